This design comes from an exercise in tuning for small area on the open sky130 flow, not from production work.
Function was checked by simulation only, so behaviour that the tests miss may differ from the original.
The runs stand in the order in which they began. Some may have run side by side, so a run need not build on the results above it, and the first need not be the original design.
Some runs may be left out. An edit can pass the tests and still lose a function that they never use.
No driver is modelled on the clock port, so clock power and skew are understated where the tree is cut down; a real chip needs a root buffer or a tree.
Power figures rest on the tool's default switching activity, not on a simulated workload.

### design/flow/run.sh
#!/bin/bash
# synth_recipe.tcl (not shown) runs the flow's synth.tcl, then flattens the netlist and writes it again
# the make line also repeats each setting of config.mk as NAME=value (left out here)
make -C /OpenROAD-flow-scripts/flow DESIGN_CONFIG=/design/flow/config.mk WORK_HOME=/design/flow/orfs CLKGATE_MAP_FILE= SYNTH_SCRIPT=/design/flow/synth_recipe.tcl finish
### design/flow/config.mk
export PLATFORM = sky130hd
export DESIGN_NAME = converter_top
export DESIGN_NICKNAME = converter_top
export VERILOG_FILES = /design/flow/design.v
export SDC_FILE = /design/flow/constraint.sdc
export NUM_CORES = 4
export LEC_CHECK = 0
export CAP_MARGIN = 20
export CORE_MARGIN = 2
export CORE_UTILIZATION = 40
export SLEW_MARGIN = 20
### design/flow/constraint.sdc
create_clock -name core_clock -period 20.0 [get_ports {clk}]
set_input_delay 4.0000 -clock core_clock [delete_from_list [all_inputs] [get_ports {clk}]]
set_output_delay 4.0000 -clock core_clock [all_outputs]
set_load 0.01 [all_outputs]
### design/flow/design.v
`timescale 1ns / 1ps
module converter_sub(freq, enable, clk, rst, beep, clk_cnt, button0, switch, a_to_g);
    input [31:0] freq;  
    input enable;  
    input clk;  
    input rst;  
    input button0;  
    input [7:0]switch;
    input [15:0]clk_cnt;  
    output beep;  
    output [39:0]a_to_g;  
    reg [31:0] count;  
    reg Beep;  
    reg [39:0] a_to_g;
    assign beep = Beep;
    parameter dit = 8'b01111111;  
    parameter dah = 8'b11110111;  
    parameter blank = 8'b11111111;  
always @ (posedge clk) begin  
    if(rst) begin
        count <= 0;
        Beep <= 0;
    end
    else if(count >= freq) begin
        count <= 0;
        if(enable) Beep <= ~Beep;
    end
        else count <= count + 1;
end
always @ (*) begin  
    a_to_g[31:0] <= {4{blank}};  
    case({switch,button0})
        9'b011100000: a_to_g[39:32] <= 8'b10001000;  
        9'b110101010: a_to_g[39:32] <= 8'b11100000;  
        9'b110111010: a_to_g[39:32] <= 8'b10110001;  
        9'b110101000: a_to_g[39:32] <= 8'b11000010;  
        9'b010000000: a_to_g[39:32] <= 8'b10110000;  
        9'b010111010: a_to_g[39:32] <= 8'b10111000;  
        9'b111101000: a_to_g[39:32] <= 8'b10100001;  
        9'b010101010: a_to_g[39:32] <= 8'b11001000;  
        9'b010100000: a_to_g[39:32] <= 8'b10110011;  
        9'b011111110: a_to_g[39:32] <= 8'b10100111;  
        9'b110111000: a_to_g[39:32] <= 8'b11011000;  
        9'b011101010: a_to_g[39:32] <= 8'b11110001;  
        9'b111100000: a_to_g[39:32] <= 8'b10101010;  
        9'b110100000: a_to_g[39:32] <= 8'b11101010;  
        9'b111111000: a_to_g[39:32] <= 8'b10100010;  
        9'b011111010: a_to_g[39:32] <= 8'b10011000;  
        9'b111101110: a_to_g[39:32] <= 8'b10001100;  
        9'b011101000: a_to_g[39:32] <= 8'b11111010;  
        9'b010101000: a_to_g[39:32] <= 8'b10100100;  
        9'b110000000: a_to_g[39:32] <= 8'b11110000;  
        9'b010111000: a_to_g[39:32] <= 8'b11000001;  
        9'b010101110: a_to_g[39:32] <= 8'b11000011;  
        9'b011111000: a_to_g[39:32] <= 8'b11010100;  
        9'b110101110: a_to_g[39:32] <= 8'b10100011;  
        9'b110111110: a_to_g[39:32] <= 8'b11000100;  
        9'b111101010: a_to_g[39:32] <= 8'b10110110;  
        default a_to_g[39:32] <= 8'b11111111;  
    endcase
    case({switch,button0,clk_cnt[15:14]})  
        11'b01000000100: a_to_g[31:24] <= dit;  
        11'b00100000100: a_to_g[31:24] <= dah;  
        11'b00010000100: a_to_g[31:24] <= dah;  
        11'b00001000100: a_to_g[31:24] <= dah;  
        11'b00000100100: a_to_g[31:24] <= dit;  
        11'b00000010100: a_to_g[31:24] <= dit;  
        11'b00000001100: a_to_g[31:24] <= dah;  
        11'b00111111100: a_to_g[31:24] <= dit;  
        11'b01011111100: a_to_g[31:24] <= dit;  
        11'b01101111100: a_to_g[31:24] <= dit;  
        11'b01110111100: a_to_g[31:24] <= dah;  
        11'b01111011100: a_to_g[31:24] <= dit;  
        11'b01111101100: a_to_g[31:24] <= dah;  
        11'b01111110100: a_to_g[31:24] <= dah;  
        11'b11000000100: a_to_g[31:24] <= dah;  
        11'b10100000100: a_to_g[31:24] <= dit;  
        11'b10010000100: a_to_g[31:24] <= dah;  
        11'b10000100100: a_to_g[31:24] <= dit;  
        11'b10000010100: a_to_g[31:24] <= dit;  
        11'b10000001100: a_to_g[31:24] <= dah;  
        11'b10111111100: a_to_g[31:24] <= dit;  
        11'b11011111100: a_to_g[31:24] <= dit;  
        11'b11101111100: a_to_g[31:24] <= dit;  
        11'b11111011100: a_to_g[31:24] <= dah;  
        11'b11111101100: a_to_g[31:24] <= dah;  
        11'b11111110100: a_to_g[31:24] <= dah;  
        11'b01000000101: a_to_g[23:16] <= dah;  
        11'b00100000101: a_to_g[23:16] <= dit;  
        11'b00010000101: a_to_g[23:16] <= dit;  
        11'b00001000101: a_to_g[23:16] <= dit;  
        11'b00000010101: a_to_g[23:16] <= dit;  
        11'b00000001101: a_to_g[23:16] <= dah;  
        11'b00111111101: a_to_g[23:16] <= dit;  
        11'b01011111101: a_to_g[23:16] <= dit;  
        11'b01101111101: a_to_g[23:16] <= dah;  
        11'b01110111101: a_to_g[23:16] <= dit;  
        11'b01111011101: a_to_g[23:16] <= dah;  
        11'b01111101101: a_to_g[23:16] <= dah;  
        11'b01111110101: a_to_g[23:16] <= dit;  
        11'b11000000101: a_to_g[23:16] <= dah;  
        11'b10100000101: a_to_g[23:16] <= dah;  
        11'b10010000101: a_to_g[23:16] <= dah;  
        11'b10000100101: a_to_g[23:16] <= dah;  
        11'b10000010101: a_to_g[23:16] <= dit;  
        11'b10111111101: a_to_g[23:16] <= dit;  
        11'b11011111101: a_to_g[23:16] <= dit;  
        11'b11101111101: a_to_g[23:16] <= dah;  
        11'b11111011101: a_to_g[23:16] <= dit;  
        11'b11111101101: a_to_g[23:16] <= dit;  
        11'b11111110101: a_to_g[23:16] <= dah;  
        11'b00100000110: a_to_g[15:8] <= dit;  
        11'b00010000110: a_to_g[15:8] <= dah;  
        11'b00001000110: a_to_g[15:8] <= dit;  
        11'b00000010110: a_to_g[15:8] <= dah;  
        11'b00000001110: a_to_g[15:8] <= dit;  
        11'b00111111110: a_to_g[15:8] <= dit;  
        11'b01101111110: a_to_g[15:8] <= dah;  
        11'b01110111110: a_to_g[15:8] <= dah;  
        11'b01111011110: a_to_g[15:8] <= dit;  
        11'b11000000110: a_to_g[15:8] <= dah;  
        11'b10100000110: a_to_g[15:8] <= dah;  
        11'b10010000110: a_to_g[15:8] <= dit;  
        11'b10000100110: a_to_g[15:8] <= dit;  
        11'b10000010110: a_to_g[15:8] <= dit;  
        11'b10111111110: a_to_g[15:8] <= dah;  
        11'b11011111110: a_to_g[15:8] <= dit;  
        11'b11101111110: a_to_g[15:8] <= dah;  
        11'b11111011110: a_to_g[15:8] <= dit;  
        11'b11111101110: a_to_g[15:8] <= dah;  
        11'b11111110110: a_to_g[15:8] <= dit;  
        11'b00100000111: a_to_g[7:0] <= dit;  
        11'b00010000111: a_to_g[7:0] <= dit;  
        11'b00000010111: a_to_g[7:0] <= dit;  
        11'b00111111111: a_to_g[7:0] <= dit;  
        11'b01101111111: a_to_g[7:0] <= dah;  
        11'b01111011111: a_to_g[7:0] <= dit;  
        11'b10100000111: a_to_g[7:0] <= dit;  
        11'b10010000111: a_to_g[7:0] <= dah;  
        11'b11011111111: a_to_g[7:0] <= dah;  
        11'b11111011111: a_to_g[7:0] <= dah;  
        11'b11111101111: a_to_g[7:0] <= dah;  
        11'b11111110111: a_to_g[7:0] <= dit;  
        default: begin
            a_to_g[31:24] <= blank;  
            a_to_g[23:16] <= blank;  
            a_to_g[15:8] <= blank;  
            a_to_g[7:0] <= blank;  
        end
    endcase
end
endmodule
`timescale 1ns / 1ps
module converter_top(clk, rst, button0, button1, button2, button3, switch, LED, NUM, display, beep);
    input clk, button0, button1, button2, button3;  
    input rst;  
    input [7:0]switch;
    output [3:0]NUM;  
    output [7:0]display;  
    output [7:0]LED;  
    output beep;
    wire [39:0] a_to_g;
    reg [31:0] freq;
    reg enable;
    reg [15:0] clk_cnt;
    reg [3:0] NUM;
    reg [7:0] display;
    parameter DO_L = 95602;
    parameter RE_L = 85179;
    parameter MI_L = 75872;
    parameter FA_L = 71633;
    parameter SO_L = 63376;
    parameter LA_L = 56818;
    parameter SI_L = 50607;
    parameter DO_M = 47801;
    parameter RE_M = 42589;
    parameter MI_M = 37936;
    parameter FA_M = 35791;
    parameter SO_M = 31887;
    parameter LA_M = 28409;
    parameter SI_M = 25419;
    parameter DO_H = 23886;
    parameter RE_H = 21267;
    parameter MI_H = 18939;
    parameter FA_H = 17876;
    parameter SO_H = 15924;
    parameter LA_H = 14184;
    parameter SI_H = 12637;
    assign LED[7] = switch[7];
    assign LED[6] = switch[6];
    assign LED[5] = switch[5];
    assign LED[4] = switch[4];
    assign LED[3] = switch[3];
    assign LED[2] = switch[2];
    assign LED[1] = switch[1];
    assign LED[0] = switch[0];
always @ (posedge clk)  
    if(rst)
        clk_cnt <= 0;
    else
        clk_cnt <= clk_cnt + 1;
always @ (posedge clk) begin 
    if(button0)
        case(clk_cnt[15:14])
            2'b00: begin
                NUM <= 4'b0111;
                display <= a_to_g[31:24];
            end
            2'b01: begin
                NUM <= 4'b1011;
                display <= a_to_g[23:16];
            end
            2'b10: begin
                NUM <= 4'b1101;
                display <= a_to_g[15:8];
            end
            2'b11: begin
                NUM <= 4'b1110;
                display <= a_to_g[7:0];
            end
        endcase
    else begin
        NUM <= 4'b0000;
        display <= a_to_g[39:32];
    end
end
always @ (*) begin  
    case ({switch[6:0],button3,button2,button1})
        10'b1000000100: begin
            freq <= DO_L;
            enable <= 1;
        end
        10'b0100000100: begin
            freq <= RE_L;
            enable <= 1;
        end
        10'b0010000100: begin
            freq <= MI_L;
            enable <= 1;
        end
        10'b0001000100: begin
            freq <= FA_L;
            enable <= 1;
        end
        10'b0000100100: begin
            freq <= SO_L;
            enable <= 1;
        end
        10'b0000010100: begin
            freq <= LA_L;
            enable <= 1;
        end
        10'b0000001100: begin
            freq <= SI_L;
           enable <= 1;
        end
        10'b1000000010: begin
            freq <= DO_M;
            enable <= 1;
        end
        10'b0100000010: begin
            freq <= RE_M;
            enable <= 1;
        end
        10'b0010000010: begin
            freq <= MI_M;
            enable <= 1;
        end
        10'b0001000010: begin
            freq <= FA_M;
            enable <= 1;
        end
        10'b0000100010: begin
            freq <= SO_M;
            enable <= 1;
        end
        10'b0000010010: begin
            freq <= LA_M;
            enable <= 1;
        end
        10'b0000001010: begin
            freq <= SI_M;
            enable <= 1;
        end
        10'b1000000001: begin
            freq <= DO_H;
            enable <= 1;
        end
        10'b0100000001: begin
            freq <= RE_H;
            enable <= 1;
        end
        10'b0010000001: begin
            freq <= MI_H;
            enable <= 1;
        end
        10'b0001000001: begin
            freq <= FA_H;
            enable <= 1;
        end
        10'b0000100001: begin
            freq <= SO_H;
            enable <= 1;
        end
        10'b0000010001: begin
            freq <= LA_H;
            enable <= 1;
        end
        10'b0000001001: begin
            freq <= SI_H;
            enable <= 1;
        end
        default: begin
            freq <= 100;
            enable <= 0;
        end
    endcase
end
converter_sub PART1(.clk(clk),
                    .rst(rst),
                    .beep(beep),
                    .freq(freq),
                    .enable(enable),
                    .clk_cnt(clk_cnt),
                    .button0(button0),
                    .switch(switch),
                    .a_to_g(a_to_g)
                   );
endmodule
==> notes.md, run 1 <==
Counting flops and latches in the post-synthesis netlist gives 61. In this run the count of I/O pins placed on the die edge is 35. The remaining routing DRC violations was 0; the number of buffers inserted during clock tree synthesis was 9.

In this run, the clock network consumes 48.9% of the power. Total core area: 0.0113 mm^2. The largest fanout of any net on the critical path was 30; the die boundary height was 111 um. The critical path in this run is classified as in2out. The number of warnings issued by yosys was 2. Setup repair after global routing left no endpoint under its margin.

The die width was 111 um. Initial antenna violation count: 0. The run gives 5.25% as the global routing met3 resource utilization. In the layout the commonest cells are nor2_1 (69), dfxtp_1 (61), nand2_1 (54). Across all layers, the routed design uses 4446 vias.

For this block, the routed nets add up to 12.3 mm of wire. After detailed routing, the average wire length per cell comes to 16.3 um. The standard cell area after detailed placement came out at 0.00489 mm^2.

Static timing analysis puts the maximum clock frequency at 0.102 GHz. Top cell family by delay on the critical path: buffers and inverters. At the later pin of the worst-skew pair, clock insertion delay measures 0.32 ns.

The endpoint class of the critical path was a primary output. The signal on the critical path passes through clkdlybuf4s50_1 > clkdlybuf4s50_1. The worst path needs 9.84 ns of the cycle, external delays included. Combinational logic burns 12.0% of the power. The logs give 0.00458 ns for the final clock skew and 0.0000408 V for the peak supply drop. The placer congestion estimate is 0.976, and the buffer and inverter count on the worst path is 2. The type of the worst min-delay path was reg2reg.

For this run, the register share of the synthesized area comes to 26.7%. In this run the power spent charging and discharging nets is 0.0764 mW. The run gives 638 as the final net count. By instance count, the cell type seen most on the critical path is clkdlybuf4s50_1. The worst path uses 49.2% of the clock period. The count of input and output buffers is 34, and the post-route setup TNS is 0 ns. The effective utilization at floorplan was 40.5%; the slew at the pin closest to its max-slew limit was 1.02 ns. For the full die area, the log shows 0.0123 mm^2. The repair_antennas step left the layout with diodes totalling 0. Dividing total power by cell area gives a power density of 62.0 mW/mm^2.

The run finished with no timing, DRC or antenna violations. The number of hold violations in the final report came out at 0. The gate count after technology mapping is 591, and the first-pass GRT wire length is 20.9 mm. The number of flops mapped to enable cells by yosys is 0. No sink is reached through more buffers than the 2 on the longest clock path.

The post-cts sizing count was 0. The first routing iteration left 375 violations. The tools report the number of placed cells counting well taps as 737.

The number of setup buffers added after CTS is 0. The met2 layer usage reported by global route is 34.2%. The tree built by TritonCTS fans out to 61 sinks. After detailed routing, the number of vias per cell comes to 5.90. The area added between synthesis and finish came out at 13.7%. The post-synthesis average cell area came out at 7.73 um^2. Of the total power, the share spent switching nets is 23.7%. The most frequent standard cell in the layout excluding fill and tap cells was nor2_1. Most instantiated flip-flop cell in the synthesis netlist: dfxtp_1. The layer with the highest usage after global routing is met2. The cell-internal power is 0.246 mW, and the delay of the slowest critical-path stage is 1.14 ns. The first detailed-routing pass took 6 iterations.

After floorplanning, the core was divided into 39 placement rows. The run gives 0 as the leftover overflow at the end of global routing. The run gives 20.4% as the overall track demand over capacity in global routing. The analysis attributes to cell leakage a power of 1.88 nW. The tools report the core occupancy in the finished layout as 46.1%. Entering global routing, the biggest net connects 41 pins. The launching element type of the critical path was an input pin. Buffers inserted to repair hold after CTS numbered 0. On the critical path, the stage with the largest delay is an instance of clkdlybuf4s50_1. The clock tree synthesis step divided the H-tree into 3 levels. Cells with a size suffix above 1 make up 8.36% of the layout. Per report_power, the sequential group accounts for 39.1% of the total.

The finished layout holds 753 standard cells, fillers aside. In this run, distinct cell masters in the synthesized netlist total 83. Data arrives at the worst endpoint at 5.84 ns. Setup violations remaining at the end of the flow were counted as 0. After routing the design area is 0.00520 mm^2. The final antenna-violating net count is 0. TritonCTS built the clock tree. For this run, asynchronously set or reset flops after synthesis account for 0%. Clock-pin slew was measured on the worst setup and hold paths at 0.05 ns. In the global route stage, met1 resource usage came out at 24.5%.

The via count of the first global-routing pass was 4453; the max-slew violation count was 0. CTS placed an instance of clkbuf_16 at the clock tree root. The tool flagged a number of max-cap violations equal to 0. The synthesized netlist occupies a cell area of 0.00457 mm^2. Detailed placement finished with a half-perimeter wire length of 8.81 mm. Power comes to 0.322 mW. The headroom to the max-slew limit was 31.5%; the critical path required time was 16.00 ns.
## stage by stage
| step | hold WS [ns] | setup slack [ns] |
|---|---|---|
| after floorplan | 0.413 | 11.88 |
| after global placement | 0.422 | 10.12 |
| after detailed placement | 0.441 | 10.09 |
| after CTS | 0.448 | 10.08 |
| after global routing | 0.471 | 10.08 |
| final | 0.440 | 10.16 |
## cells in the mapped netlist, types with 11 or more instances
master	number	area [um^2]
nor2_1	69	259
dfxtp_1	61	1220
nand2_1	54	203
nand3_1	34	170
a21oi_1	29	145
buf_2	26	130
xor2_1	23	201
nor3_1	22	110
ha_1	19	238
o21ai_0	18	90.1
nor4_1	16	100
nand4_1	15	93.8
and3_1	13	81.3
xnor2_1	12	105
buf_4	11	82.6
inv_1	11	41.3
## cell families (layout without fill, tap and decap cells)
family | count (synthesis) | after routing | share of synthesized area (%)
adder cells (fa/ha/maj) | 19 | 19 | 5.20
multiplexers | 4 | 4 | 0.931
AO/OA/AOI/OAI | 117 | 117 | 17.8
other | 1 | 14 | 0.0820
flip-flops | 61 | 61 | 26.7
AND/OR/NAND/NOR | 292 | 292 | 35.0
XOR/XNOR | 35 | 35 | 6.71
buffers and inverters | 62 | 68 | 7.53
## area by class of cell
cell class	count	area, um^2
clock buffers	13	270
clock inverters	3	42.5
fillers	1122	6080
inverters	11	41.3
multi-input cells	481	3050
flip-flops and latches	61	1220
well taps	143	179
repair buffers	41	388
## registers in the layout (all words and copies together) (netlist names)
| register | cells |
|---|---|
| PART1.count | 32 |
| clk_cnt | 16 |
| display | 8 |
| NUM | 4 |
| PART1.Beep | 1 |
## worst reg2reg max path: cells and delay by family, from the launching register on
family / cells / cell delay (ns)
DFF: 1 / 0.41
AOI/OAI and AO/OA: 6 / 1.19
and+or+nand+nor: 1 / 0.45
adders and majority gates: 1 / 0.27
## routing by layer
metal / wire length, um / vias to the layer above
met1: 5260 / 2074
met5: 0 / -
li1: - / 2158
met2: 5900 / 172
met3: 700 / 42
met4: 430 / 0
## power groups by stage
stage               registers [mW]  logic (mW)  clock network (mW)
CTS                          0.126      0.0384               0.161
detailed placement           0.129      0.0383                   0
finish                       0.126      0.0388               0.158
global route                 0.126      0.0421               0.169
global placement             0.128      0.0381                   0
floorplan                    0.129      0.0270                   0
## path summary, 6_finish.rpt
path                                   from                   endpoint  slack [ns]  depth (start not counted)
setup / recovery                  switch[7]                     LED[7]       10.16                          2
hold / removal        clk_cnt[0]$_SDFF_PP0_      clk_cnt[0]$_SDFF_PP0_        0.44                          1
hold reg to reg       clk_cnt[0]$_SDFF_PP0_      clk_cnt[0]$_SDFF_PP0_        0.44                          1
setup reg to reg  PART1.count[9]$_SDFF_PP0_  PART1.count[5]$_SDFF_PP0_       17.60                          8
==> run 2, diff against run 1 <==
==> design/flow/design.v (replaced) <==
module converter_sub(clk, rst, switch, button1, button2, button3, beep);
    input clk, rst;
    input [6:0] switch;
    input button1, button2, button3;
    output beep;
    wire [6:0] s = switch;
    wire b1 = button1, b2 = button2, b3 = button3;
    wire s_any = |s;
    wire s_two = (s[0]&(|s[6:1])) | (s[1]&(|s[6:2])) | (s[2]&(|s[6:3])) | (s[3]&(|s[6:4])) | (s[4]&(|s[6:5])) | (s[5]&s[6]);
    wire b_one = (b1 ^ b2 ^ b3) & ~(b1 & b2 & b3);
    wire valid = s_any & ~s_two & b_one;
    wire [16:0] n;
    assign n[0] = valid ? ((b3 & (s[5] | s[3] | s[0])) | (b2 & (s[6] | s[5] | s[3] | s[2] | s[1] | s[0])) | (b1 & (s[5] | s[4] | s[0]))) : 1'b0;
    assign n[1] = valid ? ((b3 & (s[6] | s[5] | s[1] | s[0])) | (b2 & (s[3] | s[2] | s[0])) | (b1 & (s[6] | s[5] | s[4]))) : 1'b0;
    assign n[2] = valid ? ((b3 & (s[0])) | (b2 & (s[5] | s[3] | s[2])) | (b1 & (s[6] | s[3] | s[2] | s[0]))) : 1'b1;
    assign n[3] = valid ? ((b3 & (s[5] | s[0])) | (b2 & (s[6] | s[5] | s[3] | s[2] | s[1] | s[0])) | (b1 & (s[6] | s[4] | s[1] | s[0]))) : 1'b0;
    assign n[4] = valid ? ((b3 & (s[6] | s[5] | s[3] | s[2] | s[1])) | (b2 & (s[6] | s[5] | s[4] | s[1])) | (b1 & (s[5] | s[4] | s[3] | s[2] | s[0]))) : 1'b0;
    assign n[5] = valid ? ((b3 & (s[6] | s[5] | s[4] | s[1] | s[0])) | (b2 & (s[6] | s[4] | s[1])) | (b1 & (s[4] | s[2] | s[1]))) : 1'b1;
    assign n[6] = valid ? ((b3 & (s[6] | s[4] | s[3] | s[1])) | (b2 & (s[5] | s[3] | s[1] | s[0])) | (b1 & (s[6] | s[4] | s[3] | s[1] | s[0]))) : 1'b1;
    assign n[7] = valid ? ((b3 & (s[5] | s[3] | s[2] | s[1] | s[0])) | (b2 & (s[6] | s[3] | s[2] | s[1])) | (b1 & (s[4] | s[3]))) : 1'b0;
    assign n[8] = valid ? ((b3 & (s[6] | s[3] | s[2] | s[1] | s[0])) | (b2 & (s[3] | s[0])) | (b1 & (s[6] | s[5] | s[4] | s[3] | s[1] | s[0]))) : 1'b0;
    assign n[9] = valid ? ((b3 & (s[3] | s[2])) | (b2 & (s[6] | s[5] | s[3] | s[1] | s[0])) | (b1 & (s[5] | s[2] | s[1]))) : 1'b0;
    assign n[10] = valid ? ((b3 & (s[6] | s[5] | s[3] | s[2] | s[1] | s[0])) | (b2 & (s[5] | s[4] | s[2] | s[1])) | (b1 & (s[6] | s[3] | s[2] | s[1]))) : 1'b0;
    assign n[11] = valid ? ((b3 & (s[5] | s[4] | s[1])) | (b2 & (s[6] | s[3] | s[2] | s[1])) | (b1 & (s[6] | s[4] | s[2]))) : 1'b0;
    assign n[12] = valid ? ((b3 & (s[6] | s[3] | s[2] | s[1])) | (b2 & (s[6] | s[4] | s[2])) | (b1 & (s[6] | s[5] | s[2] | s[1] | s[0]))) : 1'b0;
    assign n[13] = valid ? ((b3 & (s[6] | s[4] | s[2])) | (b2 & (s[6] | s[5] | s[2] | s[1] | s[0])) | (b1 & (s[2] | s[1] | s[0]))) : 1'b0;
    assign n[14] = valid ? ((b3 & (s[6] | s[5] | s[2] | s[1] | s[0])) | (b2 & (s[2] | s[1] | s[0])) | (b1 & (s[6] | s[5] | s[4] | s[3]))) : 1'b0;
    assign n[15] = valid ? ((b3 & (s[2] | s[1] | s[0])) | (b2 & (s[6] | s[5] | s[4] | s[3]))) : 1'b0;
    assign n[16] = valid ? ((b3 & (s[6] | s[5] | s[4] | s[3]))) : 1'b0;
    wire [17:0] g;
    assign g[0] = 1'b1;
    genvar i;
    generate for (i=0;i<17;i=i+1) begin : c
        assign g[i+1] = (count[i] & ~n[i]) | (count[i] & g[i]) | (~n[i] & g[i]);
    end endgenerate
    wire ge = g[17];
    reg [16:0] count;
    reg Beep;
    assign beep = Beep;
    always @(posedge clk) begin
        if (rst) begin
            count <= 17'd0;
            Beep <= 1'b0;
        end else if (ge) begin
            count <= 17'd0;
            if (valid) Beep <= ~Beep;
        end else
            count <= count + 17'd1;
    end
endmodule
module converter_top(clk, rst, button0, button1, button2, button3, switch, LED, NUM, display, beep);
    input clk, button0, button1, button2, button3;
    input rst;  
    input [7:0] switch;
    output [3:0] NUM;
    output [7:0] display;
    output [7:0] LED;
    output beep;
    assign LED = switch;
    reg [13:0] lfsr;
    reg [1:0] phase;
    wire lfsr_low0 = ~|lfsr[12:0];
    wire lfsr_wrap = lfsr_low0 & ~lfsr[13];
    wire lfsr_fb = lfsr[13] ^ lfsr[8] ^ lfsr[10] ^ lfsr[12] ^ lfsr_low0;
    always @(posedge clk)
        if (rst) begin
            lfsr  <= 14'd0;
            phase <= 2'b11;
        end else begin
            lfsr  <= {lfsr[12:0], lfsr_fb};
            if (lfsr_wrap) phase <= phase + 2'd1;
        end
    wire [4:0] enc_code;
    assign enc_code[0] = ((switch == 8'b00100000) | (switch == 8'b00010000) | (switch == 8'b00000010) | (switch == 8'b00111111) | (switch == 8'b01101111) | (switch == 8'b01111011) | (switch == 8'b10100000) | (switch == 8'b10010000) | (switch == 8'b11011111) | (switch == 8'b11111011) | (switch == 8'b11111101) | (switch == 8'b11111110));
    assign enc_code[1] = ((switch == 8'b00001000) | (switch == 8'b00000001) | (switch == 8'b01101111) | (switch == 8'b01110111) | (switch == 8'b11000000) | (switch == 8'b10010000) | (switch == 8'b10000100) | (switch == 8'b10000010) | (switch == 8'b10111111) | (switch == 8'b11011111) | (switch == 8'b11101111) | (switch == 8'b11111011) | (switch == 8'b11111101));
    assign enc_code[2] = ((switch == 8'b01000000) | (switch == 8'b00010000) | (switch == 8'b00000010) | (switch == 8'b01011111) | (switch == 8'b01101111) | (switch == 8'b01110111) | (switch == 8'b01111101) | (switch == 8'b01111110) | (switch == 8'b11000000) | (switch == 8'b10100000) | (switch == 8'b10111111) | (switch == 8'b11101111) | (switch == 8'b11111101));
    assign enc_code[3] = ((switch == 8'b01000000) | (switch == 8'b00000100) | (switch == 8'b00000001) | (switch == 8'b01101111) | (switch == 8'b01111011) | (switch == 8'b01111101) | (switch == 8'b11000000) | (switch == 8'b10100000) | (switch == 8'b10010000) | (switch == 8'b10000100) | (switch == 8'b10000001) | (switch == 8'b11101111) | (switch == 8'b11111110));
    assign enc_code[4] = ~((switch == 8'b01000000) | (switch == 8'b00000100) | (switch == 8'b00000010) | (switch == 8'b00111111) | (switch == 8'b01011111) | (switch == 8'b01101111) | (switch == 8'b01111011) | (switch == 8'b10100000) | (switch == 8'b10000100) | (switch == 8'b10000010) | (switch == 8'b10111111) | (switch == 8'b11011111) | (switch == 8'b11101111));
    wire [3:0] dah = {switch[7], switch[5], switch[3], switch[1]};
    wire [3:0] has = {switch[6], switch[4], switch[2], switch[0]};
    wire dec_ok = has[3] & (has[3] | ~has[2]) & (has[2] | ~has[1]) & (has[1] | ~has[0])
                & ~|(dah & ~has);
    wire [4:0] dec_raw = {has[3] ? dah[3] : 1'b1,
                          has[2] ? dah[2] : has[3],
                          has[1] ? dah[1] : has[2],
                          has[0] ? dah[0] : has[1],
                          has[0]};
    wire [4:0] dec_code = dec_ok ? dec_raw : 5'b10000;
    reg [4:0] code;
    reg mode;
    always @(posedge clk) begin
        code <= button0 ? enc_code : dec_code;
        mode <= button0;
    end
    wire [6:0] glyph;
    assign glyph[0] = ~((code == 5'b01100) | (code == 5'b10001) | (code == 5'b10010) | (code == 5'b01000) | (code == 5'b00101) | (code == 5'b00001) | (code == 5'b10110) | (code == 5'b11100) | (code == 5'b10100) | (code == 5'b11110) | (code == 5'b01101) | (code == 5'b11011) | (code == 5'b01010) | (code == 5'b00010) | (code == 5'b11000) | (code == 5'b01110) | (code == 5'b10111) | (code == 5'b11001));
    assign glyph[1] = ~((code == 5'b01100) | (code == 5'b10001) | (code == 5'b10101) | (code == 5'b01000) | (code == 5'b00101) | (code == 5'b11010) | (code == 5'b00001) | (code == 5'b10110) | (code == 5'b01001) | (code == 5'b01101) | (code == 5'b11011) | (code == 5'b00010) | (code == 5'b11000) | (code == 5'b00110) | (code == 5'b01110) | (code == 5'b10111));
    assign glyph[2] = ~((code == 5'b01100) | (code == 5'b10001) | (code == 5'b10101) | (code == 5'b10010) | (code == 5'b01000) | (code == 5'b00101) | (code == 5'b11010) | (code == 5'b00001) | (code == 5'b00100) | (code == 5'b10110) | (code == 5'b01001) | (code == 5'b11100) | (code == 5'b10100) | (code == 5'b11110) | (code == 5'b01101) | (code == 5'b01010) | (code == 5'b11000) | (code == 5'b00110) | (code == 5'b00011) | (code == 5'b10011));
    assign glyph[3] = ~((code == 5'b10001) | (code == 5'b10101) | (code == 5'b10010) | (code == 5'b01000) | (code == 5'b11010) | (code == 5'b00100) | (code == 5'b01111) | (code == 5'b01001) | (code == 5'b11110) | (code == 5'b00010) | (code == 5'b11000) | (code == 5'b00110) | (code == 5'b00011) | (code == 5'b01110) | (code == 5'b10011) | (code == 5'b10111) | (code == 5'b11001));
    assign glyph[4] = ~((code == 5'b01100) | (code == 5'b10001) | (code == 5'b10010) | (code == 5'b11010) | (code == 5'b00001) | (code == 5'b01111) | (code == 5'b11100) | (code == 5'b10100) | (code == 5'b11110) | (code == 5'b11011) | (code == 5'b00010) | (code == 5'b00110) | (code == 5'b00011) | (code == 5'b10011) | (code == 5'b10111));
    assign glyph[5] = ~((code == 5'b01100) | (code == 5'b10010) | (code == 5'b00001) | (code == 5'b10110) | (code == 5'b01101) | (code == 5'b11011) | (code == 5'b00110) | (code == 5'b00011) | (code == 5'b01110) | (code == 5'b10111));
    assign glyph[6] = ~((code == 5'b01100) | (code == 5'b10101) | (code == 5'b01000) | (code == 5'b00101) | (code == 5'b11010) | (code == 5'b00100) | (code == 5'b01111) | (code == 5'b11100) | (code == 5'b11110) | (code == 5'b01101) | (code == 5'b11011) | (code == 5'b00010) | (code == 5'b10011) | (code == 5'b11001));
    reg sym_bit, sym_has;
    always @(*) begin
        case (phase)
            2'd0: begin sym_bit = code[4]; sym_has = |code[3:0]; end
            2'd1: begin sym_bit = code[3]; sym_has = |code[2:0]; end
            2'd2: begin sym_bit = code[2]; sym_has = |code[1:0]; end
            default: begin sym_bit = code[1]; sym_has = code[0]; end
        endcase
    end
    assign display = mode ? {~(sym_has & ~sym_bit), 3'b111, ~(sym_has & sym_bit), 3'b111}
                          : {1'b1, glyph};
    assign NUM = mode ? ~(4'b1000 >> phase) : 4'b0000;
    converter_sub PART1(.clk(clk), .rst(rst), .switch(switch[6:0]),
                        .button1(button1), .button2(button2), .button3(button3), .beep(beep));
endmodule
==> design/flow/flow/run.sh (new file) <==
#!/bin/bash
# Layout flow: the standard synthesis, then an area re-mapping of the
# combinational logic (registers untouched), then the standard ORFS steps
# with small port buffers and a small clock tree.
set -euo pipefail
W=$(pwd)
R=$W/orfs/results/$FLOW_PLATFORM/converter_top/base
LIB=$FLOW_HOME/platforms/$FLOW_PLATFORM/lib/sky130_fd_sc_hd__tt_025C_1v80.lib

# 1. standard synthesis (yosys only)
bash standard.sh $R/1_2_yosys.v > $W/log_synth.txt 2>&1
cp $R/1_2_yosys.v $W/synth_standard.v

# 2. re-map the combinational logic for area; registers keep names and cells
sed -e "s|@LIB@|$LIB|g; s|@IN@|$W/synth_standard.v|; s|@TOP@|$FLOW_TOP|g; s|@SCRIPT@|$W/flow/remap.abc|; s|@STAT@|$W/remap_stat.txt|; s|@OUT@|$W/synth_remapped.v|" \
    $W/flow/remap.ys > $W/remap.ys
yosys -l $W/log_remap.txt -s $W/remap.ys > /dev/null 2>&1
cp $W/synth_remapped.v $R/1_2_yosys.v
touch $R/1_2_yosys.v $R/1_2_yosys.sdc

# 3. the rest of the standard flow
export BUFFER_PORTS_ARGS="-buffer_cell sky130_fd_sc_hd__buf_1"
if [ -f $W/flow/cts_args.txt ]; then export CTS_ARGS="$(cat $W/flow/cts_args.txt)"; fi
bash standard.sh > $W/log_layout.txt 2>&1
==> design/flow/flow/cts_args.txt (new file) <==
-sink_clustering_enable -sink_clustering_size 10 -repair_clock_nets -buf_list sky130_fd_sc_hd__clkbuf_4 -root_buf sky130_fd_sc_hd__clkbuf_4 -dont_use_dummy_load
==> design/flow/flow/remap.abc (new file) <==
&get -n
&deepsyn -J 50 -T 600
&put
dch -f
amap
topo
==> design/flow/flow/remap.ys (new file) <==
read_liberty -ignore_miss_func @LIB@
read_verilog @IN@
hierarchy -top @TOP@
setattr -mod -set keep_hierarchy 1 sky130_fd_sc_hd__dfxtp_1 sky130_fd_sc_hd__dfxtp_2 sky130_fd_sc_hd__dfxtp_4
flatten
opt_clean -purge
abc -script @SCRIPT@ -liberty @LIB@ -dont_use sky130_fd_sc_hd__probe_p_8 -dont_use sky130_fd_sc_hd__probec_p_8
opt_clean -purge
hilomap -singleton -hicell sky130_fd_sc_hd__conb_1 HI -locell sky130_fd_sc_hd__conb_1 LO
insbuf -buf sky130_fd_sc_hd__buf_1 A X
select @TOP@
tee -o @STAT@ stat -liberty @LIB@
write_verilog -noattr -noexpr -nohex -nodec -selected @OUT@
==> design/flow/standard.sh (new file) <==
#!/bin/bash
# synth_recipe.tcl (not shown) runs the flow's synth.tcl, then flattens the netlist and writes it again
# the make line also repeats each setting of config.mk as NAME=value (left out here)
make -C /OpenROAD-flow-scripts/flow DESIGN_CONFIG=/design/flow/config.mk WORK_HOME=/design/flow/orfs CLKGATE_MAP_FILE= SYNTH_SCRIPT=/design/flow/synth_recipe.tcl "${@:-finish}"
--- a/design/flow/config.mk
+++ b/design/flow/config.mk
@@ -8,4 +8,5 @@
 export CAP_MARGIN = 20
 export CORE_MARGIN = 2
-export CORE_UTILIZATION = 40
+export CORE_UTILIZATION = 75
+export PLACE_DENSITY = 0.85
 export SLEW_MARGIN = 20
removed: design/flow/run.sh
==> run 2 against run 1 <==
Against the previous run: worst hold slack worse by 0.023 ns; highest routed layer unchanged; sequential power is 32% lower; setup slack better by 1.2 ns; routed wire length fell by 43%; first-iteration DRC count is 56% higher; synthesized cell count down 31%; count of clock-buffer cells in the layout shrank 8; sequential cell count shrank 21; combinational power up 1%; critical path depth unchanged; critical path type unchanged; largest cell class unchanged; still clean; global-route usage up 17 points.
==> notes.md, run 2 <==
For this run, the number of Yosys warnings is 2. Measured against its own limit, the worst slew margin works out to 46.1%. The register with the most flip-flops in the layout has 17 of them. The final clock skew came out at 0.0255 ns. The critical path goes through buf_1 > buf_1.

Counting flops per register, the top entry is PART1.count. TritonCTS built the clock tree. The max-slew violation count was 0. Setup repair after global routing left no endpoint under its margin.

For the worst setup path, the data required time is 16.00 ns. The switching part of the total power works out to 33.3%. In the final layout, the registers with the most flip-flops are PART1.count x17, lfsr x14, code x5. The flow ran to the end and the layout has no timing, DRC or antenna violations. Across the VDD grid, the largest voltage drop is 0.0000579 V. In the routed design, unresolved DRC markers number 0.

The routed length per placed instance was 14.6 um; the maximum root-to-sink buffer count was 2. The critical path's most frequent cell is buf_1. In the layout the commonest cells are nor2_1 (85), clkinv_1 (70), dfxtp_1 (40). The via count of the first global-routing pass is 2846, and the proportion of layout cells with a drive suffix above 1 is 1.14%.

The HPWL after detailed placement came out at 5.21 mm. In this run, CTS created clock tree buffers numbering 5. For the number of hold violations in the final report, the log shows 0. The largest individual stage delay along the critical path comes from the cell buf_1. Clock latency on the worst-skew pair, taken at its later pin, is 0.35 ns. For this design the ratio of total power to cell area is 56.7 mW/mm^2.

The worst setup path is launched from an input pin. For this run, the top clock speed supported by timing is 0.115 GHz. The internal portion of the total power is 0.107 mW. The leftover overflow at the end of global routing is 0, and the total detailed-routing wirelength is 7.04 mm. For the number of top-level pins, the log shows 35. The die covers 0.00400 mm^2.

The run gives 3131 as the count of vias placed by the detailed router. The library cell used most frequently in the layout, excluding fill and tap cells, is nor2_1. Compared with the post-synthesis result, the final layout area differs by 7.32%. The type of the setup path with the least slack is in2out. The initialized floorplan defines 21 standard-cell rows. The detailed-routing iteration count for the pre-antenna-repair pass was 6. The slew at the pin closest to its max-slew limit came out at 0.788 ns.

The period utilization is 43.3%. Summed over all failing endpoints, the final setup total negative slack is 0 ns. The number of antenna diodes in the final layout is 0.

The first global-routing pass estimated 12.2 mm of wire. At the worst endpoint, the arrival time is 4.66 ns. The tools report the combinational share of power as 24.6%. The total core area came out at 0.00336 mm^2. Grouping stages by cell kind, the critical path spends the most delay in buffers and inverters. The final net count is 453. The clock sink total is 40, and the final setup violation count is 0.

Once the clock tree was built, the resizer swapped 0 gates to a different size. The clock slew at the register clock pins of the worst setup and hold paths was 0.12 ns; the die width was 63.2 um. The tools report the clock network fraction of design power as 21.9%. The tree is rooted in a clkbuf_4. Buffers inserted to repair hold after CTS numbered 0.

The tools report the number of setup buffers added after CTS as 0. Type of the worst min-delay path: reg2reg. The tools report the largest net degree at the start of global routing as 20. Of the total power, registers draw 53.5%. The max-cap violation count was 0. Prior to clock tree synthesis, the placed netlist has a worst setup slack of 11.31 ns. For the effective utilization at floorplan, the log shows 78.2%. For the final antenna-violating net count, the log shows 0. After technology mapping, the gate count stands at 406. For the switching power, the log shows 0.0534 mW. The largest fanout of any net on the critical path is 15, and the ratio of routed vias to standard cells is 6.48.

The tools report the endpoint class of the critical path as a primary output. For this run, the total global-route usage over all layers was measured as 37.0%. CTS built an H-tree with a depth of 2. For the finished layout, the period the worst path requires is 8.66 ns.

The tools report the cell area after synthesis as 0.00263 mm^2. The run gives 0 as the initial antenna violation count. In this run the mean area of a mapped cell was 6.48 um^2. Setup slack on the critical path of the routed design comes to 11.34 ns. In this design, the stage delay of the slowest critical-path cell is 0.45 ns. The congestion estimate from routability-driven global placement came to 1.08. The run gives 586 as the violation count after the first detailed-routing iteration.

In this run the tool buffered the top-level ports with 34 buffer cells. The die is 63.2 um tall. Summed over all cells, the static leakage comes to 0.909 nW. Counting both buffers and inverters, the worst setup path holds a total of 2.
==> run 2: cell types whose count changed in the layout (fill, tap and decap cells not counted), moves of 13 or more <==
cell	before	now
clkinv_1	0	70
buf_1	0	34
clkdlybuf4s50_1	33	0
nand2_1	54	28
nand3_1	34	10
xor2_1	23	0
dfxtp_1	61	40
ha_1	19	0
nor2_1	69	85
conb_1	14	0
o21ai_0	18	32
a211oi_1	4	17
==> run 2: routing by layer <==
| metal | part of all wire [%] | global-route usage [%] | vias to the layer above |
|---|---|---|---|
| li1 | - | - | 1517 |
| met1 | 41 | 47.2 | 1372 |
| met2 | 46 | 60.4 | 196 |
| met3 | 9.2 | 7.50 | 46 |
| met4 | 4.6 | 16.6 | 0 |
| met5 | 0 | 0 | - |
==> run 2: power groups by stage <==
| stage | logic [mW] | registers, mW | clock network (mW) |
|---|---|---|---|
| floorplan | 0.0268 | 0.0864 | 0 |
| global placement | 0.0369 | 0.0871 | 0 |
| detailed placement | 0.0380 | 0.0872 | 0 |
| CTS | 0.0382 | 0.0855 | 0.0352 |
| global route | 0.0437 | 0.0860 | 0.0380 |
| finish | 0.0393 | 0.0856 | 0.0351 |
==> run 2: worst paths after layout <==
kind         slack [ns]                         end  cells after the start                       from
min                0.42         lfsr[10]$_SDFF_PP0_                      2         lfsr[9]$_SDFF_PP0_
min reg2reg        0.42         lfsr[10]$_SDFF_PP0_                      2         lfsr[9]$_SDFF_PP0_
max reg2reg       16.25  PART1.count[16]$_SDFF_PP0_                     26  PART1.count[0]$_SDFF_PP0_
max               11.34                      LED[3]                      2                  switch[3]
==> run 2: area by class of cell <==
type                            count  area [um^2]
Multi-Input combinational cell    288         1540
Tap cell                           46         57.6
Clock buffer                        5         37.5
Timing Repair Buffer               34          128
Sequential cell                    40          801
Fill cell                         232          539
Inverter                           70          263
==> run 2: tightest hold or removal path: cells and delay by family, from the launching register on <==
family / cells / cell delay [ns]
AND/OR/NAND/NOR: 1 / 0.03
buffers and inverters: 1 / 0.05
flip-flops: 1 / 0.32
==> run 2: through the flow <==
| step | instance area, um^2 | hold WS (ns) | util, % | power, mW | std cells |
|---|---|---|---|---|---|
| after floorplan | 2630 | 0.397 | - | 0.113 | 406 |
| after global placement | 2790 | 0.401 | 82.8 | 0.124 | 478 |
| after detailed placement | 2790 | 0.409 | 82.8 | 0.125 | 478 |
| after CTS | 2820 | 0.418 | 84.0 | 0.159 | 483 |
| after global routing | 2820 | 0.445 | 84.0 | 0.168 | 483 |
| final | 2820 | 0.417 | 84.0 | 0.160 | 483 |
==> run 3, diff against run 2 <==
==> design/flow/design.v (replaced) <==
module converter_sub(clk, rst, switch, button1, button2, button3, beep);
    input clk, rst;
    input [6:0] switch;
    input button1, button2, button3;
    output beep;
    wire [6:0] s = switch;
    wire b1 = button1, b2 = button2, b3 = button3;
    wire s_any = |s;
    wire s_two = (s[0]&(|s[6:1])) | (s[1]&(|s[6:2])) | (s[2]&(|s[6:3])) | (s[3]&(|s[6:4])) | (s[4]&(|s[6:5])) | (s[5]&s[6]);
    wire b_one = (b1 ^ b2 ^ b3) & ~(b1 & b2 & b3);
    wire valid = s_any & ~s_two & b_one;
    wire b1v = b1 & valid, b2v = b2 & valid, b3v = b3 & valid;
    wire [16:0] n;
    assign n[0] = (b3v & (s[5] | s[3] | s[0])) | (b2v & (s[6] | s[5] | s[3] | s[2] | s[1] | s[0])) | (b1v & (s[5] | s[4] | s[0]));
    assign n[1] = (b3v & (s[6] | s[5] | s[1] | s[0])) | (b2v & (s[3] | s[2] | s[0])) | (b1v & (s[6] | s[5] | s[4]));
    assign n[2] = (b3v & (s[0])) | (b2v & (s[5] | s[3] | s[2])) | (b1v & (s[6] | s[3] | s[2] | s[0])) | ~valid;
    assign n[3] = (b3v & (s[5] | s[0])) | (b2v & (s[6] | s[5] | s[3] | s[2] | s[1] | s[0])) | (b1v & (s[6] | s[4] | s[1] | s[0]));
    assign n[4] = (b3v & (s[6] | s[5] | s[3] | s[2] | s[1])) | (b2v & (s[6] | s[5] | s[4] | s[1])) | (b1v & (s[5] | s[4] | s[3] | s[2] | s[0]));
    assign n[5] = (b3v & (s[6] | s[5] | s[4] | s[1] | s[0])) | (b2v & (s[6] | s[4] | s[1])) | (b1v & (s[4] | s[2] | s[1])) | ~valid;
    assign n[6] = (b3v & (s[6] | s[4] | s[3] | s[1])) | (b2v & (s[5] | s[3] | s[1] | s[0])) | (b1v & (s[6] | s[4] | s[3] | s[1] | s[0])) | ~valid;
    assign n[7] = (b3v & (s[5] | s[3] | s[2] | s[1] | s[0])) | (b2v & (s[6] | s[3] | s[2] | s[1])) | (b1v & (s[4] | s[3]));
    assign n[8] = (b3v & (s[6] | s[3] | s[2] | s[1] | s[0])) | (b2v & (s[3] | s[0])) | (b1v & (s[6] | s[5] | s[4] | s[3] | s[1] | s[0]));
    assign n[9] = (b3v & (s[3] | s[2])) | (b2v & (s[6] | s[5] | s[3] | s[1] | s[0])) | (b1v & (s[5] | s[2] | s[1]));
    assign n[10] = (b3v & (s[6] | s[5] | s[3] | s[2] | s[1] | s[0])) | (b2v & (s[5] | s[4] | s[2] | s[1])) | (b1v & (s[6] | s[3] | s[2] | s[1]));
    assign n[11] = (b3v & (s[5] | s[4] | s[1])) | (b2v & (s[6] | s[3] | s[2] | s[1])) | (b1v & (s[6] | s[4] | s[2]));
    assign n[12] = (b3v & (s[6] | s[3] | s[2] | s[1])) | (b2v & (s[6] | s[4] | s[2])) | (b1v & (s[6] | s[5] | s[2] | s[1] | s[0]));
    assign n[13] = (b3v & (s[6] | s[4] | s[2])) | (b2v & (s[6] | s[5] | s[2] | s[1] | s[0])) | (b1v & (s[2] | s[1] | s[0]));
    assign n[14] = (b3v & (s[6] | s[5] | s[2] | s[1] | s[0])) | (b2v & (s[2] | s[1] | s[0])) | (b1v & (s[6] | s[5] | s[4] | s[3]));
    assign n[15] = (b3v & (s[2] | s[1] | s[0])) | (b2v & (s[6] | s[5] | s[4] | s[3]));
    assign n[16] = (b3v & (s[6] | s[5] | s[4] | s[3]));
    wire [17:0] g;
    assign g[0] = 1'b1;
    genvar i;
    generate for (i = 0; i < 17; i = i + 1) begin : cmp
        assign g[i+1] = (count[i] & ~n[i]) | (count[i] & g[i]) | (~n[i] & g[i]);
    end endgenerate
    wire ge = g[17];
    reg [16:0] count;
    reg Beep;
    assign beep = Beep;
    always @(posedge clk) begin
        if (rst) begin
            count <= 17'd0;
            Beep <= 1'b0;
        end else if (ge) begin
            count <= 17'd0;
            if (valid) Beep <= ~Beep;
        end else
            count <= count + 17'd1;
    end
endmodule
module converter_top(clk, rst, button0, button1, button2, button3, switch, LED, NUM, display, beep);
    input clk, button0, button1, button2, button3;
    input rst;  
    input [7:0] switch;
    output [3:0] NUM;
    output [7:0] display;
    output [7:0] LED;
    output beep;
    assign LED = switch;
    reg [13:0] q;
    reg [1:0] phase;
    wire [13:0] s = q ^ 14'b10101010101010;
    wire s_low0 = ~|s[12:0];
    wire s_wrap = s_low0 & ~s[13];
    wire s_fb = s[13] ^ s[12] ^ s[10] ^ s[8] ^ s_low0;
    always @(posedge clk)
        if (rst) begin
            q     <= 14'b10101010101010;
            phase <= 2'b11;
        end else begin
            q     <= {s[12:0], s_fb} ^ 14'b10101010101010;
            if (s_wrap) phase <= phase + 2'd1;
        end
    wire [4:0] enc_code;
    wire cold = (switch[6] & switch[5]) | (switch[6] & switch[4]) | (switch[5] & switch[4]);
    wire [6:0] x = switch[6:0] ^ {7{cold}};
    wire x_one = (|x) & ~((x[0]&(|x[6:1])) | (x[1]&(|x[6:2])) | (x[2]&(|x[6:3])) | (x[3]&(|x[6:4])) | (x[4]&(|x[6:5])) | (x[5]&x[6]));
    wire [2:0] pos = {x[6]|x[5]|x[4], x[6]|x[3]|x[2], x[5]|x[3]|x[1]};
    wire [4:0] letter = {switch[7], cold, pos};
    wire enc_ok = x_one & ~(switch[7] & x[3]);
    wire [4:0] enc_letter;
    assign enc_letter[0] = ((letter == 5'b00101) | (letter == 5'b00100) | (letter == 5'b00001) | (letter == 5'b01110) | (letter == 5'b01100) | (letter == 5'b01010) | (letter == 5'b10101) | (letter == 5'b10100) | (letter == 5'b11101) | (letter == 5'b11010) | (letter == 5'b11001) | (letter == 5'b11000));
    assign enc_letter[1] = ((letter == 5'b00011) | (letter == 5'b00000) | (letter == 5'b01100) | (letter == 5'b01011) | (letter == 5'b10110) | (letter == 5'b10100) | (letter == 5'b10010) | (letter == 5'b10001) | (letter == 5'b11110) | (letter == 5'b11101) | (letter == 5'b11100) | (letter == 5'b11010) | (letter == 5'b11001));
    assign enc_letter[2] = ((letter == 5'b00110) | (letter == 5'b00100) | (letter == 5'b00001) | (letter == 5'b01101) | (letter == 5'b01100) | (letter == 5'b01011) | (letter == 5'b01001) | (letter == 5'b01000) | (letter == 5'b10110) | (letter == 5'b10101) | (letter == 5'b11110) | (letter == 5'b11100) | (letter == 5'b11001));
    assign enc_letter[3] = ((letter == 5'b00110) | (letter == 5'b00010) | (letter == 5'b00000) | (letter == 5'b01100) | (letter == 5'b01010) | (letter == 5'b01001) | (letter == 5'b10110) | (letter == 5'b10101) | (letter == 5'b10100) | (letter == 5'b10010) | (letter == 5'b10000) | (letter == 5'b11100) | (letter == 5'b11000));
    assign enc_letter[4] = ~((letter == 5'b00110) | (letter == 5'b00010) | (letter == 5'b00001) | (letter == 5'b01110) | (letter == 5'b01101) | (letter == 5'b01100) | (letter == 5'b01010) | (letter == 5'b10101) | (letter == 5'b10010) | (letter == 5'b10001) | (letter == 5'b11110) | (letter == 5'b11101) | (letter == 5'b11100));
    assign enc_code = enc_ok ? enc_letter : 5'b10000;
    wire [3:0] dah = {switch[7], switch[5], switch[3], switch[1]};
    wire [3:0] has = {switch[6], switch[4], switch[2], switch[0]};
    wire dec_ok = has[3] & (has[3] | ~has[2]) & (has[2] | ~has[1]) & (has[1] | ~has[0])
                & ~|(dah & ~has);
    wire [4:0] dec_raw = {has[3] ? dah[3] : 1'b1,
                          has[2] ? dah[2] : has[3],
                          has[1] ? dah[1] : has[2],
                          has[0] ? dah[0] : has[1],
                          has[0]};
    wire [4:0] dec_code = (dec_ok ? dec_raw : 5'b10000) ^ 5'd0;
    reg [4:0] code_q;
    reg mode;
    wire [4:0] code = code_q ^ 5'd0;
    always @(posedge clk) begin
        code_q <= button0 ? enc_code : dec_code;
        mode <= button0;
    end
    wire [6:0] glyph;
    assign glyph[0] = ~((code_q == 5'b01100) | (code_q == 5'b10001) | (code_q == 5'b10010) | (code_q == 5'b01000) | (code_q == 5'b00101) | (code_q == 5'b00001) | (code_q == 5'b10110) | (code_q == 5'b11100) | (code_q == 5'b10100) | (code_q == 5'b11110) | (code_q == 5'b01101) | (code_q == 5'b11011) | (code_q == 5'b01010) | (code_q == 5'b00010) | (code_q == 5'b11000) | (code_q == 5'b01110) | (code_q == 5'b10111) | (code_q == 5'b11001));
    assign glyph[1] = ~((code_q == 5'b01100) | (code_q == 5'b10001) | (code_q == 5'b10101) | (code_q == 5'b01000) | (code_q == 5'b00101) | (code_q == 5'b11010) | (code_q == 5'b00001) | (code_q == 5'b10110) | (code_q == 5'b01001) | (code_q == 5'b01101) | (code_q == 5'b11011) | (code_q == 5'b00010) | (code_q == 5'b11000) | (code_q == 5'b00110) | (code_q == 5'b01110) | (code_q == 5'b10111));
    assign glyph[2] = ~((code_q == 5'b01100) | (code_q == 5'b10001) | (code_q == 5'b10101) | (code_q == 5'b10010) | (code_q == 5'b01000) | (code_q == 5'b00101) | (code_q == 5'b11010) | (code_q == 5'b00001) | (code_q == 5'b00100) | (code_q == 5'b10110) | (code_q == 5'b01001) | (code_q == 5'b11100) | (code_q == 5'b10100) | (code_q == 5'b11110) | (code_q == 5'b01101) | (code_q == 5'b01010) | (code_q == 5'b11000) | (code_q == 5'b00110) | (code_q == 5'b00011) | (code_q == 5'b10011));
    assign glyph[3] = ~((code_q == 5'b10001) | (code_q == 5'b10101) | (code_q == 5'b10010) | (code_q == 5'b01000) | (code_q == 5'b11010) | (code_q == 5'b00100) | (code_q == 5'b01111) | (code_q == 5'b01001) | (code_q == 5'b11110) | (code_q == 5'b00010) | (code_q == 5'b11000) | (code_q == 5'b00110) | (code_q == 5'b00011) | (code_q == 5'b01110) | (code_q == 5'b10011) | (code_q == 5'b10111) | (code_q == 5'b11001));
    assign glyph[4] = ~((code_q == 5'b01100) | (code_q == 5'b10001) | (code_q == 5'b10010) | (code_q == 5'b11010) | (code_q == 5'b00001) | (code_q == 5'b01111) | (code_q == 5'b11100) | (code_q == 5'b10100) | (code_q == 5'b11110) | (code_q == 5'b11011) | (code_q == 5'b00010) | (code_q == 5'b00110) | (code_q == 5'b00011) | (code_q == 5'b10011) | (code_q == 5'b10111));
    assign glyph[5] = ~((code_q == 5'b01100) | (code_q == 5'b10010) | (code_q == 5'b00001) | (code_q == 5'b10110) | (code_q == 5'b01101) | (code_q == 5'b11011) | (code_q == 5'b00110) | (code_q == 5'b00011) | (code_q == 5'b01110) | (code_q == 5'b10111));
    assign glyph[6] = ~((code_q == 5'b01100) | (code_q == 5'b10101) | (code_q == 5'b01000) | (code_q == 5'b00101) | (code_q == 5'b11010) | (code_q == 5'b00100) | (code_q == 5'b01111) | (code_q == 5'b11100) | (code_q == 5'b11110) | (code_q == 5'b01101) | (code_q == 5'b11011) | (code_q == 5'b00010) | (code_q == 5'b10011) | (code_q == 5'b11001));
    reg sym_bit, sym_has;
    always @(*) begin
        case (phase)
            2'd0: begin sym_bit = code[4]; sym_has = |code[3:0]; end
            2'd1: begin sym_bit = code[3]; sym_has = |code[2:0]; end
            2'd2: begin sym_bit = code[2]; sym_has = |code[1:0]; end
            default: begin sym_bit = code[1]; sym_has = code[0]; end
        endcase
    end
    assign display = mode ? {~(sym_has & ~sym_bit), 3'b111, ~(sym_has & sym_bit), 3'b111}
                          : {1'b1, glyph};
    assign NUM = mode ? ~(4'b1000 >> phase) : 4'b0000;
    converter_sub PART1(.clk(clk), .rst(rst), .switch(switch[6:0]),
                        .button1(button1), .button2(button2), .button3(button3), .beep(beep));
endmodule
--- a/design/flow/flow/run.sh
+++ b/design/flow/flow/run.sh
@@ -12,8 +12,27 @@
 cp $R/1_2_yosys.v $W/synth_standard.v
 
-# 2. re-map the combinational logic for area; registers keep names and cells
-sed -e "s|@LIB@|$LIB|g; s|@IN@|$W/synth_standard.v|; s|@TOP@|$FLOW_TOP|g; s|@SCRIPT@|$W/flow/remap.abc|; s|@STAT@|$W/remap_stat.txt|; s|@OUT@|$W/synth_remapped.v|" \
-    $W/flow/remap.ys > $W/remap.ys
-yosys -l $W/log_remap.txt -s $W/remap.ys > /dev/null 2>&1
+# 2. re-map the combinational logic for area with several deepsyn seeds and
+#    keep the smallest result; registers keep their names and cells
+mkdir -p $W/remap
+run_seed() {
+  local s=$1
+  sed -e "s|@SEED@|$s|" $W/flow/remap.abc > $W/remap/s$s.abc
+  sed -e "s|@LIB@|$LIB|g; s|@IN@|$W/synth_standard.v|; s|@TOP@|$FLOW_TOP|g; s|@SCRIPT@|$W/remap/s$s.abc|; s|@STAT@|$W/remap/stat$s.txt|; s|@OUT@|$W/remap/out$s.v|" \
+      $W/flow/remap.ys > $W/remap/r$s.ys
+  yosys -l $W/remap/log$s.txt -s $W/remap/r$s.ys > /dev/null 2>&1 || true
+}
+for batch in "1 2 3 4" "5 6 7 8"; do
+  for s in $batch; do run_seed $s & done
+  wait
+done
+best=""; best_area=""
+for s in 1 2 3 4 5 6 7 8; do
+  [ -f $W/remap/stat$s.txt ] && [ -f $W/remap/out$s.v ] || continue
+  a=$(grep "Chip area" $W/remap/stat$s.txt | awk '{print $NF}')
+  echo "seed $s area $a" >> $W/remap/summary.txt
+  if [ -z "$best" ] || awk "BEGIN{exit !($a < $best_area)}"; then best=$s; best_area=$a; fi
+done
+echo "best seed $best area $best_area" >> $W/remap/summary.txt
+cp $W/remap/out$best.v $W/synth_remapped.v
 cp $W/synth_remapped.v $R/1_2_yosys.v
 touch $R/1_2_yosys.v $R/1_2_yosys.sdc
@@ -22,3 +41,4 @@
 export BUFFER_PORTS_ARGS="-buffer_cell sky130_fd_sc_hd__buf_1"
 if [ -f $W/flow/cts_args.txt ]; then export CTS_ARGS="$(cat $W/flow/cts_args.txt)"; fi
+if [ -f $W/flow/post_cts.tcl ]; then export POST_CTS_TCL=$W/flow/post_cts.tcl; fi
 bash standard.sh > $W/log_layout.txt 2>&1
==> design/flow/flow/post_cts.tcl (new file) <==
set ::clk_leaf_max 10
set block [ord::get_db_block]
set root ""
set leaves {}
foreach inst [$block getInsts] {
  if {![string match "sky130_fd_sc_hd__clkbuf_*" [[$inst getMaster] getName]]} { continue }
  set in [[$inst findITerm A] getNet]
  if {$in eq "NULL"} { continue }
  if {[llength [$in getBTerms]] > 0} { set root $inst } else { lappend leaves $inst }
}
set nleaf 0
foreach leaf $leaves {
  set out [[$leaf findITerm X] getNet]
  set sinks 0
  foreach it [$out getITerms] { if {[$it isInputSignal]} { incr sinks } }
  puts "clock leaf [$leaf getName]: $sinks sinks"
  if {$sinks > $::clk_leaf_max} { replace_cell [$leaf getName] sky130_fd_sc_hd__clkbuf_8 }
  incr nleaf
}
if {$root ne "" && $nleaf > 0 && $nleaf <= 4} {
  puts "removing clock root [$root getName]"
  remove_buffers [$root getName]
}
detailed_placement
check_placement -verbose
estimate_parasitics -placement
==> design/flow/flow/remap.abc (replaced) <==
&get -n
&deepsyn -J 50 -T 900 -S @SEED@
&put
dch -f
amap
topo
--- a/design/flow/flow/remap.ys
+++ b/design/flow/flow/remap.ys
@@ -5,5 +5,5 @@
 flatten
 opt_clean -purge
-abc -script @SCRIPT@ -liberty @LIB@ -dont_use sky130_fd_sc_hd__probe_p_8 -dont_use sky130_fd_sc_hd__probec_p_8
+abc -script @SCRIPT@ -liberty @LIB@ -dont_use sky130_fd_sc_hd__probe_p_8 -dont_use sky130_fd_sc_hd__probec_p_8 -dont_use sky130_fd_sc_hd__lpflow_bleeder_1 -dont_use sky130_fd_sc_hd__lpflow_clkbufkapwr_1 -dont_use sky130_fd_sc_hd__lpflow_clkbufkapwr_16 -dont_use sky130_fd_sc_hd__lpflow_clkbufkapwr_2 -dont_use sky130_fd_sc_hd__lpflow_clkbufkapwr_4 -dont_use sky130_fd_sc_hd__lpflow_clkbufkapwr_8 -dont_use sky130_fd_sc_hd__lpflow_clkinvkapwr_1 -dont_use sky130_fd_sc_hd__lpflow_clkinvkapwr_16 -dont_use sky130_fd_sc_hd__lpflow_clkinvkapwr_2 -dont_use sky130_fd_sc_hd__lpflow_clkinvkapwr_4 -dont_use sky130_fd_sc_hd__lpflow_clkinvkapwr_8 -dont_use sky130_fd_sc_hd__lpflow_decapkapwr_12 -dont_use sky130_fd_sc_hd__lpflow_decapkapwr_3 -dont_use sky130_fd_sc_hd__lpflow_decapkapwr_4 -dont_use sky130_fd_sc_hd__lpflow_decapkapwr_6 -dont_use sky130_fd_sc_hd__lpflow_decapkapwr_8 -dont_use sky130_fd_sc_hd__lpflow_inputiso0n_1 -dont_use sky130_fd_sc_hd__lpflow_inputiso0p_1 -dont_use sky130_fd_sc_hd__lpflow_inputiso1n_1 -dont_use sky130_fd_sc_hd__lpflow_inputiso1p_1 -dont_use sky130_fd_sc_hd__lpflow_inputisolatch_1 -dont_use sky130_fd_sc_hd__lpflow_isobufsrc_1 -dont_use sky130_fd_sc_hd__lpflow_isobufsrc_16 -dont_use sky130_fd_sc_hd__lpflow_isobufsrc_2 -dont_use sky130_fd_sc_hd__lpflow_isobufsrc_4 -dont_use sky130_fd_sc_hd__lpflow_isobufsrc_8 -dont_use sky130_fd_sc_hd__lpflow_isobufsrckapwr_16 -dont_use sky130_fd_sc_hd__lpflow_lsbuf_lh_hl_isowell_tap_1 -dont_use sky130_fd_sc_hd__lpflow_lsbuf_lh_hl_isowell_tap_2 -dont_use sky130_fd_sc_hd__lpflow_lsbuf_lh_hl_isowell_tap_4 -dont_use sky130_fd_sc_hd__lpflow_lsbuf_lh_isowell_4 -dont_use sky130_fd_sc_hd__lpflow_lsbuf_lh_isowell_tap_1 -dont_use sky130_fd_sc_hd__lpflow_lsbuf_lh_isowell_tap_2 -dont_use sky130_fd_sc_hd__lpflow_lsbuf_lh_isowell_tap_4 
 opt_clean -purge
 hilomap -singleton -hicell sky130_fd_sc_hd__conb_1 HI -locell sky130_fd_sc_hd__conb_1 LO
==> run 3 against run 2 <==
Against the previous run: fmax rose by 0.68%; first-iteration DRC count fell by 12%; routed wire length fell by 5.6%; register-to-register slack improved by 0.83 ns; power rose by 1.2%; combinational power rose by 11%.
==> notes.md, run 3 <==
The top cell types in the final layout, fill and taps aside, are nor2_1 (78), nand2_1 (48), clkinv_1 (43). Final setup violation count: 0. Leaving out fill and tap cells, the most frequent cell in the layout is nor2_1. The max-slew violation count came out at 0. Setup repair after global routing left no endpoint under its margin. The top cell family by delay on the critical path was buffers and inverters. The violation count after the first detailed-routing iteration is 515.

Based on the critical path, the design can be clocked at up to 0.116 GHz. For the standby leakage power, the log shows 0.938 nW. Type of the worst min-delay path: reg2reg. The die covers 0.00381 mm^2.

The run finished with no timing, DRC or antenna violations. The worst path in the final design needs a cycle of 8.60 ns, including I/O delays and setup. The detail route stage leaves a number of antenna-violating nets equal to 0. Clock latency on the worst-skew pair, taken at its later pin, is 0.15 ns.

The area added between synthesis and finish is 7.86%. The cell area that synthesis handed to floorplanning was 0.00250 mm^2. The die is 61.7 um wide.

The final layout contains routed wiring with a total length of 6.64 mm. After legalization and detailed placement, the total HPWL measured 5.06 mm. By instance count, the cell type seen most on the critical path is buf_1.

The slowest stage of the critical path belongs to the cell buf_1. The clock slew at the register clock pins of the worst setup and hold paths is 0.08 ns, and the slew at the pin closest to its max-slew limit is 1.20 ns. The largest registers in the layout are PART1.count x17, q x14, code_q x5. For the worst setup path, the data required time is 16.00 ns. In this run the vertical extent of the chip is 61.7 um. The register with the most flip-flops in the layout has 17 of them.

Together, buffers and inverters on the worst path number 2. Counting every instance in the synthesized netlist gives 378. The initialized floorplan defines 20 standard-cell rows. The endpoint class of the critical path was a primary output. In the finished design, the share of the clock period the worst path needs comes to 43.0%. The total area inside the core boundary comes to 0.00310 mm^2. The detailed-routing iteration count for the pre-antenna-repair pass is 9.

The detailed router placed 2979 vias in this run. Power density over the cells: 60.1 mW/mm^2. For the final clock skew, the log shows 0.0112 ns. The number of hold violations in the final report was 0; the routed length per placed instance was 14.7 um. The tools report the core occupancy in the finished layout as 86.9%. More flip-flops sit in one register than any other, and that register is PART1.count. The tools report the largest net degree at the start of global routing as 18. Adding up every negative setup slack in the final design gives 0 ns. The number of top-level pins was 35; the placer congestion estimate was 1.08.

Data arrives at the worst endpoint at 4.60 ns. In this run the tightest slew margin relative to its limit is 17.9%. The logs give 36.0% for the overall track demand over capacity in global routing and 0.0000472 V for the peak supply drop.

The signal on the critical path passes through buf_1 > buf_1. The tightest hold path in the finished design has a slack of 0.394 ns. For this run the aggregate overflow at the end of global routing stands at 0. Number of inserted diodes: 0.

Across the run, the number of max-cap violations was 0. The final net count is 425, and the proportion of layout cells with a drive suffix above 1 is 1.22%. On the worst path, the slowest cell contributes a delay of 0.38 ns. In the routed layout, each cell is associated on average with a via count of 6.58. The tools report the clock sink total as 40.

The tools report the number of warnings issued by yosys as 2. Via count of the first global-routing pass: 2477. The post-synthesis average cell area is 6.61 um^2. The remaining routing DRC violations is 0, and the largest fanout of any net on the critical path is 10. The first global-routing pass estimated 10.5 mm of wire. The tools report the launching element type of the critical path as an input pin.

The type of the setup path with the least slack is in2out. The initial antenna violation count is 0. The count of input and output buffers was 34. The tools report the effective utilization at floorplan as 80.5%.
## run 3: cell type report
cell class / instances / area [um^2]
Multi-Input combinational cell: 287 / 1510
Sequential cell: 40 / 801
Fill cell: 189 / 408
Inverter: 43 / 161
Timing Repair Buffer: 35 / 135
Tap cell: 44 / 55.1
Clock buffer: 4 / 36.3
## run 3: path summary, 6_finish.rpt
kind / startpoint / cells after the start / end / slack [ns]
worst max register to register: PART1.count[0]$_SDFF_PP0_ / 17 / PART1.count[16]$_SDFF_PP0_ / 17.08
worst max-delay path: switch[6] / 2 / LED[6] / 11.40
worst min-delay path: q[6]$_SDFF_PP0_ / 1 / q[7]$_SDFF_PP1_ / 0.39
worst min register to register: q[6]$_SDFF_PP0_ / 1 / q[7]$_SDFF_PP1_ / 0.39
## run 3: stage by stage
step	setup WS, ns	area [um^2]	instances	total power [mW]
finish	11.40	2700	453	0.162
global route	11.37	2700	453	0.171
detailed placement	11.42	2660	449	0.131
global placement	11.42	2660	449	0.129
floorplan	11.88	2500	378	0.118
## run 3: power by group
part	internal, mW	switching [mW]	leakage, nW	total (mW)
registers	0.0826	0.00418	0.326	0.0868
logic	0.0144	0.0292	0.592	0.0436
clock network	0.0118	0.0197	0.0210	0.0315
total	0.109	0.0531	0.938	0.162
## run 3: layer usage
layer / global-route usage (%) / wire length (um)
met2: 66.0 / 3160
met4: 10.3 / 235
met5: 0 / 0
met1: 42.7 / 2630
met3: 6.83 / 620
==> run 4, diff against run 3 <==
--- a/design/flow/flow/run.sh
+++ b/design/flow/flow/run.sh
@@ -22,10 +22,10 @@
   yosys -l $W/remap/log$s.txt -s $W/remap/r$s.ys > /dev/null 2>&1 || true
 }
-for batch in "1 2 3 4" "5 6 7 8"; do
+for batch in "1 2 3 4" "5 6 7 8" "9 10 11 12" "13 14 15 16" "17 18 19 20" "21 22 23 24"; do
   for s in $batch; do run_seed $s & done
   wait
 done
 best=""; best_area=""
-for s in 1 2 3 4 5 6 7 8; do
+for s in $(seq 1 24); do
   [ -f $W/remap/stat$s.txt ] && [ -f $W/remap/out$s.v ] || continue
   a=$(grep "Chip area" $W/remap/stat$s.txt | awk '{print $NF}')
==> run 4 against run 3 <==
Against the previous run: sequential cell count is the same; cell area shrank 0.93%; die area shrank 0.66%; clock skew grew 0.021 ns; still clean; via count shrank 0.70%; largest cell class unchanged; critical path depth is the same.
==> notes.md, run 4 <==
Traced cell by cell, the critical path runs through buf_1 > buf_1. For the full die area, the log shows 0.00378 mm^2. The clock slew at the register clock pins of the worst setup and hold paths was 0.08 ns; the violation count after the first detailed-routing iteration was 537.

The gate count after technology mapping came out at 377. Leaving out fill and tap cells, the most frequent cells in the layout are nor2_1 (87), clkinv_1 (61), dfxtp_1 (40). The tools report the initial antenna violation count as 0. Across the run, the number of max-cap violations was 0.

The first global-routing pass estimated 10.3 mm of wire. The tools report the number of warnings issued by yosys as 2. Per report_power, the clock group accounts for 20.9% of the total.

The detailed router placed 2958 vias in this run. Setup repair after global routing left no endpoint under its margin. For this run, the slowest stage of the critical path takes 0.36 ns. The critical path contains buffers and inverters numbering 2 combined. In this run the mean area of a mapped cell was 6.58 um^2. The share of total power dissipated in sequential elements is 55.6%. The final setup violation count was 0; the routed length per placed instance was 15.0 um.

The post-route setup TNS was 0 ns. Grouping stages by cell kind, the critical path spends the most delay in buffers and inverters. Clock tree synthesis found a total of 40 sinks.

The register with the most flip-flops in the layout has 17 of them. Measured along the y axis, the die boundary spans 61.5 um. The logs give 0.0000748 V for the peak supply drop and 0.105 mW for the cell-internal power. The region available for standard cell placement spans 0.00310 mm^2. At the pin with the least slew margin, the transition time is 0.997 ns.

The count of buffers added on input and output ports is 34. The largest registers in the layout are PART1.count x17, q x14, code_q x5. In the routed design, unresolved DRC markers number 0.

In this run the worst path has a maximum fanout of 10. After floorplanning, the core was divided into 20 placement rows. The final clock skew was 0.0322 ns; the switching part of the total power was 31.3%.

Entering global routing, the biggest net connects 18 pins. The HPWL after detailed placement was 4.82 mm; the cell area after synthesis was 0.00248 mm^2. Summed over all layers, the global routing overflow is 0. For this design, the slowest cell found on the critical path is buf_1. The worst pin sits at a relative slew slack of 31.8%. During I/O placement, the number of pins put on the boundary was 35. The effective utilization at floorplan is 80.0%. The area growth from synthesis to layout is 7.61%. In this run the horizontal extent of the chip is 61.5 um. The endpoint class of the critical path is a primary output. The final net count was 423; the standby leakage power was 0.887 nW. In this run the worst hold path is classified as reg2reg. The later pin in the worst-skew pair is clocked with a latency of 0.17 ns. Ratio of routed vias to standard cells: 6.56. The max-slew violation count is 0, and the clock period minus worst slack is 8.56 ns. At the worst endpoint, the arrival time is 4.56 ns. The launching element type of the critical path is an input pin.

The setup path with the least slack is of type in2out. Overall track demand over capacity in global routing: 35.7%. The proportion of layout cells with a drive suffix above 1 was 0.983%; the period utilization was 42.8%. Combinational logic burns 23.5% of the power. The power density over the cells came out at 57.4 mW/mm^2. For the fmax, the log shows 0.117 GHz. The placer congestion estimate was 1.07; the number of inserted diodes was 0. The register name with the most flops is PART1.count.

In this design, the critical path's most frequently occurring cell is buf_1. The count of nets left with antenna violations once routing finished came out at 0. The run gives 0 as the number of hold violations in the final report. Setup slack closes at 11.44 ns.

The flow ran to the end and the layout has no timing, DRC or antenna violations. In this run the power spent charging and discharging nets is 0.0479 mW. The worst slack at placement came out at 11.47 ns.

For the worst setup path, the data required time is 16.00 ns. Leaving out fill and tap cells, the most frequent cell in the layout is nor2_1. Summed over all layers, the routed wires come to 6.75 mm.

The run gives 7 as the detailed-routing iteration count for the pre-antenna-repair pass. The run gives 2480 as the via count of the first global-routing pass.
run 4: worst paths after layout:
kind | start | end | slack [ns] | cells after the start
hold / removal | q[2]$_SDFF_PP0_ | q[3]$_SDFF_PP1_ | 0.40 | 1
setup reg to reg | PART1.count[0]$_SDFF_PP0_ | PART1.count[16]$_SDFF_PP0_ | 16.10 | 26
setup / recovery | switch[1] | LED[1] | 11.44 | 2
hold reg to reg | q[2]$_SDFF_PP0_ | q[3]$_SDFF_PP1_ | 0.40 | 1
run 4: power by group through the flow:
| stage | combinational [mW] | sequential [mW] | clock [mW] |
|---|---|---|---|
| floorplan | 0.0245 | 0.0861 | 0 |
| global route | 0.0396 | 0.0855 | 0.0347 |
| finish | 0.0360 | 0.0852 | 0.0320 |
| detailed placement | 0.0345 | 0.0869 | 0 |
| global placement | 0.0334 | 0.0868 | 0 |
run 4: per-layer routing:
metal | share of wire [%] | track usage [%] | vias up
li1 | - | - | 1405
met1 | 41 | 45.8 | 1297
met2 | 46 | 59.2 | 211
met3 | 9.1 | 6.72 | 45
met4 | 3.7 | 14.0 | 0
met5 | 0 | 0 | -
run 4: area by class of cell:
class / instances / area (um^2)
clock buffers: 4 / 36.3
multi-input cells: 268 / 1420
inverters: 61 / 229
well taps: 44 / 55.1
flip-flops and latches: 40 / 801
repair buffers: 34 / 128
fillers: 201 / 433
run 4: per-stage QoR:
stage                     util, %  hold slack, ns  std cells  area [um^2]  power, mW
after floorplan                 -           0.361        377         2480      0.111
final                        86.0           0.398        451         2670      0.153
after detailed placement     84.9           0.382        447         2630      0.121
after global placement       84.9           0.378        447         2630      0.120
after global routing         86.0           0.407        451         2670      0.160
==> run 5, diff against run 4 <==
--- a/design/flow/flow/run.sh
+++ b/design/flow/flow/run.sh
@@ -22,10 +22,11 @@
   yosys -l $W/remap/log$s.txt -s $W/remap/r$s.ys > /dev/null 2>&1 || true
 }
-for batch in "1 2 3 4" "5 6 7 8" "9 10 11 12" "13 14 15 16" "17 18 19 20" "21 22 23 24"; do
+for batch in "1 2 3 4" "5 6 7 8" "9 10 11 12" "13 14 15 16" "17 18 19 20" "21 22 23 24" \
+             "25 26 27 28" "29 30 31 32" "33 34 35 36" "37 38 39 40" "41 42 43 44" "45 46 47 48"; do
   for s in $batch; do run_seed $s & done
   wait
 done
 best=""; best_area=""
-for s in $(seq 1 24); do
+for s in $(seq 1 48); do
   [ -f $W/remap/stat$s.txt ] && [ -f $W/remap/out$s.v ] || continue
   a=$(grep "Chip area" $W/remap/stat$s.txt | awk '{print $NF}')
==> run 5 against run 4 <==
Against the previous run: largest cell class unchanged; synthesized area down 0.35%; first-iteration DRC count fell by 23%; setup slack lost 0.18 ns.
==> notes.md, run 5 <==
The count of vias placed by the detailed router is 3016, and the routed length per placed instance is 15.2 um. Type of the worst min-delay path: reg2reg. The largest fanout of any net on the critical path is 17.

In the layout the commonest cells are nor2_1 (84), clkinv_1 (52), dfxtp_1 (40). In the final design database the tool counted 425 nets. In the final layout, the registers with the most flip-flops are PART1.count x17, q x14, code_q x5. The die width is 61.4 um.

In this run the mean area of a mapped cell was 6.52 um^2. IR analysis of the VDD net gives a maximum drop of 0.0000463 V. The later pin in the worst-skew pair is clocked with a latency of 0.16 ns. Leftover overflow at the end of global routing: 0. The cell area after synthesis is 0.00247 mm^2. Initial antenna violation count: 0. The area added between synthesis and finish works out to 7.69%. After floorplanning, the core was sized to cover 0.00310 mm^2.

Ranked by flip-flop count, first place goes to PART1.count. The count of buffers added on input and output ports is 34. The first-pass GRT wire length is 10.6 mm, and the data arrival at the endpoint of the critical path is 8.81 ns. In this run the critical register-to-register path is launched from PART1.count[0]$_SDFF_PP0_.

For the pin with the worst max-slew slack, the measured transition is 0.858 ns. The HPWL after detailed placement is 5.08 mm, and the final setup violation count is 0. Dividing total power by cell area gives a power density of 57.6 mW/mm^2.

The remaining routing DRC violations came out at 0. The worst path in the final design needs a cycle of 8.74 ns, including I/O delays and setup. The effective utilization at floorplan is 79.7%, and the slack of the worst reg-to-reg path is 16.43 ns. The critical path required time was 20.07 ns. The sink of the worst hold path was q[9]$_SDFF_PP1_. The proportion of layout cells with a drive suffix above 1 is 0.978%. The max-slew violation count came out at 0.

The logs give 18 for the largest net degree at the start of global routing and 2569 for the via count of the first global-routing pass. The count of cells along the worst hold path works out to 1. The worst setup path is captured at a flop. In the final layout, the multi-input gates occupy 0.00145 mm^2. After filler insertion, the fill cell instance count of the layout stands at 218. In the routed layout, each cell is associated on average with a via count of 6.66.

The flip-flop and latch area was 801 um^2. The final antenna-violating net count is 0. Setup repair after global routing left no endpoint under its margin.

Measured against its own limit, the worst slew margin works out to 42.6%. The standby leakage power was 0.867 nW. The detailed-routing iteration count for the pre-antenna-repair pass is 5, and the number of cells on the worst reg-to-reg path is 13. The tools report the launching element type of the critical path as an input pin.

In this run, the number of DRC markers left after iteration 0 of detailed routing was 414. Leaving out filler cells and counting taps, the final layout contains 453. The register with the most flip-flops in the layout has 17 of them. The logs give 0.0228 ns for the final clock skew and 0 ns for the post-route setup TNS. For this run, the total global-route usage over all layers was measured as 36.8%. By startpoint and endpoint, the worst setup path is classified as in2reg.

Synthesis produced a netlist whose cell count is 379. Once placement completed, the tool counted placed cells totaling 449. The core occupancy in the finished layout is 85.8%.

The die covers 0.00377 mm^2. From bottom edge to top edge, the die measures 61.4 um. The number of hold violations in the final report came out at 0.

For this run, the top clock speed supported by timing is 0.114 GHz. The start point of the worst min-delay path is q[8]$_SDFF_PP0_. The routed design has 6.88 mm of wire.

35 I/O pins were placed. The flow ran to the end and the layout has no timing, DRC or antenna violations. After clock tree synthesis, the clock-pin slew on the worst setup and hold paths is 0.10 ns. The most frequent standard cell in the layout excluding fill and tap cells is nor2_1. After floorplanning, the core was divided into 20 placement rows. The max-cap violation count is 0, and the placer congestion estimate is 1.05. Of the available clock period, the critical path in the final layout requires 43.7%. The run gives 40 as the clock sink total. Yosys printed 2 warnings. The endpoint of the worst-slack reg-to-reg timing path was PART1.count[7]$_SDFF_PP0_. The repair_antennas step left the layout with diodes totalling 0.
run 5: worst max-delay path, cell delays in order:
cell	delay, ns
buf_1	0.28
clkinv_1	0.23
nor2_1	0.37
clkinv_1	0.15
nor2_1	0.14
clkinv_1	0.13
a221oi_1	0.41
a31oi_1	0.18
a2111oi_1	0.71
clkinv_1	0.31
nor2_1	0.19
a41oi_1	0.06
nor4_1	0.34
a21oi_1	0.09
or4_1	0.83
a211oi_1	0.38
run 5: stage by stage:
stage	instance area, um^2	hold WS (ns)	power [mW]	worst slack, ns
2_1_floorplan	2470	0.361	0.110	11.88
3_3_place_gp	2630	0.372	0.119	11.41
3_5_place_dp	2630	0.379	0.121	11.08
5_1_grt	2660	0.404	0.159	10.78
6_report	2660	0.389	0.153	11.26
run 5: worst max-delay path by stage:
stage / to / startpoint / slack, ns / cells past startpoint
global route: PART1.count[4]$_SDFF_PP0_ / switch[4] / 10.78 / 19
floorplan: LED[0] / switch[0] / 11.88 / 1
detailed placement: PART1.count[4]$_SDFF_PP0_ / switch[4] / 11.08 / 19
global placement: PART1.count[5]$_SDFF_PP0_ / switch[4] / 11.41 / 19
finish: PART1.count[7]$_SDFF_PP0_ / switch[4] / 11.26 / 16
run 5: area by class of cell:
cell class | instances | share of cell area, %
clock buffer | 4 | 1.36
inverter | 52 | 7.33
multi-input combinational | 279 | 54.4
sequential | 40 | 30.1
tap | 44 | 2.07
timing repair buffer | 34 | 4.79
run 5: routing by layer:
layer  GRT usage, %  wire length [um]
met5              0                 0
met4           10.6               192
met3           7.14               761
met2           64.3              3250
met1           46.4              2670
run 5: power breakdown:
part / internal, mW / switching, mW
registers: 0.0821 / 0.00303
clock network: 0.0118 / 0.0207
logic: 0.0110 / 0.0247

-- re-timing with driven ports --
Ports are ideal in the flow. The routed layouts listed here were re-timed in OpenROAD.
Step 1 assumes that a clkbuf_16 drives the clock port and a buf_2 every other input.
Step 2 also shifts input and output timing later by t, the mid clock arrival at the registers, as if the neighbouring blocks saw the same clock.
Slacks: ideal / step 1 / step 2; pairs: ideal / step 1.
run	shift t [ns]	setup slack, ns	worst setup path after step 2	clock arrival spread, ns	pins driven straight from the clock port
run 1	0.355	10.159 / 10.133 / 10.133	input to output	0.005 / 0.006	1
run 2	0.362	11.339 / 11.313 / 11.009	input to register	0.026 / 0.025	1
run 3	0.193	11.398 / 11.375 / 11.375	input to output	0.011 / 0.011	4
run 4	0.199	11.436 / 11.414 / 11.320	input to register	0.033 / 0.033	4
run 5	0.200	11.257 / 11.284 / 11.084	input to register	0.024 / 0.024	4
After both steps every run listed still meets setup and hold. The setup slack of run 2, which loses most, moves by -0.026 ns with the drivers and by -0.330 ns with both steps.
